This design comes from an exercise in tuning for small area on the open sky130 flow, not from production work.
At most, simulation tests tie the RTL to the original design; equivalence was not proved.
Order is by start time. A run may have started before the one above it ended, and the first run may already hold edits.
The series may have gaps, and a smaller design here may also do less where the tests do not look.
For runs 1, 2 and 4 to 6, only the layout was checked, not whether the RTL still works.
The clock cells of runs 9 and 10 come from the design's own scripts or RTL, not from TritonCTS.
The clock port is modelled as an ideal driver, which makes a skipped or thinned clock tree look cheaper than it is; a real chip needs a root buffer or a tree.
Power and IR drop assume default switching activity.

<file path="flow/design.v">
module my_watch(clk, rst, key_reset, key_start_pause, key_display_stop,
    hex0, hex1, hex2, hex3, hex4, hex5
    );
    input clk, rst, key_reset, key_start_pause, key_display_stop;
    output [6:0] hex0, hex1, hex2, hex3, hex4, hex5;
    reg display_work;
    reg counter_work;
    localparam DELAY_TIME    =   200;   
    localparam TICK_CYCLES   =   10;    
    reg [3:0] minute_display_high;
    reg [3:0] minute_display_low;
    reg [3:0] second_display_high;
    reg [3:0] second_display_low;
    reg [3:0] msecond_display_high;
    reg [3:0] msecond_display_low;
    reg [3:0] minute_counter_high;
    reg [3:0] minute_counter_low;
    reg [3:0] second_counter_high;
    reg [3:0] second_counter_low;
    reg [3:0] msecond_counter_high;
    reg [3:0] msecond_counter_low;
    reg [31:0] counter_50M;
    reg 	    reset_1_time;
    reg [31:0]  counter_reset;
    reg		    start_1_time;
    reg [31:0]  counter_start;
    reg		    display_1_time;
    reg [31:0]  counter_display;
    sevenseg LED8_minute_display_high(minute_display_high,hex5);
    sevenseg LED8_minute_display_low(minute_display_low,hex4);
    sevenseg LED8_second_display_high(second_display_high,hex3);
    sevenseg LED8_second_display_low(second_display_low,hex2);
    sevenseg LED8_msecond_display_high(msecond_display_high,hex1);
    sevenseg LED8_msecond_display_low(msecond_display_low,hex0);
    always@(posedge clk)
    if (rst)
    begin
        counter_reset   = 0;
        counter_start   = 0;
        counter_work    = 0;
        counter_display = 0;
        counter_50M     = 0;
        display_work      = 1;
        msecond_display_high = 0;
        msecond_display_low  = 0;
        second_display_high = 0;
        second_display_low  = 0;
        minute_display_high = 0;
        minute_display_low  = 0;
        msecond_counter_high = 0;
        msecond_counter_low  = 0;
        second_counter_high = 0;
        second_counter_low  = 0;
        minute_counter_high = 0;
        minute_counter_low  = 0;
    end
    else
    begin
        if (!key_reset && !counter_reset) counter_reset            = 1;
        if (!key_start_pause && !counter_start) counter_start      = 1;
        if (!key_display_stop && !counter_display) counter_display = 1;
        if (counter_display) counter_display                       = counter_display+1;
        if (counter_reset) counter_reset                           = counter_reset+1;
        if (counter_start) counter_start                           = counter_start+1;
        if (counter_reset == DELAY_TIME)
        begin
            if (key_reset)
            begin
                counter_reset        = 0;
                counter_work         = 0;
                display_work         = 1;
                counter_50M          = 0;
                msecond_display_high = 0;
                msecond_display_low  = 0;
                second_display_high  = 0;
                second_display_low   = 0;
                minute_display_high  = 0;
                minute_display_low   = 0;
                msecond_counter_high = 0;
                msecond_counter_low  = 0;
                second_counter_high  = 0;
                second_counter_low   = 0;
                minute_counter_high  = 0;
                minute_counter_low   = 0;
            end
            else counter_reset = 1;
        end
        if (counter_start == DELAY_TIME)
        begin
            if (key_start_pause)
            begin
                counter_start = 0;
                counter_work  = !counter_work;
            end
            else counter_start = 1;
        end
        if (counter_display == DELAY_TIME)
        begin
            if (key_display_stop)
            begin
                counter_display = 0;
                display_work    = !display_work;
            end
            else counter_display = 1;
        end
        if (counter_work)
        begin
            counter_50M = counter_50M+1;
            if (counter_50M == TICK_CYCLES)
            begin
                counter_50M         = 0;
                msecond_counter_low = msecond_counter_low+1;
                if (msecond_counter_low == 10)
                begin
                    msecond_counter_low  = 0;
                    msecond_counter_high = msecond_counter_high+1;
                end
                if (msecond_counter_high == 10)
                begin
                    msecond_counter_high = 0;
                    second_counter_low   = second_counter_low+1;
                end
                if (second_counter_low == 10)
                begin
                    second_counter_low  = 0;
                    second_counter_high = second_counter_high+1;
                end
                if (second_counter_high == 6)
                begin
                    second_counter_high = 0;
                    minute_counter_low  = minute_counter_low+1;
                end
                if (minute_counter_low == 10)
                begin
                    minute_counter_low  = 0;
                    minute_counter_high = minute_counter_high+1;
                end
                if (minute_counter_high == 10)
                begin
                    minute_counter_high = 0;
                end
            end
        end
        if (display_work)
        begin
            minute_display_high  = minute_counter_high;
            minute_display_low   = minute_counter_low;
            second_display_high  = second_counter_high;
            second_display_low   = second_counter_low;
            msecond_display_high = msecond_counter_high;
            msecond_display_low  = msecond_counter_low;
        end
    end
endmodule
module sevenseg(data,
               ledsegments);
    input [3:0] data;
    output [6:0] ledsegments;
    reg [6:0] ledsegments;
    always@(*)
        case(data)
            0: ledsegments       = 7'b100_0000;
            1: ledsegments       = 7'b111_1001;
            2: ledsegments       = 7'b010_0100;
            3: ledsegments       = 7'b011_0000;
            4: ledsegments       = 7'b001_1001;
            5: ledsegments       = 7'b001_0010;
            6: ledsegments       = 7'b000_0010;
            7: ledsegments       = 7'b111_1000;
            8: ledsegments       = 7'b000_0000;
            9: ledsegments       = 7'b001_0000;
            default: ledsegments = 7'b111_1111;
        endcase
endmodule
</file>
<file path="flow/run.sh">
#!/bin/bash
# synth_recipe.tcl (not shown) runs the flow's synth.tcl, then flattens the netlist and writes it again
# the make line also repeats each setting of config.mk as NAME=value (left out here)
make -C /OpenROAD-flow-scripts/flow DESIGN_CONFIG=/design/flow/config.mk WORK_HOME=/design/flow/orfs CLKGATE_MAP_FILE= SYNTH_SCRIPT=/design/flow/synth_recipe.tcl finish
</file>
<file path="flow/config.mk">
export PLATFORM = sky130hd
export DESIGN_NAME = my_watch
export DESIGN_NICKNAME = my_watch
export VERILOG_FILES = /design/flow/design.v
export SDC_FILE = /design/flow/constraint.sdc
export NUM_CORES = 4
export LEC_CHECK = 0
export CAP_MARGIN = 20
export CORE_MARGIN = 2
export CORE_UTILIZATION = 40
export SLEW_MARGIN = 20
</file>
<file path="flow/constraint.sdc">
create_clock -name core_clock -period 10.0 [get_ports {clk}]
set_input_delay 2.0000 -clock core_clock [delete_from_list [all_inputs] [get_ports {clk}]]
set_output_delay 2.0000 -clock core_clock [all_outputs]
set_load 0.01 [all_outputs]
</file>
==> results by group, run 1 <==
Pwr
  – Lkg Pwr: 0.00551 µW
  – Power Density: 137 nW/µm²
  – Power Total: 2050 µW
  – Peak VDD IR: roughly 0.13 mV

Worst setup path
  – Critical R2R Launch: counter_reset[4]$_SDFF_PP0_
  – Reg-to-Reg End: hex5[5]$_DFF_P_
  – WS Path Type: input pin to flop
  – Buf/Inv on CP: 1
  – Worst setup SP type: input pin
  – Critical Path RT: 10430 ps
  – FF-to-FF setup slack: 1750 ps
  – CP arrival: 8890 ps
  – Setup crit end kind: flop
  – CP max FO: 8
  – Cell count of the worst reg-to-reg path: 25
  – Cell family with most CP delay: compound AO/OA/AOI/OAI gates
  – CP peak stage delay: 580 ps
  – CP max stage cell: clkdlybuf4s50_1

Clock tree
  – CTS tree: done
  – CTS Sinks: between 200 and 250
  – Postcts setup bufs: 0
  – Clock Latency Late Sink: 530 ps
  – Longest Clk Path Bufs: 3
  – Worst-path clk slew: roughly 60 ps
  – Cells resized by post-CTS repair: 0
  – CTS Buf Count: 26
  – Post-CTS Hold Buffers: 0
  – Root Driver: clkbuf_16
  – H-tree Lvls: 1

Route
  – WL final: 32900 µm
  – DR pass1 iterations: 5
  – DRT iter0 DRCs: just under 700
  – Residual DRC count: 0
  – WL/cell: 15.5 µm
  – Via density: 5.53
  – Vias: 11702
  – Final antenna-violating net count: 0

Finish
  – Number of diodes: 0
  – FILL cells: 3264
  – Share of post-route cells with drive strength above 1: under 10%
  – Layout Nets: 1703
  – Area Growth Syn to Fin: 12.7%

Yosys
  – Post-synth EDFFs: 0
  – Mapped Cells: 1650
  – Yosys cell types: between 90 and 100
  – Post-synthesis sequential element count: 220
  – Share of the yosys chip area belonging to registers: 33.3%
  – Adder-cell share of the synthesized area: just over 4%
  – Synth Area in Compound Gates: 14.1%
  – Fraction of synthesized area in multiplexers: 2.27%
  – Post-Syn Area: ~13000 µm²
  – Largest family of logic cells by synthesized area: simple AND/OR/NAND/NOR gates
  – Average size of a mapped cell: 8.02 µm²
  – Ys Warns: 2
  – Primary FF master, synth: dfxtp_1
  – Async set-reset flop share out of synthesis: 0%
  – Post-Synth XOR/XNOR Area: a little over a tenth
  – Syn_nets: 1698
  – Simple-Gate Fraction of Synth Area: 31.6%

Hold path
  – Worst Hold Endpoint: second_display_low[0]$_SDFFE_PP0P_
  – Hold Crit Class: flop to flop
  – WHS Path Cells: 2
  – Hold path start: second_display_low[0]$_SDFFE_PP0P_

STA
  – Fin Setup TNS: 0 ps
  – Max-slew violations: 0
  – Max Clk Rate: 118 MHz
  – Post-route setup slack: 1540 ps
  – Min Clock Period, post-route: between 8000 and 9000 ps
  – Final count of hold timing violations: 0
  – Relative slew slack: 34.9%
  – RSZ-0062 raised after global routing: false
  – Worst Skew: 8.70 ps
  – Final setup fails: 0
  – Worst-margin pin slew: slightly below 1000 ps
  – Final Cycle Share: 84.6%

GRT
  – Antenna violations before repair: 0
  – Gr usage total: 18.9%
  – Vias in the first global route: about 11000
  – Largest net degree at the start of global routing: 43
  – First-pass GRT wire length: 54100 µm
  – GRT overflow: 0

Placement
  – Port buffer count: 46
  – Placement Setup Slack: 1100 ps
  – Final GP Congestion: 0.889
  – Dpl hpwl: 23400 µm

Floorplanning
  – Rows: 66
  – I/O pin cnt: 47
  – Placeable core region: approximately 33000 µm²
  – Starting Density: 40.7%
  – Die height: 186 µm
  – Area of the die: about 35000 µm²
  – Die Wd: 186 µm

Status
  – Status: finished clean

Flow run
  – Max_cap viols: 0
[kinds of logic (layout without fill, tap and decap cells)]
group           count (synthesis)  count (layout)
mux                            29              29
fa+ha+maj                      43              43
simple gates                  803             803
flops                         220             220
compound gates                257             257
buf+inv                       141             165
xor+xnor                      157             157
[state kept, by name, indices dropped and copies added, names as in the netlist, 7 cells and up]
register,flops
hex3,7
hex0,7
hex4,7
counter_50M,32
counter_start,32
hex2,7
hex5,7
counter_reset,32
counter_display,32
hex1,7
[synthesized netlist by cell type, types with 15 or more instances]
library cell  instances  area, µm²
nand2_1             155        582
xnor2_1              84        736
nor2_1              223        837
or3_1                21        131
xor2_1               71        622
and3_1               30        188
inv_1                52        195
mux2i_1              21        210
o21a_1               16        120
nand4_1              57        357
nand3_1              64        320
ha_1                 43        538
nor3_1               43        215
clkbuf_1             70        263
a31oi_1              15       93.8
o21ai_0              24        120
a21oi_1              50        250
dfxtp_1             220       4400
and4_1               34        298
and2_1               39        244
nor4_1               49        307
[per-layer routing]
layer | routed length [µm] | share of wire [%] | global-route usage, %
met5 | 0 | 0 | 0
met4 | 680 | 2.1 | 5.04
met2 | 14600 | 45 | 30.2
met1 | 15900 | 48 | 26.8
met3 | 1690 | 5.2 | 2.19
[tightest hold or removal path, stage by stage, from the launching register on]
cell and delay, ps:
dfxtp_1 300, nand2_1 50, o21ai_0 60
[layout by cell type (no fill, tap or decap), types with 8 or more instances in the layout]
| cell type | instances |
|---|---|
| nor2_1 | 222 |
| dfxtp_1 | 220 |
| nand2_1 | 155 |
| xnor2_1 | 83 |
| xor2_1 | 71 |
| nand3_1 | 64 |
| nand4_1 | 57 |
| inv_1 | 52 |
| a21oi_1 | 50 |
| nor4_1 | 49 |
| clkdlybuf4s50_1 | 46 |
| nor3_1 | 43 |
| ha_1 | 43 |
| and2_1 | 39 |
| and4_1 | 34 |
| and3_1 | 30 |
| clkbuf_16 | 27 |
| o21ai_0 | 24 |
| or3_1 | 21 |
| mux2i_1 | 21 |
| o21a_1 | 16 |
| a31oi_1 | 15 |
| o211ai_1 | 14 |
| or2_2 | 14 |
| a211oi_1 | 13 |
| nor2b_1 | 13 |
| or4_1 | 12 |
| buf_4 | 12 |
| o21ai_1 | 11 |
| a31o_2 | 10 |
| nand2b_1 | 9 |
| a21o_1 | 8 |
| o31a_1 | 8 |
| a22oi_1 | 8 |
| nand4b_1 | 8 |
[worst max path at each step]
| stage | depth (start not counted) | endpoint | from | slack, ps |
|---|---|---|---|---|
| final | 25 | hex5[5]$_DFF_P_ | key_reset | 1540 |
| after floorplan | 25 | hex5[5]$_DFF_P_ | key_reset | 2500 |
| after global routing | 25 | hex5[5]$_DFF_P_ | key_reset | 980 |
| after global placement | 25 | hex5[5]$_DFF_P_ | key_reset | 1390 |
| after CTS | 25 | hex5[5]$_DFF_P_ | key_reset | 1620 |
| after detailed placement | 25 | hex5[5]$_DFF_P_ | key_reset | 1100 |
[power by group]
group	total, µW	leakage (µW)	switching [µW]	internal, µW
combinational	168	0.00330	96.8	71.4
clock	967	0.000434	373	594
sequential	912	0.00177	21.3	890
total	2050	0.00551	491	1560
[per-stage QoR]
stage               util [%]  hold slack [ps]  instances  area (µm²)
finish                  45.8              443       2116       14900
global route            45.8              488       2116       14900
detailed placement      43.1              435       2069       14000
floorplan                  -              417       1650       13200
global placement        43.1              428       2069       14000
CTS                     45.8              449       2116       14900
[cell type report]
| type | count | area (µm²) | share of cell area [%] |
|---|---|---|---|
| clock inverter | 7 | 87.6 | 0.587 |
| multi-input combinational | 1289 | 8300 | 55.6 |
| inverter | 60 | 225 | 1.51 |
| clock buffer | 40 | 795 | 5.33 |
| sequential | 220 | 4400 | 29.5 |
| tap | 442 | 553 | 3.71 |
| timing repair buffer | 58 | 551 | 3.69 |
==> run 2: changes to the inputs <==
==> flow/design.v (replaced) <==
module my_watch(clk, rst, key_reset, key_start_pause, key_display_stop,
    hex0, hex1, hex2, hex3, hex4, hex5
    );
    input clk, rst, key_reset, key_start_pause, key_display_stop;
    output [6:0] hex0, hex1, hex2, hex3, hex4, hex5;
    wire fire_r, fire_s, fire_d;
    debounce u_dr(.clk(clk), .rst(rst), .key(key_reset),        .fire(fire_r));
    debounce u_ds(.clk(clk), .rst(rst), .key(key_start_pause),  .fire(fire_s));
    debounce u_dd(.clk(clk), .rst(rst), .key(key_display_stop), .fire(fire_d));
    reg run, disp;
    reg [3:0] div;
    reg [3:0] ms_lo, ms_hi, s_lo, m_lo, m_hi;
    reg [2:0] s_hi;
    reg [3:0] d_ms_lo, d_ms_hi, d_s_lo, d_m_lo, d_m_hi;
    reg [2:0] d_s_hi;
    wire clr    = rst | fire_r;
    wire run_n  = ~rst & ((run & ~fire_r) ^ fire_s);
    wire disp_n = rst | ((disp | fire_r) ^ fire_d);
    wire load   = clr | disp_n;
    wire div9 = div[3] & div[0];
    wire tick = run_n & div9 & ~clr;
    wire c0 = tick & (ms_lo[3] & ms_lo[0]);
    wire c1 = c0 & (ms_hi[3] & ms_hi[0]);
    wire c2 = c1 & (s_lo[3] & s_lo[0]);
    wire c3 = c2 & (s_hi[2] & s_hi[0]);
    wire c4 = c3 & (m_lo[3] & m_lo[0]);
    wire c5 = c4 & (m_hi[3] & m_hi[0]);
    reg [3:0] div_n, ms_lo_n, ms_hi_n, s_lo_n, m_lo_n, m_hi_n;
    reg [2:0] s_hi_n;
    always @* begin
        if (clr)        div_n = {3'b000, run_n};
        else if (run_n) div_n = div9 ? 4'd0 : div + 4'd1;
        else            div_n = div;
        ms_lo_n = clr ? 4'd0 : c0 ? 4'd0 : tick ? ms_lo + 4'd1 : ms_lo;
        ms_hi_n = clr ? 4'd0 : c1 ? 4'd0 : c0   ? ms_hi + 4'd1 : ms_hi;
        s_lo_n  = clr ? 4'd0 : c2 ? 4'd0 : c1   ? s_lo  + 4'd1 : s_lo;
        s_hi_n  = clr ? 3'd0 : c3 ? 3'd0 : c2   ? s_hi  + 3'd1 : s_hi;
        m_lo_n  = clr ? 4'd0 : c4 ? 4'd0 : c3   ? m_lo  + 4'd1 : m_lo;
        m_hi_n  = clr ? 4'd0 : c5 ? 4'd0 : c4   ? m_hi  + 4'd1 : m_hi;
    end
    always @(posedge clk) begin
        run  <= run_n;
        disp <= disp_n;
        div  <= div_n;
        ms_lo <= ms_lo_n;
        ms_hi <= ms_hi_n;
        s_lo  <= s_lo_n;
        s_hi  <= s_hi_n;
        m_lo  <= m_lo_n;
        m_hi  <= m_hi_n;
        if (load) begin
            d_ms_lo <= ms_lo_n;
            d_ms_hi <= ms_hi_n;
            d_s_lo  <= s_lo_n;
            d_s_hi  <= s_hi_n;
            d_m_lo  <= m_lo_n;
            d_m_hi  <= m_hi_n;
        end
    end
    sevenseg LED8_minute_display_high(d_m_hi, hex5);
    sevenseg LED8_minute_display_low(d_m_lo, hex4);
    sevenseg LED8_second_display_high({1'b0, d_s_hi}, hex3);
    sevenseg LED8_second_display_low(d_s_lo, hex2);
    sevenseg LED8_msecond_display_high(d_ms_hi, hex1);
    sevenseg LED8_msecond_display_low(d_ms_lo, hex0);
endmodule
module debounce(clk, rst, key, fire);
    input clk, rst, key;
    output fire;
    reg [7:0] c;
    wire idle = (c == 8'd0);
    wire term = c[7] & c[6] & c[2] & c[1] & c[0];    
    assign fire = term & key;
    always @(posedge clk)
        if (rst | fire)   c <= 8'd0;
        else if (term)    c <= 8'd1;
        else if (idle)    c <= key ? 8'd0 : 8'd2;
        else              c <= c + 8'd1;
endmodule
module sevenseg(data, ledsegments);
    input [3:0] data;
    output reg [6:0] ledsegments;
    always @*
        case (data)
            4'd0: ledsegments = 7'b100_0000;
            4'd1: ledsegments = 7'b111_1001;
            4'd2: ledsegments = 7'b010_0100;
            4'd3: ledsegments = 7'b011_0000;
            4'd4: ledsegments = 7'b001_1001;
            4'd5: ledsegments = 7'b001_0010;
            4'd6: ledsegments = 7'b000_0010;
            4'd7: ledsegments = 7'b111_1000;
            4'd8: ledsegments = 7'b000_0000;
            4'd9: ledsegments = 7'b001_0000;
            default: ledsegments = 7'bxxx_xxxx;
        endcase
endmodule
==> run 2 against run 1 <==
Against the previous run:
- clock skew is 14 ps higher
- cell count is 63% lower
- setup slack better by 3800 ps
- largest cell class unchanged
- highest routed layer unchanged
==> results by group, run 2 <==
Clock tree
  – Post-CTS Hold Buffers: 0
  – CTS tree: done
  – Cells resized by post-CTS repair: 0
  – Postcts setup bufs: 0
  – CTS Buf Count: 17
  – Root Driver: clkbuf_16
  – H-tree Lvls: 4
  – Longest Clk Path Bufs: 2
  – Clock Latency Late Sink: 420 ps
  – Worst-path clk slew: 50 ps
  – CTS Sinks: 118

STA
  – Final Cycle Share: 46.5%
  – Relative slew slack: 53.1%
  – Fin Setup TNS: 0 ps
  – Worst Skew: 23.1 ps
  – Min Clock Period, post-route: around 4600 ps
  – Final setup fails: 0
  – RSZ-0062 raised after global routing: false
  – Final count of hold timing violations: 0
  – Fin Hold WS: 462 ps
  – Post-route setup slack: 5350 ps
  – Max-slew violations: 0
  – Worst-margin pin slew: 699 ps
  – Max Clk Rate: approximately 220 MHz

Yosys
  – Yosys cell types: just over 60
  – Fraction of synthesized area in multiplexers: 4.23%
  – Post-synthesis sequential element count: 118
  – Area leader, netlist: dfxtp_1
  – Largest family of logic cells by synthesized area: simple AND/OR/NAND/NOR gates
  – Syn_nets: between 500 and 600
  – Adder-cell share of the synthesized area: 9.72%
  – Average size of a mapped cell: around 10 µm²
  – Post-synth EDFFs: 24
  – Primary FF master, synth: dfxtp_1
  – Area share of the largest cell type after synthesis: 34.0%
  – Share of the yosys chip area belonging to registers: 47.0%
  – Mapped Cells: 546
  – Post-Syn Area: 5530 µm²
  – Most frequent cell after synthesis: dfxtp_1
  – Synth top cells by count: 94 x dfxtp_1, 66 x nor2_1, 43 x ha_1, 33 x inv_1, 27 x a21oi_1
  – Simple-Gate Fraction of Synth Area: 16.5%
  – Async set-reset flop share out of synthesis: 0%
  – Synth Area in Compound Gates: 14.7%
  – Post-Synth XOR/XNOR Area: 3.96%
  – Top post-synthesis cells by area: dfxtp_1 34%, edfxtp_1 13%, ha_1 9.7%
  – Ys Warns: 3

Worst setup path
  – CP peak stage delay: about 630 ps
  – WS Path Type: input pin to flop
  – Critical Path RT: 10340 ps
  – Worst-path cell chain: clkdlybuf4s50_1 -> nand3b_1 -> a2111oi_4 -> o211ai_1 -> mux2_2 -> a32oi_1 -> ha_1 -> a21o_1 -> a21oi_1
  – CP max stage cell: clkdlybuf4s50_1
  – CP max FO: 13
  – Setup crit end kind: flop
  – CP arrival: about 5000 ps
  – Worst setup SP type: input pin

Hold path
  – Hold Crit Class: flop to flop

Floorplanning
  – Die height: 122 µm
  – Starting Density: about two fifths
  – Area of the die: around 15000 µm²
  – I/O pin cnt: 47
  – Rows: 42
  – Die Wd: 122 µm
  – Placeable core region: 13400 µm²

GRT
  – Met3 Usage GRT: between 4 and 5%
  – GRT overflow: 0
  – Largest net degree at the start of global routing: 27
  – GRT busiest layer: met2
  – GR Util met1: 19.4%
  – Antenna violations before repair: 0
  – Gr usage total: 15.5%
  – First-pass GRT wire length: 18200 µm
  – M2 GR Usage: 25.0%
  – Vias in the first global route: between 3000 and 4000

Finish
  – Share of post-route cells with drive strength above 1: 10.1%
  – Final instance area: 6790 µm²
  – Commonest non-fill, non-tap cells in the layout: 94 x dfxtp_1, 66 x nor2_1, 46 x clkdlybuf4s50_1
  – Area Growth Syn to Fin: 22.6%
  – Number of diodes: 0
  – Commonest non-fill, non-tap cell in the layout: dfxtp_1
  – Largest regs: u_dd.c (8), u_dr.c (8), u_ds.c (8)
  – Layout Nets: roughly 650

Status
  – Status: finished clean

Pwr
  – Power Total: 1160 µW
  – Peak VDD IR: 0.110 mV
  – Lkg Pwr: 0.00280 µW
  – Power Density: 170 nW/µm²

Route
  – DRT iter0 DRCs: 198
  – DR pass1 iterations: 4
  – Residual DRC count: 0
  – WL/cell: 13.4 µm
  – Final antenna-violating net count: 0
  – Via density: between 5 and 6
  – WL final: about 11000 µm
  – Vias: roughly 4000

Placement
  – Port buffer count: 46
  – Final GP Congestion: 0.848
  – Placement Setup Slack: 4900 ps
  – Placed cell areas: just over 6000 µm²
  – Dpl hpwl: 7260 µm

Flow run
  – Max_cap viols: 0
run 2: power breakdown:
part / internal [µW] / leakage [µW] / switching, µW / total, µW
clock: 420 / 0.000298 / 201 / 621
combinational: 15.5 / 0.00145 / 24.2 / 39.7
sequential: 490 / 0.00105 / 4.98 / 495
total: 926 / 0.00280 / 230 / 1160
run 2: path summary, 6_finish.rpt:
kind	startpoint	to	slack, ps	cells after the start
worst max-delay path	rst	hex4[3]$_SDFF_PP0_	5350	9
worst min-delay path	div[2]$_SDFFE_PN0P_	div[2]$_SDFFE_PN0P_	460	2
worst max register to register	u_dd.c[2]$_SDFF_PP0_	hex2[6]$_SDFF_PP0_	6920	9
worst min register to register	div[2]$_SDFFE_PN0P_	div[2]$_SDFFE_PN0P_	460	2
run 2: cell type report:
class | instances | area, µm²
clock buffer | 22 | 454
multi-input combinational | 379 | 2730
inverter | 33 | 124
fill | 1228 | 6620
tap | 176 | 220
sequential | 118 | 2600
timing repair buffer | 51 | 498
clock inverter | 10 | 153
run 2: per-layer routing:
layer  wire length, µm  vias to the layer above  share of wire (%)
met5                 0                        -                  0
li1                  -                     2038                  -
met2              4990                       63                 47
met4               123                        0                1.2
met3               318                        9                3.0
met1              5140                     1865                 49
run 2: cell families (layout without fill, tap and decap cells):
group / after synthesis / count (layout)
AND/OR/NAND/NOR: 178 / 178
flip-flops: 118 / 118
AO/OA/AOI/OAI: 110 / 110
buffers and inverters: 49 / 116
adder cells (fa/ha/maj): 43 / 43
XOR/XNOR: 25 / 25
multiplexers: 23 / 23
run 2: critical path: cells and delay by family:
| family | cells | cell delay, ps |
|---|---|---|
| AOI/OAI and AO/OA | 5 | 1350 |
| buffers and inverters | 1 | 630 |
| adders and majority gates | 1 | 350 |
| and+or+nand+nor | 1 | 330 |
| muxes | 1 | 330 |
run 2: stage by stage:
stage | cells | util (%)
6_report | 789 | 50.6
5_1_grt | 789 | 50.6
4_1_cts | 789 | 50.6
3_5_place_dp | 757 | 46.1
3_3_place_gp | 757 | 46.1
2_1_floorplan | 546 | -
==> run 3: changes to the inputs <==
==> flow/design.v (replaced) <==
module my_watch(clk, rst, key_reset, key_start_pause, key_display_stop,
    hex0, hex1, hex2, hex3, hex4, hex5
    );
    input clk, rst, key_reset, key_start_pause, key_display_stop;
    output [6:0] hex0, hex1, hex2, hex3, hex4, hex5;
    wire fire_r, fire_s, fire_d;
    debounce u_dr(.clk(clk), .rst(rst), .key(key_reset),        .fire(fire_r));
    debounce u_ds(.clk(clk), .rst(rst), .key(key_start_pause),  .fire(fire_s));
    debounce u_dd(.clk(clk), .rst(rst), .key(key_display_stop), .fire(fire_d));
    reg run, disp;
    reg [3:0] div;
    wire clr    = rst | fire_r;
    wire run_n  = ~rst & ((run & ~fire_r) ^ fire_s);
    wire disp_n = rst | ((disp | fire_r) ^ fire_d);
    wire load   = clr | disp_n;
    always @(posedge clk) begin
        run  <= run_n;
        disp <= disp_n;
    end
    wire div9 = div[3] & div[0];
    wire tick = run_n & div9 & ~clr;
    wire [3:0] div_inc = {div[3] & ~div[0] | div[2] & div[1] & div[0],
                          div[2] ^ (div[1] & div[0]),
                          ~div[3] & (div[1] ^ div[0]),
                          ~div[0]};
    always @(posedge clk)
        if (clr)        div <= {3'b000, run_n};
        else if (run_n) div <= div_inc;
    wire c0, c1, c2, c3, c4, c5;
    wire [3:0] ms_lo, ms_hi, s_lo, m_lo, m_hi;
    wire [2:0] s_hi;
    wire [3:0] ms_lo_n, ms_hi_n, s_lo_n, m_lo_n, m_hi_n;
    wire [2:0] s_hi_n;
    digit10 u_ms_lo(.clk(clk), .clr(clr), .en(tick), .q(ms_lo), .d(ms_lo_n), .co(c0));
    digit10 u_ms_hi(.clk(clk), .clr(clr), .en(c0),   .q(ms_hi), .d(ms_hi_n), .co(c1));
    digit10 u_s_lo (.clk(clk), .clr(clr), .en(c1),   .q(s_lo),  .d(s_lo_n),  .co(c2));
    digit6  u_s_hi (.clk(clk), .clr(clr), .en(c2),   .q(s_hi),  .d(s_hi_n),  .co(c3));
    digit10 u_m_lo (.clk(clk), .clr(clr), .en(c3),   .q(m_lo),  .d(m_lo_n),  .co(c4));
    digit10 u_m_hi (.clk(clk), .clr(clr), .en(c4),   .q(m_hi),  .d(m_hi_n),  .co(c5));
    reg [3:0] d_ms_lo, d_ms_hi, d_s_lo, d_m_lo, d_m_hi;
    reg [2:0] d_s_hi;
    always @(posedge clk)
        if (load) begin
            d_ms_lo <= ms_lo_n;
            d_ms_hi <= ms_hi_n;
            d_s_lo  <= s_lo_n;
            d_s_hi  <= s_hi_n;
            d_m_lo  <= m_lo_n;
            d_m_hi  <= m_hi_n;
        end
    seg10 LED8_minute_display_high(d_m_hi, hex5);
    seg10 LED8_minute_display_low(d_m_lo, hex4);
    seg6  LED8_second_display_high(d_s_hi, hex3);
    seg10 LED8_second_display_low(d_s_lo, hex2);
    seg10 LED8_msecond_display_high(d_ms_hi, hex1);
    seg10 LED8_msecond_display_low(d_ms_lo, hex0);
endmodule
module debounce(clk, rst, key, fire);
    input clk, rst, key;
    output fire;
    reg [7:0] c;
    wire idle = (c == 8'd0);
    wire term = c[7] & c[6] & c[2] & c[1] & c[0];    
    assign fire = term & key;
    always @(posedge clk)
        if (rst | fire)   c <= 8'd0;
        else if (term)    c <= 8'd1;
        else if (idle)    c <= key ? 8'd0 : 8'd2;
        else              c <= c + 8'd1;
endmodule
module digit10(clk, clr, en, q, d, co);
    input clk, clr, en;
    output reg [3:0] q;
    output [3:0] d;
    output co;
    wire [3:0] inc = {q[3] & ~q[0] | q[2] & q[1] & q[0],
                      q[2] ^ (q[1] & q[0]),
                      ~q[3] & (q[1] ^ q[0]),
                      ~q[0]};
    assign co = en & q[3] & q[0];
    assign d = clr ? 4'd0 : en ? inc : q;
    always @(posedge clk) q <= d;
endmodule
module digit6(clk, clr, en, q, d, co);
    input clk, clr, en;
    output reg [2:0] q;
    output [2:0] d;
    output co;
    wire [2:0] inc = {q[2] ? ~q[0] : q[1] & q[0],
                      ~q[2] & (q[1] ^ q[0]),
                      ~q[0]};
    assign co = en & q[2] & q[0];
    assign d = clr ? 3'd0 : en ? inc : q;
    always @(posedge clk) q <= d;
endmodule
module seg10(d, s);
    input [3:0] d;
    output [6:0] s;
    wire one  = ~d[3] & ~d[2] & ~d[1] & d[0];
    wire four = d[2] & ~d[1] & ~d[0];
    assign s[0] = one | four;
    assign s[1] = d[2] & (d[1] ^ d[0]);
    assign s[2] = ~d[2] & d[1] & ~d[0];
    assign s[3] = one | four | d[2] & d[1] & d[0];
    assign s[4] = d[0] | d[2] & ~d[1];
    assign s[5] = d[1] & d[0] | ~d[3] & ~d[2] & (d[1] | d[0]);
    assign s[6] = ~d[3] & ~d[2] & ~d[1] | d[2] & d[1] & d[0];
endmodule
module seg6(d, s);
    input [2:0] d;
    output [6:0] s;
    wire one_four = ~d[2] & ~d[1] & d[0] | d[2] & ~d[0];
    assign s[0] = one_four;
    assign s[1] = d[2] & d[0];
    assign s[2] = d[1] & ~d[0];
    assign s[3] = one_four;
    assign s[4] = d[0] | d[2];
    assign s[5] = ~d[2] & (d[1] | d[0]);
    assign s[6] = ~d[2] & ~d[1];
endmodule
==> run 3 against run 2 <==
Against the previous run:
- still clean
- via count fell by 28%
- critical path depth down 4
- cell count shrank 27%
- register-to-register slack improved by 550 ps
- synthesized cell count decreased by 26%
- non-clock buffer count is 4 lower
- worst hold slack improved by 27 ps
- die area down 30%
- setup slack improved by 380 ps
- wire length decreased by 35%
- maximum frequency increased by 9.0%
- sequential share of layout area decreased by 0.20 points
- critical endpoint is now d_m_hi[2]$_DFFE_PP_
==> results by group, run 3 <==
Yosys
  – Post-Syn Area: 3850 µm²
  – Mapped Cells: ~400
  – Yosys cell types: 48
  – Primary FF master, synth: dfxtp_1
  – Area leader, netlist: dfxtp_1
  – Area share of the largest cell type after synthesis: 27.1%
  – Syn_nets: 432
  – Share of the yosys chip area belonging to registers: 45.8%
  – Post-synthesis sequential element count: 76
  – Top post-synthesis cells by area: dfxtp_1 27%, edfxtp_1 19%, ha_1 7.5%
  – Post-synth EDFFs: 24
  – Ys Warns: 4
  – Most frequent cell after synthesis: dfxtp_1
  – Synth top cells by count: 52 x dfxtp_1, 43 x nor2_1, 24 x edfxtp_1, 23 x ha_1, 23 x nand2_1
  – Average size of a mapped cell: 9.52 µm²
  – Async set-reset flop share out of synthesis: 0%

Worst setup path
  – Reg-to-Reg End: d_m_hi[2]$_DFFE_PP_
  – Setup crit end kind: flop
  – CP max FO: 23
  – Cell count of the worst reg-to-reg path: 4
  – Start point of the critical path: key_reset
  – Critical R2R Launch: u_dr.c[6]$_SDFF_PP0_
  – CP arrival: between 4000 and 5000 ps
  – Setup crit end: d_m_hi[2]$_DFFE_PP_
  – Worst setup SP type: input pin
  – Critical Path RT: 9970 ps
  – FF-to-FF setup slack: ~7500 ps
  – WS Path Type: input pin to flop

GRT
  – GRT overflow: 0
  – Antenna violations before repair: 0
  – Gr usage total: between 10% and 20%
  – Largest net degree at the start of global routing: 24
  – First-pass GRT wire length: 12000 µm
  – Vias in the first global route: 2739

STA
  – Relative slew slack: 36.9%
  – Fin Setup TNS: 0 ps
  – Final Cycle Share: between 40% and 50%
  – Max-slew violations: 0
  – Worst-margin pin slew: 946 ps
  – Worst Skew: 10.9 ps
  – Final setup fails: 0
  – Min Clock Period, post-route: 4260 ps
  – Final count of hold timing violations: 0
  – Max Clk Rate: 235 MHz
  – RSZ-0062 raised after global routing: false

Finish
  – Commonest non-fill, non-tap cells in the layout: 52 x dfxtp_1, 46 x clkdlybuf4s50_1, 43 x nor2_1
  – Area Growth Syn to Fin: 20.0%
  – Share of post-route cells with drive strength above 1: 8.02%
  – Post-layout util: 49.7%
  – Layout Nets: 472
  – Number of diodes: 0
  – Storage cell area: 1760 µm²
  – Largest regs: u_dd.c (8), u_dr.c (8), u_ds.c (8)
  – Commonest non-fill, non-tap cell in the layout: dfxtp_1
  – FILL cells: 932
  – Area of the multi-input gates: 1910 µm²

Clock tree
  – Postcts setup bufs: 0
  – Longest Clk Path Bufs: 2
  – Worst-path clk slew: 80 ps
  – Post-CTS Hold Buffers: 0
  – Cells resized by post-CTS repair: 0
  – CTS tree: done
  – Root Driver: clkbuf_8
  – CTS Sinks: 76
  – H-tree Lvls: 3
  – Clock Latency Late Sink: 350 ps
  – CTS Buf Count: 9

Route
  – DR pass1 iterations: 4
  – Final antenna-violating net count: 0
  – Vias: 2880
  – Residual DRC count: 0
  – WL final: 6850 µm
  – Via density: 4.98
  – DRT iter0 DRCs: 60
  – WL/cell: 11.9 µm

Pwr
  – Peak VDD IR: about 0.065 mV
  – Lkg Pwr: approximately 0.0018 µW
  – Power Density: 135 nW/µm²

Placement
  – Port buffer count: 46
  – Final GP Congestion: around 0.77
  – Dpl hpwl: around 5100 µm

Hold path
  – Hold Crit Class: flop to flop

Floorplanning
  – Area of the die: 10400 µm²
  – I/O pin cnt: 47
  – Die Wd: 102 µm
  – Starting Density: 41.4%
  – Rows: 35
  – Placeable core region: 9280 µm²
  – Die height: 102 µm

Status
  – Status: finished clean

Flow run
  – Max_cap viols: 0
-- run 3: changes by cell type in the layout (fill, tap and decap cells not counted), moves of 11 or more --
cell	delta
nor2_1	-23
mux2i_1	-11
and3_1	-11
dfxtp_1	-42
ha_1	-20
clkbuf_16	-17
inv_1	-11
-- run 3: layout make-up --
class	instances	share of cell area (%)
sequential	76	38.2
inverter	22	1.79
multi-input combinational	288	41.4
timing repair buffer	47	10.1
clock buffer	10	2.98
tap	129	3.50
clock inverter	6	2.03
-- run 3: cells by family (layout without fill, tap and decap cells) --
kind of cell               after synthesis  in the layout  synth area share [%]
and+or+nand+nor                        171            171                  23.9
DFF                                     76             76                  45.8
AOI/OAI and AO/OA                       62             62                  10.7
buffers and inverters                   40             85                  4.49
adders and majority gates               23             23                  7.48
xor gates and xnor gates                22             22                  5.01
muxes                                   10             10                  2.64
-- run 3: power by group --
part	leakage (µW)	switching [µW]	internal [µW]
sequential	0.000714	4.74	320
combinational	0.000985	18.0	14.1
clock	0.000113	116	149
total	0.00181	139	484
-- run 3: worst min-delay path by stage --
stage / start / endpoint / slack [ps] / cells past startpoint
floorplan: div[1]$_SDFFE_PN0P_ / div[1]$_SDFFE_PN0P_ / 450 / 2
detailed placement: u_ms_hi.q[2]$_DFF_P_ / u_ms_hi.q[2]$_DFF_P_ / 480 / 1
global placement: u_dd.c[7]$_SDFF_PP0_ / u_dd.c[7]$_SDFF_PP0_ / 470 / 2
CTS: div[1]$_SDFFE_PN0P_ / div[1]$_SDFFE_PN0P_ / 490 / 2
finish: div[1]$_SDFFE_PN0P_ / div[1]$_SDFFE_PN0P_ / 490 / 2
global route: div[1]$_SDFFE_PN0P_ / div[1]$_SDFFE_PN0P_ / 500 / 2
-- run 3: layer usage --
metal	part of all wire (%)	vias to the layer above	global-route usage [%]
li1	-	1511	-
met1	48	1300	18.8
met2	45	53	23.2
met3	3.8	16	2.87
met4	2.4	0	7.18
met5	0	-	0
-- run 3: critical path: stages --
cell and delay [ps]:
clkdlybuf4s50_1 510, nand3_1 130, nor2_1 380, or2_2 410, or3_1 790
-- run 3: stage by stage --
stage / hold slack [ps] / instances / power, µW / worst slack [ps] / area, µm²
finish: 490 / 578 / 622 / 5740 / 4620
CTS: 489 / 578 / 630 / 5680 / 4620
floorplan: 449 / 404 / 357 / 6260 / 3850
global placement: 469 / 562 / 364 / 5330 / 4390
global route: 502 / 578 / 649 / 5470 / 4620
detailed placement: 476 / 562 / 365 / 5300 / 4390
==> run 4: changes to the inputs <==
--- a/flow/design.v
+++ b/flow/design.v
@@ -58,15 +58,15 @@
 module debounce(clk, rst, key, fire);
     input clk, rst, key;
     output fire;
-    reg [7:0] c;
-    wire idle = (c == 8'd0);
-    wire term = c[7] & c[6] & c[2] & c[1] & c[0];    
+    reg [7:0] s;
+    wire idle = ~(s[0] | s[1] | s[2] | s[4] | s[5] | s[7]);
+    wire term = ~s[7] & s[6] & ~s[5] & s[3] & ~s[2] & ~s[1] & ~s[0];
+    wire fb   = s[7] ^ s[2];
     assign fire = term & key;
     always @(posedge clk)
-        if (rst | fire)   c <= 8'd0;
-        else if (term)    c <= 8'd1;
-        else if (idle)    c <= key ? 8'd0 : 8'd2;
-        else              c <= c + 8'd1;
+        if (rst)       s <= 8'h00;
+        else if (term) s <= {~key, 7'b0};
+        else           s <= {s[6:0], fb | (idle & ~key)};
 endmodule
 module digit10(clk, clr, en, q, d, co);
     input clk, clr, en;
==> flow/flow/run.sh (new file) <==
#!/bin/bash
# Own layout flow: the standard ORFS flow with
#  - synthesis mapped by ABC with an area-oriented script (flow/abc_area.script),
#    all else in synthesis as standard.sh does it (same registers and names);
#  - port buffers of the smallest buffer cell;
#  - clock tree from small clock buffers without dummy loads.
# Each step's full output goes to a log file in the work folder.
set -euo pipefail
W=$(pwd)
rm -rf "$W/scripts_area"
cp -r "$FLOW_HOME/scripts" "$W/scripts_area"
cp "$W/flow/abc_area.script" "$W/scripts_area/abc_area.script"

bash standard.sh SCRIPTS_DIR="$W/scripts_area" ABC_AREA=1 synth > "$W/synth.log" 2>&1

bash standard.sh \
  BUFFER_PORTS_ARGS="-buffer_cell sky130_fd_sc_hd__buf_1" \
  CTS_ARGS="$(cat "$W/flow/cts_args")" \
  finish > "$W/layout.log" 2>&1
==> flow/flow/abc_area.script (new file) <==
strash
&get -n
&st
&dch
&nf -R 1000
&put
topo
==> flow/flow/cts_args (new file) <==
-sink_clustering_enable -repair_clock_nets -dont_use_dummy_load -buf_list {sky130_fd_sc_hd__clkbuf_4 sky130_fd_sc_hd__clkbuf_8} -root_buf sky130_fd_sc_hd__clkbuf_8
==> flow/standard.sh (new file) <==
#!/bin/bash
# synth_recipe.tcl (not shown) runs the flow's synth.tcl, then flattens the netlist and writes it again
# the make line also repeats each setting of config.mk as NAME=value (left out here)
make -C /OpenROAD-flow-scripts/flow DESIGN_CONFIG=/design/flow/config.mk WORK_HOME=/design/flow/orfs CLKGATE_MAP_FILE= SYNTH_SCRIPT=/design/flow/synth_recipe.tcl "${@:-finish}"
removed: flow/run.sh
==> run 4 against run 3 <==
Against the previous run:
- power fell by 20%
- cell count fell by 21%
- synthesized cell count down 25%
- critical path depth up 7
- still clean on timing, DRC and antenna
- largest power group unchanged
==> results by group, run 4 <==
Yosys
  – Share of the yosys chip area belonging to registers: 56.4%
  – Post-synthesis sequential element count: 76
  – Post-synth EDFFs: 24
  – Synth top cells by count: 52 x dfxtp_1, 30 x a21oi_1, 24 x edfxtp_1, 19 x nor3_1, 18 x nor2_1
  – Area leader, netlist: dfxtp_1
  – Average size of a mapped cell: between 10 and 15 µm²
  – Async set-reset flop share out of synthesis: 0%
  – Mapped Cells: 301
  – Syn_nets: about 320
  – Post-Syn Area: 3130 µm²
  – Ys Warns: 4
  – Primary FF master, synth: dfxtp_1
  – Top post-synthesis cells by area: dfxtp_1 33%, edfxtp_1 23%, ha_1 6.8%
  – Yosys cell types: 29
  – Most frequent cell after synthesis: dfxtp_1
  – Area share of the largest cell type after synthesis: 33.3%

Placement
  – Final GP Congestion: 0.769
  – Dpl hpwl: roughly 3500 µm
  – Port buffer count: 46

Clock tree
  – Longest Clk Path Bufs: 2
  – H-tree Lvls: 3
  – Postcts setup bufs: 0
  – CTS tree: done
  – CTS Buf Count: 9
  – Post-CTS Hold Buffers: 0
  – Root Driver: clkbuf_8
  – Cells resized by post-CTS repair: 0
  – Worst-path clk slew: 70 ps
  – CTS Sinks: 76
  – Clock Latency Late Sink: between 300 and 400 ps

Floorplanning
  – Die height: between 90 and 100 µm
  – Starting Density: 40.9%
  – I/O pin cnt: 47
  – Die Wd: 92.4 µm
  – Placeable core region: roughly 7600 µm²
  – Area of the die: 8540 µm²
  – Rows: 32

STA
  – Final Cycle Share: 54.7%
  – RSZ-0062 raised after global routing: false
  – Final setup fails: 0
  – Min Clock Period, post-route: about 5500 ps
  – Final count of hold timing violations: 0
  – Worst Skew: 22.3 ps
  – Relative slew slack: 30.6%
  – Max Clk Rate: 183 MHz
  – Fin Setup TNS: 0 ps
  – Max-slew violations: 0
  – Worst-margin pin slew: 1040 ps
  – Fin Hold WS: ~450 ps

Worst setup path
  – WS Path Type: input pin to flop
  – FF-to-FF setup slack: roughly 5300 ps
  – CP arrival: roughly 5500 ps
  – Critical Path RT: 10050 ps
  – Worst setup SP type: input pin
  – CP max FO: 24
  – Setup crit end kind: flop

Pwr
  – Power Total: approximately 500 µW
  – Power Density: 142 nW/µm²
  – Lkg Pwr: 0.00138 µW
  – Peak VDD IR: 0.0844 mV

GRT
  – Gr usage total: 13.0%
  – GRT busiest layer: met2
  – First-pass GRT wire length: 8910 µm
  – Largest net degree at the start of global routing: 25
  – Antenna violations before repair: 0
  – GR Util met1: 17.8%
  – Vias in the first global route: 2028
  – M2 GR Usage: roughly a fifth
  – GRT overflow: 0
  – Met3 Usage GRT: 2.69%

Route
  – DR pass1 iterations: 4
  – Residual DRC count: 0
  – DRT iter0 DRCs: 79
  – Vias: 2237
  – Final antenna-violating net count: 0
  – WL final: 5130 µm
  – Via density: 4.91
  – WL/cell: about 11 µm

Finish
  – Commonest non-fill, non-tap cells in the layout: 52 x dfxtp_1, 46 x buf_1, 30 x a21oi_1
  – Share of post-route cells with drive strength above 1: 2.54%
  – Commonest non-fill, non-tap cell in the layout: dfxtp_1
  – Post-layout util: 46.2%
  – Area Growth Syn to Fin: 13.1%
  – FILL cells: 718
  – Layout Nets: 378
  – Largest regs: u_dd.s (8), u_dr.s (8), u_ds.s (8)
  – Number of diodes: 0

Hold path
  – Hold Crit Class: flop to flop

Flow run
  – Max_cap viols: 0

Status
  – Status: finished clean
[run 4: worst max-delay path, cell delays in order]
cell	delay, ps
buf_1	360
nor2_1	510
and3_1	310
and3_1	230
and2_0	350
and3_1	370
and3_1	280
and3_1	290
and2_0	440
nand3_1	150
xor2_1	160
nor2_1	70
[run 4: kinds of logic (layout without fill, tap and decap cells)]
| family | count (synthesis) | count (layout) | share of synthesized area [%] |
|---|---|---|---|
| and+or+nand+nor | 129 | 129 | 22.2 |
| DFF | 76 | 76 | 56.4 |
| AOI/OAI and AO/OA | 56 | 56 | 10.9 |
| buffers and inverters | 19 | 72 | 2.52 |
| adders and majority gates | 17 | 17 | 6.81 |
| xor gates and xnor gates | 3 | 3 | 0.841 |
| muxes | 1 | 1 | 0.360 |
[run 4: metrics by stage]
stage	cells	worst slack, ps	cell area (µm²)
2_1_floorplan	301	4960	3130
6_report	456	4530	3530
5_1_grt	456	4060	3530
3_5_place_dp	447	4230	3410
3_3_place_gp	447	4320	3410
4_1_cts	456	4580	3530
[run 4: area by class of cell]
cell class	count	area (µm²)	area share, %
well taps	102	128	3.61
flip-flops and latches	76	1760	49.8
clock buffers	9	124	3.50
repair buffers	46	173	4.88
multi-input cells	206	1280	36.4
inverters	17	63.8	1.81
[run 4: worst paths after layout]
check	from	to	cells past startpoint
setup reg to reg	u_dr.s[7]$_SDFF_PP0_	d_m_hi[2]$_DFFE_PP_	17
hold reg to reg	u_ds.s[3]$_SDFF_PP0_	u_ds.s[4]$_SDFF_PP0_	1
setup / recovery	rst	d_m_hi[2]$_DFFE_PP_	12
hold / removal	u_ds.s[3]$_SDFF_PP0_	u_ds.s[4]$_SDFF_PP0_	1
[run 4: where the power goes]
| part | switching [µW] | internal [µW] | total (µW) |
|---|---|---|---|
| registers | 1.64 | 319 | 320 |
| logic | 5.79 | 3.70 | 9.49 |
| clock network | 90.4 | 80.2 | 171 |
| total | 97.8 | 403 | 500 |
[run 4: metal layers]
metal | vias up | share of wire, %
li1 | 1181 | -
met1 | 998 | 52
met2 | 51 | 42
met3 | 7 | 4.2
met4 | 0 | 1.9
met5 | - | 0
==> run 5: changes to the inputs <==
--- a/flow/design.v
+++ b/flow/design.v
@@ -8,7 +8,6 @@
     debounce u_ds(.clk(clk), .rst(rst), .key(key_start_pause),  .fire(fire_s));
     debounce u_dd(.clk(clk), .rst(rst), .key(key_display_stop), .fire(fire_d));
     reg run, disp;
-    reg [3:0] div;
     wire clr    = rst | fire_r;
     wire run_n  = ~rst & ((run & ~fire_r) ^ fire_s);
     wire disp_n = rst | ((disp | fire_r) ^ fire_d);
@@ -17,14 +16,13 @@
         run  <= run_n;
         disp <= disp_n;
     end
-    wire div9 = div[3] & div[0];
-    wire tick = run_n & div9 & ~clr;
-    wire [3:0] div_inc = {div[3] & ~div[0] | div[2] & div[1] & div[0],
-                          div[2] ^ (div[1] & div[0]),
-                          ~div[3] & (div[1] ^ div[0]),
-                          ~div[0]};
+    reg [3:0] div;
+    localparam [15:0] DIV_I0 = 16'h0303, DIV_I1 = 16'hf0f0, DIV_I2 = 16'haaaa, DIV_I3 = 16'h00ff;
+    localparam [15:0] DIV_LAST = 16'h1100;
+    wire [3:0] div_inc = {DIV_I3[div], DIV_I2[div], DIV_I1[div], DIV_I0[div]};
+    wire tick = run_n & DIV_LAST[div] & ~clr;
     always @(posedge clk)
-        if (clr)        div <= {3'b000, run_n};
+        if (clr)        div <= run_n ? 4'd13 : 4'd1;
         else if (run_n) div <= div_inc;
     wire c0, c1, c2, c3, c4, c5;
     wire [3:0] ms_lo, ms_hi, s_lo, m_lo, m_hi;
@@ -73,12 +71,11 @@
     output reg [3:0] q;
     output [3:0] d;
     output co;
-    wire [3:0] inc = {q[3] & ~q[0] | q[2] & q[1] & q[0],
-                      q[2] ^ (q[1] & q[0]),
-                      ~q[3] & (q[1] ^ q[0]),
-                      ~q[0]};
-    assign co = en & q[3] & q[0];
-    assign d = clr ? 4'd0 : en ? inc : q;
+    localparam [15:0] I0 = 16'h9995, I1 = 16'h0afa, I2 = 16'hff00, I3 = 16'h5555;
+    localparam [15:0] LAST = 16'h8080;
+    wire [3:0] inc = {I3[q], I2[q], I1[q], I0[q]};
+    assign co = en & LAST[q];
+    assign d = clr ? 4'd3 : en ? inc : q;
     always @(posedge clk) q <= d;
 endmodule
 module digit6(clk, clr, en, q, d, co);
@@ -86,35 +83,24 @@
     output reg [2:0] q;
     output [2:0] d;
     output co;
-    wire [2:0] inc = {q[2] ? ~q[0] : q[1] & q[0],
-                      ~q[2] & (q[1] ^ q[0]),
-                      ~q[0]};
-    assign co = en & q[2] & q[0];
-    assign d = clr ? 3'd0 : en ? inc : q;
+    localparam [7:0] I0 = 8'h5f, I1 = 8'h33, I2 = 8'haa;
+    localparam [7:0] LAST = 8'h03;
+    wire [2:0] inc = {I2[q], I1[q], I0[q]};
+    assign co = en & LAST[q];
+    assign d = clr ? 3'd7 : en ? inc : q;
     always @(posedge clk) q <= d;
 endmodule
 module seg10(d, s);
     input [3:0] d;
     output [6:0] s;
-    wire one  = ~d[3] & ~d[2] & ~d[1] & d[0];
-    wire four = d[2] & ~d[1] & ~d[0];
-    assign s[0] = one | four;
-    assign s[1] = d[2] & (d[1] ^ d[0]);
-    assign s[2] = ~d[2] & d[1] & ~d[0];
-    assign s[3] = one | four | d[2] & d[1] & d[0];
-    assign s[4] = d[0] | d[2] & ~d[1];
-    assign s[5] = d[1] & d[0] | ~d[3] & ~d[2] & (d[1] | d[0]);
-    assign s[6] = ~d[3] & ~d[2] & ~d[1] | d[2] & d[1] & d[0];
+    localparam [15:0] S0 = 16'h0505, S1 = 16'hf000, S2 = 16'h0303, S3 = 16'h0537,
+                      S4 = 16'hd5d5, S5 = 16'h0357, S6 = 16'h003f;
+    assign s = {S6[d], S5[d], S4[d], S3[d], S2[d], S1[d], S0[d]};
 endmodule
 module seg6(d, s);
     input [2:0] d;
     output [6:0] s;
-    wire one_four = ~d[2] & ~d[1] & d[0] | d[2] & ~d[0];
-    assign s[0] = one_four;
-    assign s[1] = d[2] & d[0];
-    assign s[2] = d[1] & ~d[0];
-    assign s[3] = one_four;
-    assign s[4] = d[0] | d[2];
-    assign s[5] = ~d[2] & (d[1] | d[0]);
-    assign s[6] = ~d[2] & ~d[1];
+    localparam [7:0] S0 = 8'h55, S1 = 8'h03, S2 = 8'h0c, S3 = 8'h55,
+                     S4 = 8'h77, S5 = 8'h3c, S6 = 8'h91;
+    assign s = {S6[d], S5[d], S4[d], S3[d], S2[d], S1[d], S0[d]};
 endmodule
==> flow/flow/run.sh (replaced) <==
#!/bin/bash
# Own layout flow: the standard ORFS flow (standard.sh) with
#  - synthesis mapped by ABC with an area-oriented script (flow/abc_area.script)
#    and without the adder extraction; everything else in synthesis is as
#    standard.sh does it (same registers, names and flattening);
#  - port buffers of the smallest buffer cell;
#  - a clock tree built with the options in flow/cts_args (no dummy loads).
# Each step's full output goes to a log file in the work folder.
set -euo pipefail
W=$(pwd)
rm -rf "$W/scripts_area"
cp -r "$FLOW_HOME/scripts" "$W/scripts_area"
cp "$W/flow/abc_area.script" "$W/scripts_area/abc_area.script"

bash standard.sh SCRIPTS_DIR="$W/scripts_area" ABC_AREA=1 ADDER_MAP_FILE= synth > "$W/synth.log" 2>&1

bash standard.sh \
  BUFFER_PORTS_ARGS="-buffer_cell sky130_fd_sc_hd__buf_1" \
  CTS_ARGS="$(cat "$W/flow/cts_args")" \
  finish > "$W/layout.log" 2>&1
==> flow/flow/abc_area.script (replaced) <==
strash
&get -n
&st
&dch -f
&nf -R 1000
&put
&get -n
&st
&dch -f
&nf -R 1000
&put
topo
==> flow/flow/cts_args (replaced) <==
-sink_clustering_enable -repair_clock_nets -dont_use_dummy_load -buf_list {sky130_fd_sc_hd__clkbuf_16} -root_buf sky130_fd_sc_hd__clkbuf_16 -sink_clustering_size 100 -sink_clustering_max_diameter 500
==> run 5 against run 4 <==
Against the previous run:
- still clean on timing, DRC and antenna
- register-to-register slack improved by 100 ps
- worst hold slack got worse by 20 ps
- global-route usage rose by 0.24 points
==> results by group, run 5 <==
STA
  – Min Clock Period, post-route: 5360 ps
  – Final count of hold timing violations: 0
  – Worst Skew: 9.37 ps
  – Fin Setup TNS: 0 ps
  – Final setup fails: 0
  – Max Clk Rate: approximately 190 MHz
  – Final Cycle Share: 53.6%
  – RSZ-0062 raised after global routing: false
  – Worst-margin pin slew: a little under 1000 ps
  – Relative slew slack: 34.2%
  – Max-slew violations: 0

Route
  – WL/cell: 11.5 µm
  – Via density: 5.00
  – Vias: just over 2000
  – WL final: approximately 4700 µm
  – Final antenna-violating net count: 0
  – Residual DRC count: 0
  – DRT iter0 DRCs: between 100 and 150
  – DR pass1 iterations: 4

GRT
  – Largest net degree at the start of global routing: 24
  – First-pass GRT wire length: 7750 µm
  – GRT overflow: 0
  – Antenna violations before repair: 0
  – Gr usage total: between 10% and 20%
  – Vias in the first global route: ~1800

Yosys
  – Average size of a mapped cell: 10.2 µm²
  – Fraction of synthesized area in multiplexers: 0%
  – Share of the yosys chip area belonging to registers: around 64%
  – Async set-reset flop share out of synthesis: 0%
  – Ys Warns: 4
  – Primary FF master, synth: dfxtp_1
  – Mapped Cells: 273
  – Synth Area in Compound Gates: 14.1%
  – Syn_nets: 278
  – Synth top cells by count: 49 x dfxtp_1, 41 x nand2_1, 33 x o21ai_0, 27 x edfxtp_1, 25 x a21oi_1
  – Simple-Gate Fraction of Synth Area: between 10% and 20%
  – Post-Synth XOR/XNOR Area: 0.942%
  – Yosys cell types: 24
  – Largest family of logic cells by synthesized area: simple AND/OR/NAND/NOR gates
  – Area leader, netlist: dfxtp_1
  – Post-Syn Area: 2790 µm²
  – Area share of the largest cell type after synthesis: 35.2%
  – Post-synthesis sequential element count: 76
  – Post-synth EDFFs: 27
  – Top post-synthesis cells by area: dfxtp_1 35%, edfxtp_1 29%, o21ai_0 5.9%
  – Most frequent cell after synthesis: dfxtp_1
  – Adder-cell share of the synthesized area: 0%

Floorplanning
  – Die Wd: roughly 90 µm
  – Rows: 30
  – I/O pin cnt: 47
  – Placeable core region: just under 7000 µm²
  – Starting Density: 41.3%
  – Area of the die: 7660 µm²
  – Die height: just under 90 µm

Finish
  – Area Growth Syn to Fin: 18.3%
  – Share of post-route cells with drive strength above 1: 3.65%
  – Storage cell area: between 1500 and 2000 µm²
  – Final instance area: 3300 µm²
  – Number of diodes: 0
  – Commonest non-fill, non-tap cells in the layout: 49 x dfxtp_1, 46 x buf_1, 41 x nand2_1
  – Largest regs: u_dd.s (8), u_dr.s (8), u_ds.s (8)
  – Post-layout util: 48.9%
  – Area of the multi-input gates: 975 µm²
  – FILL cells: 634
  – Layout Nets: roughly 340
  – Commonest non-fill, non-tap cell in the layout: dfxtp_1

Pwr
  – Switching Fraction: 18.5%
  – Clock share of power: 43.7%
  – Peak VDD IR: 0.120 mV
  – Sequential Power Share: between 50% and 60%
  – Lkg Pwr: around 0.0012 µW
  – Power Density: 180 nW/µm²
  – Pint: 484 µW
  – Sw power: approximately 110 µW
  – Logic pwr share: 1.8%

Worst setup path
  – Worst setup SP type: input pin
  – FF-to-FF setup slack: 5370 ps
  – Setup crit end kind: flop
  – CP arrival: roughly 5400 ps
  – Cell family with most CP delay: simple AND/OR/NAND/NOR gates
  – CP max FO: 23
  – Buf/Inv on CP: 3
  – Worst-path cell chain: buf_1 -> buf_4 -> nor2_1 -> buf_4 -> nand2_1 -> nor4_2 -> nand4_1 -> nor2_1 -> nand4_1 -> nor3_1 -> and4_1 -> nand2_1 -> a21oi_1 -> o21ai_0
  – WS Path Type: input pin to flop
  – Critical Path RT: 10050 ps
  – CP peak stage delay: 600 ps
  – CP max stage cell: nor3_1

Clock tree
  – Clock Latency Late Sink: between 300 and 400 ps
  – Postcts setup bufs: 0
  – CTS Sinks: between 70 and 80
  – CTS tree: done
  – CTS Buf Count: 9
  – Longest Clk Path Bufs: 2
  – Root Driver: clkbuf_16
  – H-tree Lvls: 3
  – Cells resized by post-CTS repair: 0
  – Post-CTS Hold Buffers: 0
  – Worst-path clk slew: 50 ps

Flow run
  – Max_cap viols: 0

Placement
  – Placed cell areas: 3070 µm²
  – Port buffer count: 46
  – Final GP Congestion: 0.829
  – Dpl hpwl: around 3200 µm

Hold path
  – Hold Crit Class: flop to flop

Status
  – Status: finished clean
-- run 5: worst register-to-register path, stage by stage, from the launching register on --
cell,delay [ps]
dfxtp_1,320
or3_1,390
nor4_1,470
nand2_1,150
nand2_1,110
xnor2_1,120
nor4_2,590
nand4_1,280
nor2_1,300
nand4_1,270
nor3_1,600
and4_1,410
nand2_1,90
a21oi_1,140
o21ai_0,130
-- run 5: final timing paths --
check	from	to	depth (start not counted)
worst max-delay path	rst	d_m_hi[0]$_DFFE_PP_	14
worst min-delay path	u_ds.s[6]$_SDFF_PP0_	u_ds.s[7]$_SDFF_PP0_	2
worst max register to register	u_dr.s[2]$_SDFF_PP0_	d_m_hi[0]$_DFFE_PP_	14
worst min register to register	u_ds.s[6]$_SDFF_PP0_	u_ds.s[7]$_SDFF_PP0_	2
-- run 5: power groups by stage --
| stage | Sequential [µW] | Clock (µW) | Combinational [µW] |
|---|---|---|---|
| floorplan | 329 | 0 | 6.53 |
| global placement | 330 | 0 | 10.6 |
| detailed placement | 330 | 0 | 10.8 |
| CTS | 324 | 267 | 10.8 |
| global route | 324 | 278 | 12.0 |
| finish | 324 | 260 | 10.6 |
-- run 5: area by class of cell --
| cell class | count | area share [%] |
|---|---|---|
| Sequential cell | 76 | 54.3 |
| Tap cell | 80 | 3.03 |
| Multi-Input combinational cell | 190 | 29.5 |
| Clock buffer | 9 | 6.82 |
| Timing Repair Buffer | 48 | 5.68 |
| Inverter | 6 | 0.682 |
-- run 5: cell families (layout without fill, tap and decap cells) --
logic type / Yosys count / after routing
AND/OR/NAND/NOR: 114 / 114
AO/OA/AOI/OAI: 73 / 73
buffers and inverters: 7 / 63
XOR/XNOR: 3 / 3
flip-flops: 76 / 76
-- run 5: stage by stage --
| step | power, µW | hold WS (ps) | instances | worst slack (ps) |
|---|---|---|---|---|
| final | 594 | 433 | 409 | 4640 |
| after global routing | 613 | 461 | 409 | 4150 |
| after CTS | 602 | 432 | 409 | 4300 |
| after detailed placement | 341 | 424 | 400 | 3980 |
| after global placement | 341 | 431 | 400 | 4230 |
| after floorplan | 336 | 410 | 273 | 4480 |
-- run 5: layer usage --
metal / track usage (%) / share of wire, %
met4: 7.13 / 1.4
met3: 4.74 / 3.9
met5: 0 / 0
met2: 21.2 / 45
met1: 15.6 / 49
==> run 6: changes to the inputs <==
==> flow/flow/cts_args (replaced) <==
-sink_clustering_enable -repair_clock_nets -dont_use_dummy_load -buf_list {sky130_fd_sc_hd__clkbuf_8} -root_buf sky130_fd_sc_hd__clkbuf_8 -sink_clustering_size 40 -sink_clustering_max_diameter 200
==> run 6 against run 5 <==
Against the previous run:
- synthesized area unchanged
- clock skew grew 3.7 ps
- wire length is 1.1% lower
- clock power is 34% lower
- critical path type unchanged
- synthesized cell count is the same
- sequential share of layout area is 1.7 points higher
- largest cell class unchanged
- global-route usage is 0.27 points lower
- sequential power barely moved
==> results by group, run 6 <==
Finish
  – FILL cells: 645
  – Final instance area: 3200 µm²
  – Area Growth Syn to Fin: 14.7%
  – Layout Nets: 337
  – Commonest non-fill, non-tap cells in the layout: 49 x dfxtp_1, 46 x buf_1, 41 x nand2_1
  – Largest regs: u_dd.s (8), u_dr.s (8), u_ds.s (8)
  – Number of diodes: 0
  – Share of post-route cells with drive strength above 1: 3.64%
  – Commonest non-fill, non-tap cell in the layout: dfxtp_1

Worst setup path
  – Worst setup SP type: input pin
  – Setup crit end kind: flop
  – WS Path Type: input pin to flop
  – Critical Path RT: between 10000 and 15000 ps
  – CP arrival: 5410 ps
  – CP max FO: 23
  – FF-to-FF setup slack: 5380 ps

Yosys
  – Simple-Gate Fraction of Synth Area: approximately 20%
  – Area share of the largest cell type after synthesis: between 30% and 40%
  – Synth Area in Compound Gates: 14.1%
  – Async set-reset flop share out of synthesis: 0%
  – Post-Synth XOR/XNOR Area: 0.942%
  – Primary FF master, synth: dfxtp_1
  – Synth top cells by count: 49 x dfxtp_1, 41 x nand2_1, 33 x o21ai_0, 27 x edfxtp_1, 25 x a21oi_1
  – Largest family of logic cells by synthesized area: simple AND/OR/NAND/NOR gates
  – Ys Warns: 4
  – Mapped Cells: 273
  – Post-Syn Area: around 2800 µm²
  – Fraction of synthesized area in multiplexers: 0%
  – Most frequent cell after synthesis: dfxtp_1
  – Adder-cell share of the synthesized area: 0%
  – Post-synthesis sequential element count: 76
  – Average size of a mapped cell: between 10 and 15 µm²
  – Top post-synthesis cells by area: dfxtp_1 35%, edfxtp_1 29%, o21ai_0 5.9%
  – Post-synth EDFFs: 27
  – Area leader, netlist: dfxtp_1
  – Syn_nets: 278
  – Share of the yosys chip area belonging to registers: 64.2%
  – Yosys cell types: 24

Route
  – DRT iter0 DRCs: between 100 and 150
  – WL final: 4660 µm
  – Residual DRC count: 0
  – Via density: 4.93
  – DR pass1 iterations: 4
  – Final antenna-violating net count: 0
  – Vias: 2022
  – WL/cell: 11.4 µm

Placement
  – Placed cell areas: a little over 3000 µm²
  – Dpl hpwl: 3230 µm
  – Final GP Congestion: 0.829
  – Port buffer count: 46
  – Placement Setup Slack: 3980 ps

Floorplanning
  – Area of the die: about 7700 µm²
  – Placeable core region: 6760 µm²
  – Die Wd: 87.5 µm
  – Rows: 30
  – Die height: 87.5 µm
  – Starting Density: 41.3%
  – I/O pin cnt: 47

STA
  – Final setup fails: 0
  – RSZ-0062 raised after global routing: false
  – Post-route setup slack: 4660 ps
  – Worst Skew: 13.1 ps
  – Fin Setup TNS: 0 ps
  – Final count of hold timing violations: 0
  – Relative slew slack: 34.5%
  – Final Cycle Share: a little over half
  – Max-slew violations: 0
  – Worst-margin pin slew: 981 ps
  – Max Clk Rate: 187 MHz
  – Min Clock Period, post-route: about 5300 ps

Clock tree
  – CTS tree: done
  – Post-CTS Hold Buffers: 0
  – CTS Sinks: 76
  – H-tree Lvls: 3
  – Cells resized by post-CTS repair: 0
  – Postcts setup bufs: 0
  – Worst-path clk slew: 70 ps
  – CTS Buf Count: 9
  – Root Driver: clkbuf_8
  – Clock Latency Late Sink: roughly 340 ps
  – Longest Clk Path Bufs: 2

Pwr
  – Pint: 406 µW
  – Logic pwr share: ~2.1%
  – Power Density: 158 nW/µm²
  – Sw power: a little under 100 µW
  – Lkg Pwr: 0.00116 µW
  – Peak VDD IR: 0.0837 mV
  – Switching Fraction: between 15 and 20%
  – Clock share of power: 33.9%
  – Sequential Power Share: approximately 64%

GRT
  – Gr usage total: a little over an eighth
  – Largest net degree at the start of global routing: 24
  – Vias in the first global route: 1735
  – First-pass GRT wire length: 7600 µm
  – GRT overflow: 0
  – Antenna violations before repair: 0

Flow run
  – Max_cap viols: 0

Status
  – Status: finished clean

Hold path
  – Hold Crit Class: flop to flop
[run 6: worst paths after layout]
path / startpoint / to / depth (start not counted)
worst max-delay path: rst / d_m_hi[0]$_DFFE_PP_ / 15
worst max register to register: u_dr.s[2]$_SDFF_PP0_ / d_m_hi[0]$_DFFE_PP_ / 15
worst min register to register: u_dd.s[6]$_SDFF_PP0_ / u_dd.s[7]$_SDFF_PP0_ / 2
worst min-delay path: u_dd.s[6]$_SDFF_PP0_ / u_dd.s[7]$_SDFF_PP0_ / 2
[run 6: layout make-up]
cell class	instances	area [µm²]	share of cell area, %
Clock buffer	9	124	3.87
Inverter	6	22.5	0.704
Multi-Input combinational cell	190	968	30.3
Sequential cell	76	1790	56.0
Tap cell	80	100	3.13
Timing Repair Buffer	49	193	6.02
[run 6: through the flow]
stage                     utilization [%]  hold WS [ps]  power, µW  cells
after CTS                            47.3           434        512    409
final                                47.4           435        504    410
after detailed placement             45.4           424        341    400
after floorplan                         -           410        336    273
after global routing                 47.4           464        525    410
after global placement               45.4           431        341    400
[run 6: worst max-delay path, cell delays in order]
cell and delay (ps):
buf_1 70, buf_4 190, nor2_1 110, buf_4 230
nand2_1 70, nor4_1 370, clkbuf_2 260, nand4_1 190
nor2_1 280, nand4_1 270, nor3_1 600, and4_1 400
nand2_1 90, a21oi_1 140, o21ai_0 130
[run 6: logic make-up (layout without fill, tap and decap cells)]
| kind of cell | after synthesis | after routing |
|---|---|---|
| xor+xnor | 3 | 3 |
| flops | 76 | 76 |
| compound gates | 73 | 73 |
| simple gates | 114 | 114 |
| buf+inv | 7 | 64 |
[run 6: power by group through the flow]
stage	clock, µW	sequential (µW)	combinational [µW]
floorplan	0	329	6.53
global placement	0	330	10.6
detailed placement	0	330	10.8
CTS	178	323	10.8
global route	190	323	12.0
finish	171	323	10.6
[run 6: per-layer routing]
layer | global-route usage, % | routed length, µm
met1 | 15.4 | 2310
met2 | 21.0 | 2070
met3 | 5.31 | 193
met4 | 5.45 | 85
met5 | 0 | 0
==> run 7: changes to the inputs <==
--- a/flow/design.v
+++ b/flow/design.v
@@ -56,15 +56,17 @@
 module debounce(clk, rst, key, fire);
     input clk, rst, key;
     output fire;
-    reg [7:0] s;
+    localparam [7:0] INV = 8'ha5;
+    reg  [7:0] p;
+    wire [7:0] s = p ^ INV;
     wire idle = ~(s[0] | s[1] | s[2] | s[4] | s[5] | s[7]);
     wire term = ~s[7] & s[6] & ~s[5] & s[3] & ~s[2] & ~s[1] & ~s[0];
     wire fb   = s[7] ^ s[2];
     assign fire = term & key;
     always @(posedge clk)
-        if (rst)       s <= 8'h00;
-        else if (term) s <= {~key, 7'b0};
-        else           s <= {s[6:0], fb | (idle & ~key)};
+        if (rst)       p <= INV;
+        else if (term) p <= {~key, 7'b0} ^ INV;
+        else           p <= {s[6:0], fb | (idle & ~key)} ^ INV;
 endmodule
 module digit10(clk, clr, en, q, d, co);
     input clk, clr, en;
==> flow/flow/cts_args (replaced) <==
-sink_clustering_enable -repair_clock_nets -dont_use_dummy_load -buf_list {sky130_fd_sc_hd__clkbuf_4} -root_buf sky130_fd_sc_hd__clkbuf_4
==> run 7 against run 6 <==
Against the previous run:
- critical path depth decreased by 2
- clock skew increased by 12 ps
- design area decreased by 2.9%
- still clean on timing, DRC and antenna
- clock power decreased by 27%
- critical endpoint unchanged
- largest cell class unchanged
- cell count decreased by 0.24%
- non-clock buffer count decreased by 2
- sequential share of layout area increased by 1.7 points
- via count increased by 1.6%
==> results by group, run 7 <==
Status
  – Status: finished clean

Placement
  – Final GP Congestion: between 0.7 and 0.8
  – Placed instance count: 400
  – Placement Setup Slack: 3850 ps
  – Port buffer count: 46
  – Dpl hpwl: between 3000 and 4000 µm

STA
  – Final count of hold timing violations: 0
  – Final Cycle Share: 57.1%
  – Final setup fails: 0
  – Max-slew violations: 0
  – Relative slew slack: 35.4%
  – RSZ-0062 raised after global routing: false
  – Post-route setup slack: 4290 ps
  – Min Clock Period, post-route: 5710 ps
  – Fin Setup TNS: 0 ps
  – Max Clk Rate: 175 MHz
  – Worst-margin pin slew: between 900 and 1000 ps
  – Worst Skew: approximately 25 ps

Finish
  – Largest regs: u_dd.p (8), u_dr.p (8), u_ds.p (8)
  – Commonest non-fill, non-tap cell in the layout: dfxtp_1
  – Layout Nets: 336
  – Number of diodes: 0
  – FILL cells: roughly 650
  – Post-layout util: 46.0%
  – Commonest non-fill, non-tap cells in the layout: 49 x dfxtp_1, 46 x buf_1, 43 x nand2_1
  – Final cell count without fillers: around 410
  – Area Growth Syn to Fin: 12.4%
  – Share of post-route cells with drive strength above 1: 3.34%

Yosys
  – Primary FF master, synth: dfxtp_1
  – Top post-synthesis cells by area: dfxtp_1 35%, edfxtp_1 29%, o21ai_0 6.0%
  – Most frequent cell after synthesis: dfxtp_1
  – Yosys cell types: 25
  – Post-Syn Area: 2760 µm²
  – Area share of the largest cell type after synthesis: 35.5%
  – Synth top cells by count: 49 x dfxtp_1, 43 x nand2_1, 33 x nor2_1, 33 x o21ai_0, 27 x edfxtp_1
  – Ys Warns: 4
  – Post-synthesis sequential element count: 76
  – Mapped Cells: 274
  – Share of the yosys chip area belonging to registers: 64.8%
  – Post-synth EDFFs: 27
  – Async set-reset flop share out of synthesis: 0%
  – Average size of a mapped cell: 10.1 µm²
  – Syn_nets: around 280
  – Area leader, netlist: dfxtp_1

Clock tree
  – CTS tree: done
  – Worst-path clk slew: about 110 ps
  – Root Driver: clkbuf_4
  – Postcts setup bufs: 0
  – H-tree Lvls: 3
  – CTS Sinks: 76
  – Clock Latency Late Sink: 390 ps
  – CTS Buf Count: 9
  – Cells resized by post-CTS repair: 0
  – Post-CTS Hold Buffers: 0
  – Longest Clk Path Bufs: 2

Route
  – WL/cell: 11.3 µm
  – DR pass1 iterations: 4
  – Via density: 5.02
  – Residual DRC count: 0
  – DRT iter0 DRCs: roughly 110
  – WL final: 4640 µm
  – Final antenna-violating net count: 0
  – Vias: 2055

Floorplanning
  – I/O pin cnt: 47
  – Area of the die: 7590 µm²
  – Starting Density: 40.9%
  – Die Wd: 87.1 µm
  – Die height: 87.1 µm
  – Placeable core region: a little under 7000 µm²
  – Rows: 30

Worst setup path
  – Cell family with most CP delay: simple AND/OR/NAND/NOR gates
  – Start point of the critical path: rst
  – CP arrival: 5840 ps
  – CP max stage cell: nor4_1
  – Reg-to-Reg End: d_m_hi[0]$_DFFE_PP_
  – Worst-path cell chain: buf_1 -> nor2_1 -> buf_4 -> nand2_1 -> nor4_1 -> nand4_1 -> nor2_1 -> nand4_1 -> nor3_1 -> and4_1 -> nand2_1 -> a21oi_1 -> o21ai_0
  – CP peak stage delay: 730 ps
  – Worst setup SP type: input pin
  – FF-to-FF setup slack: 5510 ps
  – Buf/Inv on CP: 2
  – Setup crit end kind: flop
  – Cell count of the worst reg-to-reg path: 14
  – Critical R2R Launch: u_dr.p[7]$_SDFF_PP1_
  – CP max FO: 22
  – WS Path Type: input pin to flop
  – Critical Path RT: 10130 ps

GRT
  – First-pass GRT wire length: 7910 µm
  – GRT overflow: 0
  – Gr usage total: approximately 13%
  – Vias in the first global route: 1826
  – Largest net degree at the start of global routing: 24
  – Antenna violations before repair: 0

Pwr
  – Sequential Power Share: between 70 and 80%
  – Logic pwr share: 2.0%
  – Lkg Pwr: 0.00113 µW
  – Peak VDD IR: roughly 0.09 mV
  – Pint: 367 µW
  – Power Density: 147 nW/µm²
  – Switching Fraction: 19.9%
  – Clock share of power: 27.2%
  – Sw power: 90.8 µW

Flow run
  – Max_cap viols: 0

Hold path
  – Hold path start: u_dr.p[6]$_SDFF_PP0_
  – Hold Crit Class: flop to flop
  – WHS Path Cells: 1
  – Worst Hold Endpoint: u_dr.p[7]$_SDFF_PP1_
## run 7: through the flow
step	cell area (µm²)	hold WS [ps]	total power [µW]
CTS	3100	366	465
global placement	3040	361	340
detailed placement	3040	367	340
finish	3110	366	457
floorplan	2760	353	336
global route	3110	383	480
## run 7: worst max path at each step
stage | slack [ps] | cells after the start | end
2_1_floorplan | 4410 | 12 | d_m_hi[0]$_DFFE_PP_
3_3_place_gp | 4020 | 13 | d_m_hi[0]$_DFFE_PP_
3_5_place_dp | 3850 | 13 | d_m_hi[0]$_DFFE_PP_
4_1_cts | 4300 | 13 | d_m_hi[0]$_DFFE_PP_
5_1_grt | 3760 | 13 | d_m_hi[0]$_DFFE_PP_
6_report | 4290 | 13 | d_m_hi[0]$_DFFE_PP_
## run 7: area by class of cell
cell class                      instances  area [µm²]  area share, %
Sequential cell                        76        1790           57.7
Multi-Input combinational cell        191         945           30.4
Timing Repair Buffer                   47         180           5.80
Tap cell                               80         100           3.22
Clock buffer                            9        67.6           2.17
Inverter                                6        22.5          0.725
## run 7: per-layer routing
| metal | vias up | global-route usage [%] | share of wire, % |
|---|---|---|---|
| met4 | 0 | 4.34 | 0.82 |
| met2 | 50 | 22.1 | 45 |
| li1 | 1093 | - | - |
| met1 | 908 | 16.0 | 49 |
| met3 | 4 | 5.97 | 5.0 |
| met5 | - | 0 | 0 |
## run 7: logic make-up after synthesis
family,after synthesis,share of synthesized area [%]
simple gates,115,19.0
flops,76,64.8
compound gates,73,14.2
buf+inv,7,1.09
xor+xnor,3,0.951
## run 7: power groups by stage
stage          sequential (µW)  clock (µW)  combinational (µW)
2_1_floorplan              330           0                6.10
3_5_place_dp               331           0                9.54
3_3_place_gp               331           0                9.42
6_report                   324         124                9.33
4_1_cts                    324         131                9.51
5_1_grt                    324         145                10.9
==> run 8: changes to the inputs <==
--- a/flow/config.mk
+++ b/flow/config.mk
@@ -7,5 +7,5 @@
 export LEC_CHECK = 0
 export CAP_MARGIN = 20
 export CORE_MARGIN = 2
-export CORE_UTILIZATION = 40
+export CORE_UTILIZATION = 65
 export SLEW_MARGIN = 20
==> run 8 against run 7 <==
Against the previous run:
- sequential power is essentially flat
- count of clock-buffer cells in the layout unchanged
- maximum frequency fell by 3.5%
- register-to-register slack lost 170 ps
- setup slack lost 210 ps
- power down 0.50%
- clock skew hardly changed
- non-clock buffer count did not move
- design area shrank 1.3%
- largest power group unchanged
- still clean on timing, DRC and antenna
- sequential share of layout area increased by 0.75 points
==> results by group, run 8 <==
GRT
  – First-pass GRT wire length: 8060 µm
  – Gr usage total: 21.5%
  – GRT overflow: 0
  – Vias in the first global route: 1875
  – Antenna violations before repair: 0
  – Largest net degree at the start of global routing: 24

Floorplanning
  – Area of the die: 4790 µm²
  – Die Wd: 69.2 µm
  – I/O pin cnt: 47
  – Die height: between 60 and 70 µm
  – Rows: 23
  – Starting Density: 68.1%
  – Placeable core region: a little over 4000 µm²

Clock tree
  – Cells resized by post-CTS repair: 0
  – Longest Clk Path Bufs: 2
  – Postcts setup bufs: 0
  – CTS Sinks: 76
  – Post-CTS Hold Buffers: 0
  – CTS Buf Count: 9
  – Root Driver: clkbuf_4
  – CTS tree: done
  – H-tree Lvls: 3
  – Worst-path clk slew: 110 ps
  – Clock Latency Late Sink: 400 ps

Route
  – DRT iter0 DRCs: 119
  – WL/cell: 12.6 µm
  – Final antenna-violating net count: 0
  – WL final: 4780 µm
  – DR pass1 iterations: 4
  – Via density: 5.56
  – Residual DRC count: 0
  – Vias: approximately 2100

Hold path
  – Hold Crit Class: flop to flop

Finish
  – Post-layout util: 75.6%
  – Commonest non-fill, non-tap cell in the layout: dfxtp_1
  – Commonest non-fill, non-tap cells in the layout: 49 x dfxtp_1, 46 x buf_1, 43 x nand2_1
  – Share of post-route cells with drive strength above 1: 3.04%
  – Largest regs: u_dd.p (8), u_dr.p (8), u_ds.p (8)
  – Area Growth Syn to Fin: 11.0%
  – Number of diodes: 0
  – Layout Nets: 336
  – Final instance area: 3070 µm²

STA
  – RSZ-0062 raised after global routing: false
  – Fin Setup TNS: 0 ps
  – Min Clock Period, post-route: 5920 ps
  – Max Clk Rate: 169 MHz
  – Final setup fails: 0
  – Final count of hold timing violations: 0
  – Worst Skew: 25.6 ps
  – Final Cycle Share: about three fifths
  – Max-slew violations: 0
  – Worst-margin pin slew: 1060 ps
  – Relative slew slack: 29.4%

Yosys
  – Average size of a mapped cell: 10.1 µm²
  – Area share of the largest cell type after synthesis: around 35%
  – Syn_nets: around 280
  – Primary FF master, synth: dfxtp_1
  – Most frequent cell after synthesis: dfxtp_1
  – Area leader, netlist: dfxtp_1
  – Mapped Cells: ~270
  – Post-Syn Area: 2760 µm²
  – Async set-reset flop share out of synthesis: 0%
  – Share of the yosys chip area belonging to registers: 64.8%
  – Synth top cells by count: 49 x dfxtp_1, 43 x nand2_1, 33 x nor2_1, 33 x o21ai_0, 27 x edfxtp_1
  – Post-synthesis sequential element count: 76
  – Yosys cell types: 25
  – Top post-synthesis cells by area: dfxtp_1 35%, edfxtp_1 29%, o21ai_0 6.0%
  – Ys Warns: 4
  – Post-synth EDFFs: 27

Flow run
  – Max_cap viols: 0

Worst setup path
  – Setup crit end kind: flop
  – CP max stage cell: nor4_1
  – Worst-path cell chain: buf_1 -> nor2_1 -> buf_4 -> nand2_1 -> nor4_1 -> nand4_1 -> nor2_1 -> nand4_1 -> nor3_1 -> and4_1 -> nand2_1 -> a21oi_1 -> o21ai_0
  – CP arrival: slightly above 6000 ps
  – WS Path Type: input pin to flop
  – CP peak stage delay: 770 ps
  – Critical Path RT: 10120 ps
  – Worst setup SP type: input pin
  – CP max FO: 22

Placement
  – Port buffer count: 46
  – Final GP Congestion: 0.828
  – Placed cell areas: 3000 µm²
  – Dpl hpwl: between 3000 and 4000 µm

Pwr
  – Power Density: ~150 nW/µm²
  – Peak VDD IR: 0.120 mV
  – Lkg Pwr: 0.00113 µW
  – Power Total: 455 µW

Status
  – Status: finished clean
## run 8: worst max-delay path, delay by kind of cell
kind	cells	cell delay, ps
buffers and inverters	2	560
AND/OR/NAND/NOR	9	3140
AO/OA/AOI/OAI	2	310
## run 8: power by group
part | switching, µW | internal, µW
registers | 2.34 | 321
logic | 5.87 | 3.48
clock network | 80.4 | 41.8
## run 8: layer usage
metal | track usage [%] | share of wire, %
met1 | 26.1 | 45
met2 | 34.1 | 48
met3 | 7.99 | 5.2
met4 | 10.0 | 1.6
met5 | 0 | 0
## run 8: logic make-up after synthesis
group / synth area share (%)
simple gates: 19.0
compound gates: 14.2
xor+xnor: 0.951
flops: 64.8
buf+inv: 1.09
## run 8: layout make-up
type / count / area [µm²]
Inverter: 6 / 22.5
Timing Repair Buffer: 47 / 180
Fill cell: 299 / 991
Clock buffer: 9 / 67.6
Tap cell: 50 / 62.6
Multi-Input combinational cell: 191 / 942
Sequential cell: 76 / 1790
## run 8: stage by stage
step / hold slack [ps] / setup WS, ps / cells
floorplan: 353 / 4410 / 274
global placement: 364 / 4070 / 370
detailed placement: 364 / 3740 / 370
CTS: 377 / 4150 / 379
global route: 397 / 3590 / 379
finish: 379 / 4080 / 379
## run 8: path summary, 6_finish.rpt
check                  startpoint                   end  slack, ps  cells past startpoint
max                           rst   d_m_hi[0]$_DFFE_PP_       4080                     13
min reg2reg  u_dr.p[6]$_SDFF_PP0_  u_dr.p[7]$_SDFF_PP1_        380                      1
min          u_dr.p[6]$_SDFF_PP0_  u_dr.p[7]$_SDFF_PP1_        380                      1
max reg2reg  u_dr.p[7]$_SDFF_PP1_   d_m_hi[0]$_DFFE_PP_       5340                     14
==> run 9: changes to the inputs <==
--- a/flow/flow/run.sh
+++ b/flow/flow/run.sh
@@ -4,7 +4,8 @@
 #    and without the adder extraction; everything else in synthesis is as
 #    standard.sh does it (same registers, names and flattening);
 #  - port buffers of the smallest buffer cell;
-#  - a clock tree built with the options in flow/cts_args (no dummy loads).
+#  - the clock tree that CTS builds replaced by 4 clock buffers, one per
+#    quarter of the registers, driven by the clock port (flow/mancts.tcl).
 # Each step's full output goes to a log file in the work folder.
 set -euo pipefail
 W=$(pwd)
@@ -17,4 +18,6 @@
 bash standard.sh \
   BUFFER_PORTS_ARGS="-buffer_cell sky130_fd_sc_hd__buf_1" \
   CTS_ARGS="$(cat "$W/flow/cts_args")" \
+  POST_CTS_TCL="$W/flow/mancts.tcl" \
+  MAN_CTS_BUF=sky130_fd_sc_hd__clkbuf_8 MAN_CTS_NX=2 MAN_CTS_NY=2 \
   finish > "$W/layout.log" 2>&1
==> flow/flow/mancts.tcl (new file) <==
set block [ord::get_db_block]
set bufm [[ord::get_db] findMaster $::env(MAN_CTS_BUF)]
set nx $::env(MAN_CTS_NX)
set ny $::env(MAN_CTS_NY)
set clknet [[$block findBTerm clk] getNet]
set sinks {}
set rm {}
foreach inst [$block getInsts] {
  set m [[$inst getMaster] getName]
  if {[string match "sky130_fd_sc_hd__clkbuf_*" $m] && [string match "clkbuf_*" [$inst getName]]} {
    lappend rm $inst
    continue
  }
  foreach it [$inst getITerms] {
    if {[[$it getMTerm] getName] eq "CLK"} { lappend sinks $it }
  }
}
set oldnets {}
foreach inst $rm {
  foreach it [$inst getITerms] {
    set n [$it getNet]
    if {$n ne "NULL" && $n ne $clknet} { lappend oldnets $n }
    $it disconnect
  }
  odb::dbInst_destroy $inst
}
# register positions and their bounding box
set xs {}; set ys {}
foreach it $sinks {
  set b [[$it getInst] getBBox]
  lappend xs [expr {([$b xMin] + [$b xMax]) / 2}]
  lappend ys [expr {([$b yMin] + [$b yMax]) / 2}]
}
set x0 [tcl::mathfunc::min {*}$xs]; set x1 [tcl::mathfunc::max {*}$xs]
set y0 [tcl::mathfunc::min {*}$ys]; set y1 [tcl::mathfunc::max {*}$ys]
# group by position: sort by x into nx columns, each column by y into ny rows
set idx {}
for {set i 0} {$i < [llength $sinks]} {incr i} { lappend idx [list $i [lindex $xs $i] [lindex $ys $i]] }
set idx [lsort -real -index 1 $idx]
set n [llength $idx]
set groups {}
for {set c 0} {$c < $nx} {incr c} {
  set col [lrange $idx [expr {$c * $n / $nx}] [expr {($c + 1) * $n / $nx - 1}]]
  set col [lsort -real -index 2 $col]
  set m [llength $col]
  for {set r 0} {$r < $ny} {incr r} {
    lappend groups [lrange $col [expr {$r * $m / $ny}] [expr {($r + 1) * $m / $ny - 1}]]
  }
}
set g 0
foreach grp $groups {
  set net [odb::dbNet_create $block clknet_man_$g]
  $net setSigType CLOCK
  set sx 0; set sy 0
  foreach e $grp {
    set it [lindex $sinks [lindex $e 0]]
    $it disconnect
    $it connect $net
    set sx [expr {$sx + [lindex $e 1]}]
    set sy [expr {$sy + [lindex $e 2]}]
  }
  set buf [odb::dbInst_create $block $bufm clkbuf_man_$g]
  [$buf findITerm A] connect $clknet
  [$buf findITerm X] connect $net
  $buf setLocation [expr {int($sx / [llength $grp])}] [expr {int($sy / [llength $grp])}]
  $buf setPlacementStatus PLACED
  incr g
}
foreach net [lsort -unique $oldnets] {
  if {[llength [$net getITerms]] == 0 && [llength [$net getBTerms]] == 0} { odb::dbNet_destroy $net }
}
puts "manual clock tree: [llength $sinks] registers, removed [llength $rm] buffers, $g buffers of $::env(MAN_CTS_BUF)"
set_placement_padding -global -left 0 -right 0
detailed_placement
check_placement
==> run 9 against run 8 <==
Against the previous run:
- clock power fell by 13%
- setup slack got worse by 260 ps
- wire length rose by 0.82%
- critical path depth did not move
- via count fell by 0.47%
- synthesized area did not move
- clock skew fell by 19 ps
- core utilization fell by 0.31 points
- critical endpoint unchanged
- sequential cell count did not move
- first-iteration DRC count rose by 92%
- combinational power barely moved
- synthesized cell count did not move
==> results by group, run 9 <==
Status
  – Status: finished clean

Placement
  – Dpl hpwl: 3320 µm
  – Placement Setup Slack: 3740 ps
  – Placed cell areas: 3000 µm²
  – Final GP Congestion: 0.828
  – Port buffer count: 46

Worst setup path
  – Cell family with most CP delay: simple AND/OR/NAND/NOR gates
  – CP arrival: 6080 ps
  – Worst setup SP type: input pin
  – Setup crit end kind: flop
  – Setup crit end: d_m_hi[0]$_DFFE_PP_
  – WS Path Type: input pin to flop
  – CP max stage cell: nor4_1
  – Start point of the critical path: rst
  – Critical Path RT: 9900 ps
  – Critical R2R Launch: u_dr.p[7]$_SDFF_PP1_
  – Crit path depth: 13
  – Worst-path cell chain: buf_1 -> nor2_1 -> buf_4 -> nand2_1 -> nor4_1 -> nand4_1 -> nor2_1 -> nand4_1 -> nor3_1 -> and4_1 -> nand2_1 -> a21oi_1 -> o21ai_0
  – Reg-to-Reg End: d_m_hi[0]$_DFFE_PP_
  – Cell count of the worst reg-to-reg path: 14
  – FF-to-FF setup slack: between 5000 and 6000 ps
  – Buf/Inv on CP: 2
  – CP peak stage delay: just under 800 ps
  – CP max FO: 22

STA
  – RSZ-0062 raised after global routing: false
  – Min Clock Period, post-route: slightly above 6000 ps
  – Final Cycle Share: 61.8%
  – Worst Skew: 6.32 ps
  – Relative slew slack: between 20% and 30%
  – Post-route setup slack: 3820 ps
  – Worst-margin pin slew: 1080 ps
  – Max-slew violations: 0
  – Final count of hold timing violations: 0
  – Fin Setup TNS: 0 ps
  – Max Clk Rate: 162 MHz
  – Final setup fails: 0

Floorplanning
  – Placeable core region: between 4000 and 5000 µm²
  – I/O pin cnt: 47
  – Die height: 69.2 µm
  – Starting Density: 68.1%
  – Die Wd: 69.2 µm
  – Rows: 23
  – Area of the die: 4790 µm²

Route
  – WL final: 4820 µm
  – Final antenna-violating net count: 0
  – WL/cell: approximately 13 µm
  – Vias: around 2100
  – DR pass1 iterations: 4
  – Residual DRC count: 0
  – DRT iter0 DRCs: 228
  – Via density: roughly 5.6

GRT
  – Met3 Usage GRT: 5.09%
  – Largest net degree at the start of global routing: 24
  – First-pass GRT wire length: about 8000 µm
  – M2 GR Usage: 34.9%
  – Antenna violations before repair: 0
  – GRT busiest layer: met2
  – Vias in the first global route: 1843
  – GRT overflow: 0
  – GR Util met1: about a quarter
  – Gr usage total: slightly above 20%

Clock tree
  – Worst-path clk slew: 110 ps
  – Clock Latency Late Sink: between 150 and 200 ps
  – CTS Sinks: 76

Hold path
  – Hold Crit Class: flop to flop
  – Hold path start: u_dd.p[4]$_SDFF_PP0_

Yosys
  – Post-synth EDFFs: 27
  – Synth top cells by count: 49 x dfxtp_1, 43 x nand2_1, 33 x nor2_1, 33 x o21ai_0, 27 x edfxtp_1
  – Primary FF master, synth: dfxtp_1
  – Post-synthesis sequential element count: 76
  – Top post-synthesis cells by area: dfxtp_1 35%, edfxtp_1 29%, o21ai_0 6.0%
  – Mapped Cells: 274
  – Area share of the largest cell type after synthesis: roughly 35%
  – Yosys cell types: 25
  – Async set-reset flop share out of synthesis: 0%
  – Ys Warns: 4
  – Post-Syn Area: 2760 µm²
  – Share of the yosys chip area belonging to registers: 64.8%
  – Average size of a mapped cell: 10.1 µm²
  – Most frequent cell after synthesis: dfxtp_1
  – Syn_nets: 279
  – Area leader, netlist: dfxtp_1

Flow run
  – Max_cap viols: 0

Finish
  – FILL cells: about 300
  – Post-layout util: about three quarters
  – Largest regs: u_dd.p (8), u_dr.p (8), u_ds.p (8)
  – Layout Nets: 331
  – Commonest non-fill, non-tap cells in the layout: 49 x dfxtp_1, 46 x buf_1, 43 x nand2_1
  – Commonest non-fill, non-tap cell in the layout: dfxtp_1
  – Share of post-route cells with drive strength above 1: 1.54%
  – Number of diodes: 0
  – Area Growth Syn to Fin: 10.5%
  – Final instance area: 3050 µm²

Pwr
  – Peak VDD IR: 0.119 mV
  – Power Density: 144 nW/µm²
  – Lkg Pwr: 0.00112 µW
[run 9: cell counts after synthesis]
No cell type changed its count.
[run 9: report_power, final]
group	internal, µW	leakage (µW)	switching, µW
Sequential	321	0.000664	2.34
Clock	37.3	0.0000288	68.9
Combinational	3.48	0.000429	5.89
[run 9: layout make-up]
cell class                      instances  area [µm²]  share of cell area [%]
Timing Repair Buffer                   47         180                    5.90
Multi-Input combinational cell        191         942                    30.8
Inverter                                6        22.5                   0.737
Tap cell                               50        62.6                    2.05
Buffer                                  4        55.1                    1.80
Sequential cell                        76        1790                    58.7
[run 9: worst min-delay path by stage]
stage                           end  slack (ps)  depth (start not counted)
2_1_floorplan  u_dd.p[5]$_SDFF_PP1_         350                          1
3_3_place_gp   u_dr.p[5]$_SDFF_PP1_         360                          1
3_5_place_dp   u_dd.p[5]$_SDFF_PP1_         360                          1
5_1_grt        u_dd.p[5]$_SDFF_PP1_         400                          1
6_report       u_dd.p[5]$_SDFF_PP1_         390                          1
[run 9: metal layers]
metal / share of wire, % / wire [µm]
met1: 45 / 2160
met2: 49 / 2380
met3: 4.9 / 236
met4: 0.87 / 42
met5: 0 / 0
[run 9: cell families (layout without fill, tap and decap cells)]
logic type | Yosys count | in the layout | share of synthesized area, %
buffers and inverters | 7 | 57 | 1.09
DFF | 76 | 76 | 64.8
xor gates and xnor gates | 3 | 3 | 0.951
and+or+nand+nor | 115 | 115 | 19.0
AOI/OAI and AO/OA | 73 | 73 | 14.2
[run 9: metrics by stage]
step           power, µW  cells  hold slack [ps]
6_report             439    374              386
5_1_grt              454    374              397
3_5_place_dp         340    370              364
3_3_place_gp         340    370              364
2_1_floorplan        336    274              353
==> run 10: changes to the inputs <==
--- a/flow/config.mk
+++ b/flow/config.mk
@@ -8,4 +8,5 @@
 export CAP_MARGIN = 20
 export CORE_MARGIN = 2
 export CORE_UTILIZATION = 65
+export GPL_TIMING_DRIVEN = 0
 export SLEW_MARGIN = 20
==> run 10 against run 9 <==
Against the previous run:
- critical path depth shrank 1
- combinational power shrank 2%
- still clean on timing, DRC and antenna
- synthesized area is the same
- register-to-register slack gained 60 ps
==> results by group, run 10 <==
Status
  – Status: finished clean

Yosys
  – Largest family of logic cells by synthesized area: simple AND/OR/NAND/NOR gates
  – Mapped Cells: 274
  – Adder-cell share of the synthesized area: 0%
  – Post-synthesis sequential element count: between 70 and 80
  – Post-Syn Area: 2760 µm²
  – Ys Warns: 4
  – Simple-Gate Fraction of Synth Area: 19.0%
  – Average size of a mapped cell: 10.1 µm²
  – Fraction of synthesized area in multiplexers: 0%
  – Top post-synthesis cells by area: dfxtp_1 35%, edfxtp_1 29%, o21ai_0 6.0%
  – Area leader, netlist: dfxtp_1
  – Syn_nets: 279
  – Primary FF master, synth: dfxtp_1
  – Synth top cells by count: 49 x dfxtp_1, 43 x nand2_1, 33 x nor2_1, 33 x o21ai_0, 27 x edfxtp_1
  – Yosys cell types: 25
  – Async set-reset flop share out of synthesis: 0%
  – Share of the yosys chip area belonging to registers: 64.8%
  – Synth Area in Compound Gates: 14.2%
  – Most frequent cell after synthesis: dfxtp_1
  – Area share of the largest cell type after synthesis: 35.5%
  – Post-Synth XOR/XNOR Area: 0.951%
  – Post-synth EDFFs: 27

Pwr
  – Pint: 362 µW
  – Sequential Power Share: 73.7%
  – Sw power: between 70 and 80 µW
  – Peak VDD IR: 0.117 mV
  – Logic pwr share: 2.1%
  – Power Density: 143 nW/µm²
  – Lkg Pwr: 0.00112 µW
  – Switching Fraction: 17.6%
  – Power Total: between 400 and 500 µW
  – Clock share of power: 24.2%

GRT
  – Antenna violations before repair: 0
  – Gr usage total: about a fifth
  – First-pass GRT wire length: 7420 µm
  – GRT busiest layer: met2
  – Largest net degree at the start of global routing: 24
  – M2 GR Usage: between 30% and 40%
  – GRT overflow: 0
  – Vias in the first global route: 1725
  – Met3 Usage GRT: 5.09%
  – GR Util met1: between 20% and 30%

Placement
  – Final GP Congestion: around 0.79
  – Placed instance count: 370
  – Placed cell areas: 3000 µm²
  – Port buffer count: 46
  – Dpl hpwl: 3050 µm

Route
  – Vias: roughly 2100
  – Via density: about 5.5
  – WL/cell: 11.8 µm
  – Final antenna-violating net count: 0
  – DR pass1 iterations: 4
  – WL final: 4400 µm
  – DRT iter0 DRCs: 162
  – Residual DRC count: 0

STA
  – Worst Skew: 6.37 ps
  – Final count of hold timing violations: 0
  – Max Clk Rate: around 160 MHz
  – Final setup fails: 0
  – Min Clock Period, post-route: just over 6000 ps
  – Worst-margin pin slew: 1030 ps
  – Relative slew slack: ~31%
  – Final Cycle Share: 61.8%
  – RSZ-0062 raised after global routing: false
  – Fin Setup TNS: 0 ps
  – Max-slew violations: 0

Worst setup path
  – CP max FO: 22
  – Worst setup SP type: input pin
  – Critical Path RT: 9910 ps
  – CP arrival: 6090 ps
  – Setup crit end kind: flop
  – WS Path Type: input pin to flop

Finish
  – Largest regs: u_dd.p (8), u_dr.p (8), u_ds.p (8)
  – Commonest non-fill, non-tap cells in the layout: 49 x dfxtp_1, 46 x buf_1, 43 x nand2_1
  – Area Growth Syn to Fin: 10.8%
  – Final cell count without fillers: 374
  – Share of post-route cells with drive strength above 1: 2.16%
  – Commonest non-fill, non-tap cell in the layout: dfxtp_1
  – Final instance area: 3060 µm²
  – Number of diodes: 0
  – Layout Nets: 331

Floorplanning
  – Starting Density: 68.1%
  – Rows: 23
  – Area of the die: around 4800 µm²
  – Placeable core region: 4060 µm²
  – Die Wd: about 70 µm
  – Die height: 69.2 µm
  – I/O pin cnt: 47

Flow run
  – Max_cap viols: 0

Clock tree
  – Clock Latency Late Sink: 160 ps
  – CTS Sinks: 76
  – Worst-path clk slew: 100 ps

Hold path
  – Hold Crit Class: flop to flop
run 10: cell counts after synthesis:
Identical to the previous run, type by type.
run 10: area by class of cell:
type	instances	area [µm²]
well taps	50	62.6
plain buffers	5	62.6
flip-flops and latches	76	1790
repair buffers	46	173
fillers	317	995
multi-input cells	191	951
inverters	6	22.5
run 10: cells by family (layout without fill, tap and decap cells):
logic type / Yosys count / count (layout)
flip-flops: 76 / 76
AO/OA/AOI/OAI: 73 / 73
AND/OR/NAND/NOR: 115 / 115
XOR/XNOR: 3 / 3
buffers and inverters: 7 / 57
run 10: stage by stage:
stage               setup slack [ps]  hold WS [ps]  util [%]
global placement                3090           362      73.9
detailed placement              3420           368      74.0
finish                          3820           390      75.5
global route                    3230           410      75.5
floorplan                       4410           353         -
run 10: critical path, stage by stage:
cell	delay, ps
buf_1	290
nor2_2	720
nand2_1	140
nor4_2	530
nand4_1	270
nor2_1	320
nand4_1	290
nor3_1	730
and4_1	420
nand2_1	100
a21oi_1	130
o21ai_0	120
run 10: layer usage:
layer | up-vias | share of wire (%) | wire length, µm
li1 | 1078 | - | -
met1 | 942 | 46 | 2040
met2 | 51 | 48 | 2120
met3 | 4 | 4.8 | 211
met4 | 0 | 0.84 | 37
met5 | - | 0 | 0
run 10: power by group through the flow:
stage	Clock (µW)	Sequential [µW]	Combinational, µW
finish	106	324	9.17
detailed placement	0	331	9.31
global placement	0	331	8.98
global route	118	324	10.7
floorplan	0	330	6.10
run 10: worst paths after layout:
| kind | cells after the start | endpoint | slack [ps] | start |
|---|---|---|---|---|
| worst max-delay path | 12 | d_m_hi[0]$_DFFE_PP_ | 3820 | rst |
| worst min-delay path | 1 | u_ds.p[5]$_SDFF_PP1_ | 390 | u_ds.p[4]$_SDFF_PP0_ |
| worst max register to register | 14 | d_m_hi[0]$_DFFE_PP_ | 5380 | u_dr.p[7]$_SDFF_PP1_ |
| worst min register to register | 1 | u_ds.p[5]$_SDFF_PP1_ | 390 | u_ds.p[4]$_SDFF_PP0_ |

[separate check: timing with driven ports]
No port has a modelled driver above. Below, the same layouts with a new extraction and two added sets of constraints.
Step 1 (the two cells are an assumption about what drives the block):
set clk [get_ports {clk}]
set_driving_cell -lib_cell sky130_fd_sc_hd__clkbuf_16 $clk
set_driving_cell -lib_cell sky130_fd_sc_hd__buf_2 [delete_from_list [all_inputs] $clk]
Step 2 adds t to the input delays and takes it off the output delays; t is the mean of the earliest and latest rising clock arrival at the registers after step 1. Input paths then give back, and output paths get back, about the clock's delay inside the block.
a / b / c = ideal ports / drivers / drivers and shift; a / b = the first two.
run | shift t [ns] | setup slack, ns | worst setup path at the end | worst slew at a driven data input, ns | cell pins on the clock port's net
run 1 | 0.581 | 1.540 / 1.532 / 0.950 | input to register | 0.06 | 1
run 2 | 0.443 | 5.355 / 5.370 / 4.927 | input to register | 0.03 | 1
run 3 | 0.372 | 5.737 / 5.745 / 5.372 | input to register | 0.03 | 1
run 4 | 0.358 | 4.531 / 4.540 / 4.182 | input to register | 0.03 | 1
run 5 | 0.349 | 4.637 / 4.648 / 4.298 | input to register | 0.04 | 1
run 6 | 0.359 | 4.664 / 4.669 / 4.310 | input to register | 0.04 | 1
run 7 | 0.408 | 4.293 / 4.299 / 3.891 | input to register | 0.03 | 1
run 8 | 0.411 | 4.085 / 4.090 / 3.679 | input to register | 0.03 | 1
run 9 | 0.215 | 3.822 / 3.860 / 3.645 | input to register | 0.03 | 4
run 10 | 0.215 | 3.820 / 3.858 / 3.642 | input to register | 0.03 | 4
After both steps every run listed still meets setup and hold. The setup slack of run 1, which loses most, moves by -0.008 ns with the drivers and by -0.590 ns with both steps.
